From an optimization exercise on the open Yosys and OpenROAD flow, aimed at small area and a short achievable clock period; shortcuts taken in it are not production practice. Only simulation tests tie the RTL to the original design; equivalence was not proved. Runs are listed by start time; runs that overlapped did not see each other's results, and the first one shown may already differ from the original design. Some runs may be left out. An edit can pass the tests and still lose a function that they never use.

==> flow/design.v <==
`timescale 1ns / 1ps
module ABC(
    input                               clk                        ,
    input                               rst_n                      ,
    input wrdata_en,
    input [255:0] wrdata_pld,
    input wrdata_lw,
    input rdata_en,
    output rdatardy,
    output arb_req,
    output arb_lw,
    output [255:0] arb_pld
    );
reg [7:0] cnt;
wire cnt_add_flag;
wire cnt_sub_flag;
wire wr_en;
wire rd_en;
wire [256:0] wr_data;
wire [256:0] rd_data;
wire fifo_data_rdy;
reg fifo_data_rdy_1ff;
wire cnt_hold_flag;
wire empty;
wire full;
assign cnt_add_flag = wrdata_lw & wr_en;
assign cnt_sub_flag = arb_lw & rd_en;
assign cnt_hold_flag = cnt_add_flag & cnt_sub_flag;
assign wr_en = (wrdata_en == 1'b1) && (rdatardy == 1'b1);
assign wr_data = {wrdata_lw, wrdata_pld};
assign rdatardy = (full != 1);
always @(posedge clk or negedge rst_n) begin
    if(rst_n == 1'b0) begin
        cnt <= 8'd0;
    end
    else if(cnt_hold_flag == 1'b1) begin
        cnt <= cnt;
    end
    else if(cnt_add_flag == 1'b1) begin
        cnt <= cnt + 1'b1;
    end
    else if(cnt_sub_flag == 1'b1) begin
        cnt <= cnt - 1'b1;
    end
end
assign rd_en = (fifo_data_rdy == 1'b1) && (rdata_en == 1'b1) ;  
assign fifo_data_rdy = (cnt != 8'd0);    
assign arb_req = rd_en;         
assign arb_lw = rd_data[256];
assign arb_pld = rd_data[255:0];      
sync_fifo
#(.DATA_WIDTH(257), .ADDR_WIDTH(4), .FIFO_DEPTH(16))
U_SYNC (
    .clk(clk)        ,
    .rst_n(rst_n)    ,
    .rd_en(rd_en)    ,
    .rd_data(rd_data),
    .wr_en(wr_en)    ,
    .wr_data(wr_data),
    .empty(empty)    ,
    .full(full)
);                                                            
endmodule
module sync_fifo
#(parameter DATA_WIDTH = 256,
  parameter ADDR_WIDTH = 7,
  parameter FIFO_DEPTH = 16)(
    input   wire            clk,
    input   wire            rst_n,
    input   wire            wr_en,
    input   wire            rd_en,
    input   wire    [DATA_WIDTH - 1:0]   wr_data,
    output  wire            empty,
    output  wire            full,
    output          [DATA_WIDTH - 1:0]  rd_data
);
reg  [DATA_WIDTH - 1:0]  mem[FIFO_DEPTH - 1:0];
wire [ADDR_WIDTH - 1:0]  w_addr,r_addr;
reg  [ADDR_WIDTH:0]      r_addr_a, w_addr_a; 
assign r_addr = r_addr_a[ADDR_WIDTH - 1:0];
assign w_addr = w_addr_a[ADDR_WIDTH - 1:0];
assign rd_data = mem[r_addr];
always@(posedge clk or negedge rst_n) begin
    if(rst_n == 1'b0)
        r_addr_a <= {ADDR_WIDTH{1'b0}};
    else begin
        if(rd_en==1 && empty==0) begin
            r_addr_a <= r_addr_a + 1;
        end
    end
end
always@(posedge clk or negedge rst_n)
    if(rst_n == 1'b0)
        w_addr_a <= {ADDR_WIDTH{1'b0}};
    else begin
        if(wr_en==1 && full==0) begin
            mem[w_addr] <= wr_data;
            w_addr_a <= w_addr_a + 1;
        end
    end
assign empty = (r_addr_a == w_addr_a) ? 1 : 0;
assign full  = (r_addr_a[ADDR_WIDTH] != w_addr_a[ADDR_WIDTH]  && r_addr_a[ADDR_WIDTH - 1:0] == w_addr_a[ADDR_WIDTH - 1:0]) ? 1 : 0; 
endmodule
==> flow/run.sh <==
#!/bin/bash
# synth_recipe.tcl (not shown) runs the flow's synth.tcl, then flattens the netlist and writes it again
# the make line also repeats each setting of config.mk as NAME=value (left out here)
make -C /OpenROAD-flow-scripts/flow DESIGN_CONFIG=/design/flow/config.mk WORK_HOME=/design/flow/orfs CLKGATE_MAP_FILE= SYNTH_SCRIPT=/design/flow/synth_recipe.tcl finish
==> flow/config.mk <==
export PLATFORM = sky130hd
export DESIGN_NAME = ABC
export DESIGN_NICKNAME = ABC
export VERILOG_FILES = /design/flow/design.v
export SDC_FILE = /design/flow/constraint.sdc
export NUM_CORES = 4
export LEC_CHECK = 0
export CAP_MARGIN = 20
export CORE_MARGIN = 2
export CORE_UTILIZATION = 40
export SLEW_MARGIN = 20
==> flow/constraint.sdc <==
create_clock -name core_clock -period 5.5 [get_ports {clk}]
set_input_delay 1.1000 -clock core_clock [delete_from_list [all_inputs] [get_ports {clk}]]
set_output_delay 1.1000 -clock core_clock [all_outputs]
set_load 0.01 [all_outputs]
==> run summary, run 1 <==
fin. max-slew vios=0; PortBufs=519; CTS H-tree depth=5; worst r2r path cells=10; io pins=520; Core Area=382000 um^2; Worst Setup Start Kind=flop; commonest cells after routing, fill and taps aside=edfxtp_1, a22oi_1, clkdlybuf4s50_1; Netlist cell types=77; RR Endpoint=U_SYNC.mem[10][175]; #FFs+latches synth=4130; drt first-iter violations=13400; Crit Path Class=flop to output port; Syn Std Cell Area=153000 um^2; wl on met1=200000 um; synth warn=3; hold path start=cnt[7]; die area=388000 um^2; drt total wl=528000 um; Slew @ Worst Pin=1210 ps; Tcrit/Tclk final=99.5%; syn avg cell area=18.0 um^2; Layout area overhead=18.9%; Post-Syn Instances=8518; Cells after DPL=13800; Clock Sinks=4130; CTS Buffer Depth=4; initial core utilization=40.1%; Fin. Hold Viols=0; Routability Congestion=0.800; Post-synth ARST share=0.436%; most area-consuming cells after synthesis=edfxtp_1, a22oi_1, a221oi_1; number of global-route vias before repair=88900; DR top layer=met5; HPWL Detailed=277000 um; Vias per Instance=6.26; post-route minimum period=5470 ps; Die H=623 um; Final setup viols=0; # hold bufs at CTS=0; Routed Antenna Nets=0; clock slew at reported path FFs=60 ps; Rel. slew slack=19.1%; number of synthesized flops with an enable pin=4112; via count=92200; R2R setup slack=1220 ps; Yosys top cell by area=edfxtp_1; WL met2=251000 um; largest net degree at the start of global routing=125; HP Class=flop to flop; layout net count=9557; WL met3=54300 um; # rows=227; clock latency on the worst-skew pair=1000 ps; RR Startpoint=U_SYNC.r_addr_a[2]; Worst setup EP type=output port; slowest stage delay, CP=640 ps; GRT Overall Usage=26.4%; global-route wire length before repair=720000 um; TritonCTS clock tree=done; Filler cells=31700; initial antenna violation count=103; commonest non-fill, non-tap cell in the layout=edfxtp_1; Top FF cell, synth=edfxtp_1; layout cell share with drive strength beyond 1=13.5%; DIE WIDTH=623 um; hold endpoint=cnt[7]; CP Cell Sequence=ha_4, buf_16, buf_16, a21oi_1, a221oi_1, a21oi_1, a31oi_1, clkdlybuf4s50_1; worst hold stages=1; total CTS buffers=413; worst path required time=4400 ps; RSZ-0062 raised after global routing=true; post-route DRC violation count=0; Non-Filler Instances=14700; clk_skew=53.7 ps; root buf cell=clkbuf_16; Max Fanout on Critical Path=62; critical path's slowest cell=clkdlybuf4s50_1; drt pass-1 iters=7; sequential area share after synthesis=80.9%; routed wire length per instance=35.8 um; status=finished clean; area share of the largest cell type after synthesis=80.6%; arrival time at the worst endpoint=4370 ps; net count after synthesis=8794; Remaining Overflow, GRT=0; fmax=183 MHz; MaxCap Viol Count=0
==> critical path: cells and delay by family, from the launching register on <==
family / cells / cell delay [ps]
AOI/OAI and AO/OA: 4 / 1070
adders and majority gates: 1 / 300
buffers and inverters: 3 / 1350
DFF: 1 / 460
==> metrics by stage <==
stage               instance area [um^2]  worst slack (ps)  utilization [%]  setup TNS [ps]  hold slack, ps
global route                      182000             -23.3             47.7           -29.2             501
CTS                               182000             -94.6             47.6            -110             480
global placement                  167000               216             43.8               0             459
finish                            182000              27.3             47.7               0             478
detailed placement                167000               460             43.8               0             468
floorplan                         153000             -4270                -               -             439
==> cell families after synthesis <==
| kind of cell | synth area share [%] |
|---|---|
| AO/OA/AOI/OAI | 12.1 |
| XOR/XNOR | 0.120 |
| adder cells (fa/ha/maj) | 0.127 |
| buffers and inverters | 1.83 |
| flip-flops | 80.9 |
| multiplexers | 2.37 |
| AND/OR/NAND/NOR | 2.54 |
==> state kept, by name, indices dropped and copies added, names as in the netlist <==
name             flops
U_SYNC.mem        4112
U_SYNC.r_addr_a      5
U_SYNC.w_addr_a      5
cnt                  8
==> worst max path at each step <==
| stage | start | end | slack, ps |
|---|---|---|---|
| finish | U_SYNC.r_addr_a[0] | arb_pld[72] | 30 |
| global route | U_SYNC.r_addr_a[1] | arb_pld[72] | -20 |
| CTS | U_SYNC.r_addr_a[2] | arb_pld[71] | -90 |
| detailed placement | U_SYNC.r_addr_a[3] | arb_pld[227] | 460 |
| global placement | U_SYNC.r_addr_a[3] | arb_pld[227] | 220 |
| floorplan | wrdata_en | U_SYNC.mem[3][0] | -4270 |
==> synth_stat cells (18+ instances only) <==
cell type,n
o2111ai_1,20
edfxtp_1,4112
o21ai_0,250
mux2_2,78
a41oi_1,64
buf_1,76
buf_4,36
o22a_1,50
a221oi_1,321
a222oi_1,218
mux2i_1,210
mux4_2,22
dfrtp_1,18
a211oi_1,24
nand2_1,370
nor2_1,398
a22oi_1,658
a22o_1,214
buf_2,214
clkbuf_1,278
a31oi_1,133
a21oi_1,297
nand3_1,54
a221o_1,24
o211ai_1,25
nor3_1,28
and3_1,30
o22ai_1,69
==> cell type report <==
type                    instances  area (um^2)  area share [%]
diodes                         50          125          0.0687
well taps                    5038         6300            3.46
multi-input cells            3765        27400            15.0
clock buffers                 498        10700            5.90
repair buffers                958        10900            5.97
inverters                      13         75.1          0.0412
flip-flops and latches       4130       124000            68.1
clock inverters               267         2650            1.45
==> timing repair <==
item / CTS / global route
resized for setup: 99 / 31
buffers inserted: 56 / 14
pin swaps: 11 / 3
gates cloned: 5 / 3
setup endpoints to repair: 236 / 75
==> per-layer routing <==
layer / vias to the layer above / global-route usage (%)
met5: - / 0
met4: 54 / 11.0
met3: 926 / 5.37
met2: 5643 / 42.6
met1: 48400 / 34.8
li1: 37100 / -
Power of run 1 is not shown: the default activity estimate is doubtful for this run.
==> run 2: changes to the inputs <==
==> flow/design.v (replaced) <==
module ABC(
    input          clk,
    input          rst_n,
    input          wrdata_en,
    input  [255:0] wrdata_pld,
    input          wrdata_lw,
    input          rdata_en,
    output         rdatardy,
    output         arb_req,
    output         arb_lw,
    output [255:0] arb_pld
    );
reg  [256:0] hd;         
reg          hv;         
reg  [256:0] ram [0:14];
reg  [14:0]  wp;         
reg  [14:0]  rp;         
reg  [15:0]  hsel;       
reg  [3:0]   rcnt;       
reg          rne;        
reg          rfull;      
reg          full;       
reg  [4:0]   pcnt;       
reg          pnz;        
wire wr = wrdata_en & ~full;
wire rd = rdata_en & pnz;
assign rdatardy = ~full;
assign arb_req  = rd;
assign arb_pld  = hd[255:0];
assign arb_lw   = hd[256];
wire [256:0] din = {wrdata_lw, wrdata_pld};
genvar g;
generate
    for (g = 0; g < 15; g = g + 1) begin : g_ent
        always @(posedge clk)
            if (wp[g] & ~rfull)
                ram[g] <= din;
    end
endgenerate
reg [256:0] hnext;
integer k;
always @(*) begin
    hnext = {257{hsel[15]}} & din;
    for (k = 0; k < 15; k = k + 1)
        hnext = hnext | ({257{hsel[k]}} & ram[k]);
end
wire hload  = rd | ~hv;
always @(posedge clk)
    if (hload)
        hd <= hnext;
wire pop    = hload & rne;
wire push   = wr & (rne | (hv & ~rd));
wire hv_n   = hload ? (rne | wr) : 1'b1;
wire [3:0]  rcnt_n = rcnt + {3'd0, push} - {3'd0, pop};
wire [14:0] wp_n   = push ? {wp[13:0], wp[14]} : wp;
wire [14:0] rp_n   = pop  ? {rp[13:0], rp[14]} : rp;
wire        rne_n  = (rcnt_n != 4'd0);
wire        padd   = wr & wrdata_lw;
wire        psub   = rd & hd[256];
wire [4:0]  pcnt_n = pcnt + {4'd0, padd} - {4'd0, psub};
always @(posedge clk or negedge rst_n) begin
    if (!rst_n) begin
        hv    <= 1'b0;
        wp    <= 15'd1;
        rp    <= 15'd1;
        hsel  <= 16'h8000;
        rcnt  <= 4'd0;
        rne   <= 1'b0;
        rfull <= 1'b0;
        full  <= 1'b0;
        pcnt  <= 5'd0;
        pnz   <= 1'b0;
    end else begin
        hv    <= hv_n;
        wp    <= wp_n;
        rp    <= rp_n;
        hsel  <= rne_n ? {1'b0, rp_n} : 16'h8000;
        rcnt  <= rcnt_n;
        rne   <= rne_n;
        rfull <= (rcnt_n == 4'd15);
        full  <= hv_n & (rcnt_n == 4'd15);
        pcnt  <= pcnt_n;
        pnz   <= (pcnt_n != 5'd0);
    end
end
endmodule
==> run 2 against run 1 <==
Wire length fell by 16%. Synthesized area decreased by 3.2%. First-iteration DRC count is 26% lower. Flip-flop and latch count up 42. Register-to-register slack improved by 780 ps. Clock skew is 13 ps higher. Setup slack gained 1800 ps. Final cell count down 11%. Final area shrank 5.1%. Still clean. Critical path depth rose by 6.
==> run summary, run 2 <==
critical path's slowest cell=a21oi_4; Rel. slew slack=22.2%; Remaining Overflow, GRT=0; # hold bufs at CTS=0; RSZ-0062 raised after global routing=false; net count after synthesis=7344; Post-synth ARST share=1.44%; fin util=46.8%; root buf cell=clkbuf_16; Routability Congestion=0.751; Top FF cell, synth=edfxtp_1; top-count cell post-synth=edfxtp_1; HPWL Detailed=203000 um; Crit path max-delay family=simple AND/OR/NAND/NOR gates; Tcrit/Tclk final=67.4%; Post-Syn Instances=7072; post-route minimum period=3710 ps; Max Fanout on Critical Path=55; DIE WIDTH=613 um; Syn Std Cell Area=148000 um^2; max FFs per register=3855; initial antenna violation count=117; Non-Filler Instances=13000; Clock Sinks=4172; TritonCTS clock tree=done; worst path required time=6330 ps; RR Startpoint=pnz; syn avg cell area=21.0 um^2; layout cell share with drive strength beyond 1=10.0%; RR Endpoint=hsel[11]; post-route DRC violation count=0; Crit Path Class=primary input to flop; largest reg by FF count=ram; most area-consuming cells after synthesis=edfxtp_1, a221oi_1, a22o_1; clk_skew=67.0 ps; clock latency on the worst-skew pair=970 ps; fmax=270 MHz; Top Registers=ram x3855, hd x257, hsel x16; number of global-route vias before repair=79600; worst r2r path cells=13; sequential area share after synthesis=84.3%; # rows=223; MaxCap Viol Count=0; number of synthesized flops with an enable pin=4112; commonest non-fill, non-tap cell in the layout=edfxtp_1; WP depth=14; synth warn=2; Worst Setup Start Kind=primary input; CTS H-tree depth=5; Post-CTS Setup Bufs=0; Core Area=369000 um^2; Setup WS pre-CTS=808 ps; Final setup viols=0; HP Class=primary input to asynchronous set/reset pin; setup ws final=1790 ps; CTS Buffer Depth=4; Routed Antenna Nets=0; die area=375000 um^2; Fin. Hold Viols=0; io pins=520; area share of the largest cell type after synthesis=83.3%; Layout area overhead=16.6%; Worst setup EP type=flop; post_cts resized=0; slowest stage delay, CP=440 ps; drt first-iter violations=9898; routed wire length per instance=34.0 um; arrival time at the worst endpoint=4530 ps; commonest cells after routing, fill and taps aside=edfxtp_1, a22o_1, a221oi_1; total CTS buffers=409; CP Cell Sequence=clkdlybuf4s50_1, and2_4, nor2b_4, inv_16, nand2_8, inv_1, ha_1, inv_1, ha_1, fa_1, xor2_1, or3_4, a21oi_4, nor2b_1; largest net degree at the start of global routing=111; R2R setup slack=2000 ps; #FFs+latches synth=4172; status=finished clean; GRT Overall Usage=23.0%; global-route wire length before repair=614000 um; Netlist cell types=42; Vias per Instance=6.16; post-placement cell area=159000 um^2; Crit path buffers/inverters=4; fin. max-slew vios=0; layout net count=7959; Post-synth top cells=edfxtp_1, a221oi_1, a22o_1, nand4_1, clkbuf_1; Slew @ Worst Pin=1170 ps; final instance area=173000 um^2; PortBufs=519; Die H=613 um; drt total wl=443000 um; Cells after DPL=12200; Yosys top cell by area=edfxtp_1; clock slew at reported path FFs=60 ps; initial core utilization=40.2%; via count=80200; drt pass-1 iters=6
[run 2: cell types whose count changed after synthesis, moves of 69 or more]
cell / before / now
mux2i_1: 210 / 0
a31oi_1: 133 / 0
a22oi_1: 658 / 0
clkbuf_1: 278 / 165
buf_6: 8 / 81
a222oi_1: 218 / 0
nand4_1: 5 / 257
a22o_1: 214 / 1028
nor2_1: 398 / 0
o21ai_0: 250 / 1
o22ai_1: 69 / 0
a221oi_1: 321 / 1028
a21oi_1: 297 / 1
nand2_1: 370 / 1
[run 2: metrics by stage]
stage | hold WS, ps | setup TNS, ps
floorplan | 478 | -9038360
global placement | 500 | 0
detailed placement | 498 | 0
CTS | 224 | 0
global route | 312 | 0
finish | 275 | 0
[run 2: how the worst max path moves through the flow]
stage	startpoint	end	slack (ps)
global placement	rdata_en	hsel[7]	840
floorplan	rfull	ram[0][0]	-2460
global route	rdata_en	hsel[11]	1670
CTS	rdata_en	hsel[11]	1870
finish	rdata_en	hsel[11]	1790
detailed placement	rdata_en	hsel[11]	810
[run 2: worst reg2reg max path: stages (launching register included)]
cell and delay (ps):
dfrtp_1 370, and2_4 150, nor2b_4 260, inv_16 170, nand2_8 240, inv_1 70, ha_1 290, inv_1 50
ha_1 210, fa_1 430, xor2_1 200, or3_4 360, a21oi_4 440, nor2b_1 120
[run 2: final cells by class]
type / instances / area [um^2]
repair buffers: 672 / 7460
flip-flops and latches: 4172 / 125000
well taps: 4950 / 6190
inverters: 16 / 76.3
clock buffers: 490 / 10600
multi-input cells: 2416 / 20700
diodes: 60 / 150
fillers: 30500 / 196000
clock inverters: 257 / 2550
[run 2: routing by layer]
metal	GRT usage (%)	wire [um]
met5	0	326
met1	30.1	173000
met4	8.15	13800
met2	38.6	219000
met3	3.83	36500
[run 2: kinds of logic after synthesis]
| family | count (synthesis) | share of synthesized area [%] |
|---|---|---|
| adder cells (fa/ha/maj) | 11 | 0.103 |
| XOR/XNOR | 5 | 0.0295 |
| buffers and inverters | 484 | 1.79 |
| AND/OR/NAND/NOR | 305 | 1.31 |
| AO/OA/AOI/OAI | 2065 | 12.2 |
| flip-flops | 4172 | 84.3 |
| multiplexers | 30 | 0.251 |
Power of run 2 is not shown: the default activity estimate is doubtful for this run.
==> run 3: changes to the inputs <==
--- a/flow/design.v
+++ b/flow/design.v
@@ -12,9 +12,10 @@
     );
 reg  [256:0] hd;         
 reg          hv;         
-reg  [256:0] ram [0:14];
+reg  [15*257-1:0] ram;   
 reg  [14:0]  wp;         
 reg  [14:0]  rp;         
+reg  [14:0]  occ;        
 reg  [15:0]  hsel;       
 reg  [3:0]   rcnt;       
 reg          rne;        
@@ -32,37 +33,60 @@
 genvar g;
 generate
     for (g = 0; g < 15; g = g + 1) begin : g_ent
+        wire we   = wp[g] & ~rfull;
+        wire keep = occ[g];
         always @(posedge clk)
-            if (wp[g] & ~rfull)
-                ram[g] <= din;
+            ram[g*257 +: 257] <= ({257{we}} & din) | ({257{keep}} & ram[g*257 +: 257]);
     end
 endgenerate
+wire hload  = rd | ~hv;
 reg [256:0] hnext;
 integer k;
 always @(*) begin
-    hnext = {257{hsel[15]}} & din;
+    hnext = ({257{~hload}} & hd) | ({257{hload & hsel[15]}} & din);
     for (k = 0; k < 15; k = k + 1)
-        hnext = hnext | ({257{hsel[k]}} & ram[k]);
+        hnext = hnext | ({257{hload & hsel[k]}} & ram[k*257 +: 257]);
 end
-wire hload  = rd | ~hv;
 always @(posedge clk)
-    if (hload)
-        hd <= hnext;
+    hd <= hnext;
 wire pop    = hload & rne;
 wire push   = wr & (rne | (hv & ~rd));
 wire hv_n   = hload ? (rne | wr) : 1'b1;
-wire [3:0]  rcnt_n = rcnt + {3'd0, push} - {3'd0, pop};
+wire [3:0]  rcnt_i = rcnt + 4'd1;
+wire [3:0]  rcnt_d = rcnt - 4'd1;
+wire        r_is1  = (rcnt == 4'd1);
+wire        r_is14 = (rcnt == 4'd14);
+reg  [3:0]  rcnt_n;
+reg         rne_n, rfull_n;
+always @(*) begin
+    case ({push, pop})
+        2'b10:   begin rcnt_n = rcnt_i; rne_n = 1'b1;   rfull_n = r_is14; end
+        2'b01:   begin rcnt_n = rcnt_d; rne_n = ~r_is1; rfull_n = 1'b0;   end
+        default: begin rcnt_n = rcnt;   rne_n = rne;    rfull_n = rfull;  end
+    endcase
+end
 wire [14:0] wp_n   = push ? {wp[13:0], wp[14]} : wp;
 wire [14:0] rp_n   = pop  ? {rp[13:0], rp[14]} : rp;
-wire        rne_n  = (rcnt_n != 4'd0);
 wire        padd   = wr & wrdata_lw;
 wire        psub   = rd & hd[256];
-wire [4:0]  pcnt_n = pcnt + {4'd0, padd} - {4'd0, psub};
+wire [4:0]  pcnt_i = pcnt + 5'd1;
+wire [4:0]  pcnt_d = pcnt - 5'd1;
+wire        p_is1  = (pcnt == 5'd1);
+reg  [4:0]  pcnt_n;
+reg         pnz_n;
+always @(*) begin
+    case ({padd, psub})
+        2'b10:   begin pcnt_n = pcnt_i; pnz_n = 1'b1;   end
+        2'b01:   begin pcnt_n = pcnt_d; pnz_n = ~p_is1; end
+        default: begin pcnt_n = pcnt;   pnz_n = pnz;    end
+    endcase
+end
 always @(posedge clk or negedge rst_n) begin
     if (!rst_n) begin
         hv    <= 1'b0;
         wp    <= 15'd1;
         rp    <= 15'd1;
+        occ   <= 15'd0;
         hsel  <= 16'h8000;
         rcnt  <= 4'd0;
         rne   <= 1'b0;
@@ -74,13 +98,14 @@
         hv    <= hv_n;
         wp    <= wp_n;
         rp    <= rp_n;
+        occ   <= (occ & ~({15{pop}} & rp)) | ({15{push}} & wp);
         hsel  <= rne_n ? {1'b0, rp_n} : 16'h8000;
         rcnt  <= rcnt_n;
         rne   <= rne_n;
-        rfull <= (rcnt_n == 4'd15);
-        full  <= hv_n & (rcnt_n == 4'd15);
+        rfull <= rfull_n;
+        full  <= hv_n & rfull_n;
         pcnt  <= pcnt_n;
-        pnz   <= (pcnt_n != 5'd0);
+        pnz   <= pnz_n;
     end
 end
 endmodule
==> flow/flow/run.sh (new file) <==
#!/bin/bash
set -euo pipefail
cd "$(dirname "$0")/.."
bash standard.sh \
  MATCH_CELL_FOOTPRINT=0 \
  "BUFFER_PORTS_ARGS=-buffer_cell sky130_fd_sc_hd__buf_2" \
  finish > flow_make.log 2>&1
==> flow/standard.sh (new file) <==
#!/bin/bash
# synth_recipe.tcl (not shown) runs the flow's synth.tcl, then flattens the netlist and writes it again
# the make line also repeats each setting of config.mk as NAME=value (left out here)
make -C /OpenROAD-flow-scripts/flow DESIGN_CONFIG=/design/flow/config.mk WORK_HOME=/design/flow/orfs CLKGATE_MAP_FILE= SYNTH_SCRIPT=/design/flow/synth_recipe.tcl "${@:-finish}"
--- a/flow/config.mk
+++ b/flow/config.mk
@@ -7,5 +7,6 @@
 export LEC_CHECK = 0
 export CAP_MARGIN = 20
 export CORE_MARGIN = 2
-export CORE_UTILIZATION = 40
+export CORE_UTILIZATION = 65
+export SETUP_SLACK_MARGIN = 2.5
 export SLEW_MARGIN = 20
removed: flow/run.sh
==> run 3 against run 2 <==
Critical endpoint is now hd[34]. Synthesized area rose by 0.15%. Sequential share of layout area fell by 21 points. Register-to-register slack improved by 440 ps. Wire length rose by 30%. Final area fell by 5.2%. Synthesized cell count rose by 87%. Count of clock-buffer cells in the layout rose by 95. Hold slack got worse by 180 ps. Global-route usage rose by 24 points. Highest routed layer unchanged. Critical path depth fell by 10. First-iteration DRC count rose by 110%. Flip-flop and latch count rose by 15.
==> run summary, run 3 <==
met1 Use GR=62.1%; global-route wire length before repair=829000 um; RR Endpoint=hd[34]; Worst setup EP type=flop; Routability Congestion=0.826; via count=127000; Filler cells=16000; RR Startpoint=hsel[10]; Remaining Overflow, GRT=0; largest reg by FF count=ram; CTS H-tree depth=5; arrival time at the worst endpoint=3970 ps; fin. max-slew vios=0; max FFs per register=3855; io pins=520; syn avg cell area=11.2 um^2; total CTS buffers=411; met3 Use GR=13.4%; clock latency on the worst-skew pair=990 ps; Core Area=227000 um^2; synth warn=1; Rel. slew slack=10.4%; sequential area share after synthesis=56.7%; HPWL Detailed=257000 um; Top Registers=ram x3855, hd x257, hsel x16; # rows=175; post-route DRC violation count=0; Netlist cell types=41; Worst Setup Start Kind=flop; Crit path max-delay family=simple AND/OR/NAND/NOR gates; Post-synth top cells=dfxtp_1, a22o_1, a22oi_1, clkbuf_1, nand3_1; post-route minimum period=3060 ps; CTS Buffer Depth=4; number of synthesized flops with an enable pin=0; PortBufs=519; Fin. Hold Viols=0; clk_skew=45.9 ps; critical path's slowest cell=dfrtp_4; post-placement cell area=150000 um^2; MaxCap Viol Count=0; Slew @ Worst Pin=1340 ps; status=finished clean; met2 GRT Util=69.8%; grt peak-use layer=met2; Die H=482 um; Post-Syn Instances=13200; CP Cell Sequence=and2_4, buf_4, a22oi_1, nand3_1; largest net degree at the start of global routing=165; DIE WIDTH=482 um; fmax=327 MHz; Syn Std Cell Area=148000 um^2; #FFs+latches synth=4187; Top FF cell, synth=dfxtp_1; top-count cell post-synth=dfxtp_1; Critical path origin=hsel[10]; commonest cells after routing, fill and taps aside=dfxtp_1, a22o_1, a22oi_1; Crit Path Class=flop to flop; routed wire length per instance=36.4 um; GRT Overall Usage=47.2%; initial core utilization=65.3%; Layout area overhead=10.4%; commonest non-fill, non-tap cell in the layout=dfxtp_1; layout net count=12700; Max Fanout on Critical Path=43; RSZ-0062 raised after global routing=false; most area-consuming cells after synthesis=dfxtp_1, a22o_1, a22oi_1; TritonCTS clock tree=done; Vias per Instance=8.03; Yosys top cell by area=dfxtp_1; root buf cell=clkbuf_16; worst r2r path cells=4; clock slew at reported path FFs=60 ps; drt first-iter violations=20700; number of global-route vias before repair=121000; final instance area=164000 um^2; R2R setup slack=2440 ps; Post-synth ARST share=1.79%; die area=232000 um^2; Final setup viols=0; slowest stage delay, CP=1080 ps; setup_tns=0 ps; HP Class=primary input to asynchronous set/reset pin; Crit path buffers/inverters=1; area share of the largest cell type after synthesis=55.4%; drt total wl=576000 um; drt pass-1 iters=11; initial antenna violation count=111; Routed Antenna Nets=0; Tcrit/Tclk final=55.6%; layout cell share with drive strength beyond 1=11.4%; Clock Sinks=4187; worst path required time=6410 ps; net count after synthesis=13500
==> run 3: logic make-up (layout without fill, tap and decap cells) <==
| family | Yosys count | after routing | share of synthesized area, % |
|---|---|---|---|
| compound gates | 6209 | 6209 | 34.5 |
| xor+xnor | 9 | 9 | 0.0531 |
| fa+ha+maj | 10 | 10 | 0.0843 |
| buf+inv | 1922 | 1432 | 5.43 |
| flops | 4187 | 4187 | 56.7 |
| mux | 17 | 17 | 0.127 |
| other cells | 0 | 81 | 0 |
| simple gates | 864 | 864 | 3.13 |
==> run 3: per-stage QoR <==
stage               util (%)  std cells  worst slack (ps)  hold slack [ps]
floorplan                  -      13200              2510              438
global placement        65.8      15000              1470              449
detailed placement      65.8      15000              1380              451
CTS                     72.0      15700              2520             72.2
global route            72.1      15800              2530              110
finish                  72.1      15800              2440             95.0
==> run 3: final cells by class <==
class                      instances  area [um^2]  area share [%]
inverter                           8         31.3          0.0191
timing repair buffer             695         5090            3.10
antenna                           81          203           0.124
multi-input combinational       7109        56300            34.4
clock inverter                   144         2040            1.24
sequential                      4187        84300            51.5
clock buffer                     585        12100            7.37
tap                             3009         3760            2.30
==> run 3: worst max path at each step <==
stage          slack (ps)       to  depth (start not counted)
2_1_floorplan        2510      rne                         10
3_3_place_gp         1470      rne                          7
3_5_place_dp         1380  hsel[2]                          7
4_1_cts              2520  hd[113]                          6
5_1_grt              2530   hd[34]                          4
6_report             2440   hd[34]                          4
==> run 3: routing by layer <==
layer / up-vias / share of wire [%]
met5: - / 0.085
met4: 72 / 6.2
met3: 2412 / 14
met2: 11100 / 43
met1: 63100 / 37
li1: 50300 / -
==> run 3: repair_timing <==
action                     CTS  global route
pin swaps                    1             0
setup endpoints to repair   17            35
gates resized for setup      0             1
setup buffers                1             0
hold buffers                 0             0
cloned                       0             0
hold endpoints to repair     0             0
Power of run 3 is not shown: the default activity estimate is doubtful for this run.
==> run 4: changes to the inputs <==
==> flow/flow/run.sh (replaced) <==
#!/bin/bash
set -euo pipefail
cd "$(dirname "$0")/.."
here=$(pwd)
bash standard.sh \
  MATCH_CELL_FOOTPRINT=0 \
  "BUFFER_PORTS_ARGS=-buffer_cell sky130_fd_sc_hd__buf_2" \
  "CTS_ARGS=-sink_clustering_enable -repair_clock_nets -root_buf sky130_fd_sc_hd__clkbuf_16 -buf_list sky130_fd_sc_hd__clkbuf_16 -sink_clustering_size 25 -sink_clustering_max_diameter 50" \
  "POST_RESIZE_TCL=$here/flow/upsize.tcl" \
  finish > flow_make.log 2>&1
==> flow/flow/upsize.tcl (new file) <==
# Hook run after the placement resizer: the head-word registers, which drive
# the arb_pld/arb_lw port buffers over a long wire, get a stronger drive.
set n_up 0
foreach c [get_cells *] {
  set name [get_full_name $c]
  set ref [get_property $c ref_name]
  if {[regexp {^hd\[[0-9]+\]\$} $name]} {
    set to ""
    if {$ref eq "sky130_fd_sc_hd__dfxtp_1"} {
      set to sky130_fd_sc_hd__dfxtp_2
    }
    if {$to ne ""} {
      replace_cell $c $to
      incr n_up
    }
  }
}
puts "upsize.tcl: upsized $n_up registers"
--- a/flow/config.mk
+++ b/flow/config.mk
@@ -8,5 +8,5 @@
 export CAP_MARGIN = 20
 export CORE_MARGIN = 2
 export CORE_UTILIZATION = 65
-export SETUP_SLACK_MARGIN = 2.5
+export SETUP_SLACK_MARGIN = 2.6
 export SLEW_MARGIN = 20
==> run 4 against run 3 <==
Still clean on timing, DRC and antenna. Wire length rose by 0.45%. Final cell count shrank 0.80%. Flip-flop and latch count unchanged. Via count down 0.45%. Register-to-register slack worse by 60 ps. Clock skew up 4.1 ps. Global-route usage rose by 0.067 points. First-iteration DRC count up 6.8%. Sequential share of layout area up 0.94 points. Die area stayed put. Count of clock-buffer cells in the layout decreased by 245. Critical endpoint is now hd[68]. Largest cell class unchanged.
==> run summary, run 4 <==
drt total wl=578000 um; Post-Syn Instances=13200; RSZ-0062 raised after global routing=true; clock latency on the worst-skew pair=980 ps; clock slew at reported path FFs=80 ps; Post-synth ARST share=1.79%; via count=126000; synth warn=1; sequential area share after synthesis=56.7%; io pins=520; number of synthesized flops with an enable pin=0; Top Registers=ram x3855, hd x257, hsel x16; Fin. Hold Viols=0; status=finished clean; drt first-iter violations=22100; combinational family with the most area after synthesis=compound AO/OA/AOI/OAI gates; WHS=454 ps; Max Fanout on Critical Path=66; commonest non-fill, non-tap cell in the layout=a22o_1; Worst setup EP type=flop; MaxCap Viol Count=0; syn avg cell area=11.2 um^2; DIE WIDTH=482 um; Rel. slew slack=18.1%; RR Startpoint=hv; Post-Synth XOR/XNOR Area=0.0531%; fmax=321 MHz; Vias per Instance=8.06; HPWL Detailed=259000 um; worst path required time=6380 ps; post-route minimum period=3110 ps; Compound-Gate Fraction of Synth Area=34.5%; mux cell area share after synthesis=0.127%; GRT Overall Usage=47.3%; Tcrit/Tclk final=56.6%; layout net count=12600; Critical path origin=hv; PortBufs=519; Routability Congestion=0.839; die area=232000 um^2; CTS H-tree depth=5; Post-synth top cells=dfxtp_1, a22o_1, a22oi_1, clkbuf_1, nand3_1; arrival time at the worst endpoint=3990 ps; global-route wire length before repair=828000 um; post-placement cell area=150000 um^2; net count after synthesis=13500; clk_skew=50.0 ps; area share of the largest cell type after synthesis=55.4%; total CTS buffers=335; initial antenna violation count=116; CTS Buffer Depth=4; final instance area=162000 um^2; Slew @ Worst Pin=1230 ps; largest net degree at the start of global routing=140; Core Area=227000 um^2; post-route DRC violation count=0; routed wire length per instance=36.8 um; Layout area overhead=8.80%; Adder-Cell Fraction of Synth Area=0.0843%; #FFs+latches synth=4187; Syn Std Cell Area=148000 um^2; setup_tns=0 ps; Netlist cell types=41; Yosys top cell by area=dfxtp_1; # rows=175; Clock Sinks=4187; Remaining Overflow, GRT=0; Filler cells=16300; drt pass-1 iters=9; most area-consuming cells after synthesis=dfxtp_1, a22o_1, a22oi_1; Top FF cell, synth=dfxtp_1; commonest cells after routing, fill and taps aside=a22o_1, dfxtp_1, a22oi_1; fin. max-slew vios=0; HP Class=flop to flop; largest reg by FF count=ram; layout cell share with drive strength beyond 1=12.8%; Crit Path Class=flop to flop; Final setup viols=0; Routed Antenna Nets=0; Worst Setup Start Kind=flop; top-count cell post-synth=dfxtp_1; initial core utilization=65.3%; Simple-Gate Fraction of Synth Area=3.13%; number of global-route vias before repair=121000; Die H=482 um; root buf cell=clkbuf_16; TritonCTS clock tree=done; hold path start=ram[2712]; max FFs per register=3855
## run 4: metal layers
metal / track usage (%) / part of all wire [%] / up-vias
met1: 62.8 / 37 / 62800
met3: 14.4 / 15 / 2198
li1: - / - / 50200
met5: 0 / 0.091 / -
met2: 69.3 / 43 / 11100
met4: 25.1 / 5.6 / 80
## run 4: logic make-up (layout without fill, tap and decap cells)
kind of cell             Yosys count  count (layout)
buffers and inverters           1922            1300
flip-flops                      4187            4187
other                              0              82
multiplexers                      17              17
adder cells (fa/ha/maj)           10              10
XOR/XNOR                           9               9
AND/OR/NAND/NOR                  864             868
AO/OA/AOI/OAI                   6209            6209
## run 4: worst max-delay path: stages (launching register included)
cell and delay (ps):
dfrtp_1 390, a21bo_4 560, and2_4 970, buf_12 400
a22oi_1 210, nand3_1 130
## run 4: layout make-up
type,count,area (um^2),share of cell area [%]
tap,3009,3760,2.33
sequential,4187,84600,52.4
clock buffer,340,8510,5.27
multi-input combinational,7113,56400,34.9
inverter,8,31.3,0.0194
timing repair buffer,698,5080,3.15
clock inverter,254,2910,1.80
antenna,82,205,0.127
## run 4: what timing repair did
action,in CTS,in global routing
buffers inserted,2,0
hold endpoints to repair,8,0
endpoints found under the setup margin,55,126
gates cloned,3,2
resized for setup,2,2
hold buffers,1,0
pin swaps,3,0
## run 4: through the flow
stage / setup slack, ps / util [%] / std cells
finish: 2390 / 71.1 / 15700
global route: 2510 / 71.0 / 15700
CTS: 2610 / 70.9 / 15600
detailed placement: 1280 / 65.9 / 15000
global placement: 1360 / 65.7 / 15000
floorplan: 2600 / - / 13200
## run 4: path summary, 6_finish.rpt
check	endpoint	slack [ps]	cells after the start
setup / recovery	hd[68]	2390	5
hold / removal	hd[142]	450	2
setup reg to reg	hd[68]	2390	5
hold reg to reg	hd[142]	450	2
max in group asynchronous	occ[12]	3730	3
min in group asynchronous	pnz	520	2
Power of run 4 is not shown: the default activity estimate is doubtful for this run.
==> run 5: changes to the inputs <==
--- a/flow/config.mk
+++ b/flow/config.mk
@@ -9,4 +9,4 @@
 export CORE_MARGIN = 2
 export CORE_UTILIZATION = 65
 export SETUP_SLACK_MARGIN = 2.6
-export SLEW_MARGIN = 20
+export SLEW_MARGIN = 50
==> run 5 against run 4 <==
Via count is 0.16% higher. Register-to-register slack better by 190 ps. Still clean on timing, DRC and antenna. Final area is 1.7% higher. Largest cell class unchanged. Highest routed layer unchanged. Flip-flop and latch count stayed put. Setup slack better by 190 ps. Critical endpoint is now hd[39]. Core utilization is 1.2 points higher. Maximum frequency is 6.6% higher. Critical path depth is 1 higher. Final cell count is 0.67% higher. Clock skew is 2.6 ps higher.
==> run summary, run 5 <==
Compound-Gate Fraction of Synth Area=34.5%; Max Fanout on Critical Path=115; Netlist cell types=41; RSZ-0062 raised after global routing=true; initial antenna violation count=120; Crit path max-delay family=buffers and inverters; CTS Buffer Depth=4; Final setup viols=0; worst hold stages=2; io pins=520; slowest stage delay, CP=620 ps; Post-synth ARST share=1.79%; setup_tns=0 ps; multi-input logic area=56400 um^2; critical path's slowest cell=buf_4; HP Class=flop to flop; Worst setup EP type=flop; HPWL Detailed=288000 um; Top Registers=ram x3855, hd x257, hsel x16; drt pass-1 iters=9; root buf cell=clkbuf_16; Yosys top cell by area=dfxtp_1; MaxCap Viol Count=0; commonest cells after routing, fill and taps aside=a22o_1, dfxtp_1, a22oi_1; worst path required time=6360 ps; combinational family with the most area after synthesis=compound AO/OA/AOI/OAI gates; most used cell, CP=nand3_1; largest reg by FF count=ram; top-count cell post-synth=dfxtp_1; Clock Sinks=4187; Die H=482 um; arrival time at the worst endpoint=3770 ps; Layout area overhead=10.7%; fin util=72.3%; Routed Antenna Nets=0; Syn Std Cell Area=148000 um^2; die area=232000 um^2; worst r2r path cells=6; synth warn=1; fin. max-slew vios=0; Fin. Hold Viols=0; TritonCTS clock tree=done; status=finished clean; mux cell area share after synthesis=0.127%; drt total wl=575000 um; drt first-iter violations=21600; Adder-Cell Fraction of Synth Area=0.0843%; CP Cell Sequence=a21bo_4, buf_4, buf_12, nand3_1, o22ai_1, nand3_1; number of synthesized flops with an enable pin=0; commonest non-fill, non-tap cell in the layout=a22o_1; syn avg cell area=11.2 um^2; #FFs+latches synth=4187; global-route wire length before repair=831000 um; Post-Synth XOR/XNOR Area=0.0531%; GRT Overall Usage=47.4%; Routability Congestion=0.839; most area-consuming cells after synthesis=dfxtp_1, a22o_1, a22oi_1; Simple-Gate Fraction of Synth Area=3.13%; sequential area share after synthesis=56.7%; clock slew at reported path FFs=90 ps; WP depth=6; Vias per Instance=8.02; routed wire length per instance=36.4 um; Crit Path Class=flop to flop; Core Area=227000 um^2; post-route minimum period=2920 ps; post-route DRC violation count=0; Filler cells=15900; Worst Setup Start Kind=flop; storage element area=84600 um^2; clock latency on the worst-skew pair=990 ps; fmax=343 MHz; largest net degree at the start of global routing=116; PortBufs=519; Tcrit/Tclk final=53.1%; Post-Syn Instances=13200; area share of the largest cell type after synthesis=55.4%; via count=127000; net count after synthesis=13500; Top FF cell, synth=dfxtp_1; max FFs per register=3855; clk_skew=52.6 ps; number of global-route vias before repair=122000; # rows=175; DIE WIDTH=482 um; Rel. slew slack=41.5%; layout cell share with drive strength beyond 1=13.5%; Slew @ Worst Pin=878 ps; initial core utilization=65.3%; Post-synth top cells=dfxtp_1, a22o_1, a22oi_1, clkbuf_1, nand3_1; layout net count=12700; total CTS buffers=332; Crit path buffers/inverters=2; Remaining Overflow, GRT=0; CTS H-tree depth=5
run 5: changes by cell type in the layout (fill, tap and decap cells not counted), sizes merged:
cell / change
buf: +109
and2: -4
clkbuf: +2
clkinv: +1
bufinv: +1
inv: -15
clkinvlp: +11
run 5: cells by family after synthesis:
logic type	count (synthesis)
xor gates and xnor gates	9
AOI/OAI and AO/OA	6209
and+or+nand+nor	864
buffers and inverters	1922
adders and majority gates	10
muxes	17
DFF	4187
run 5: repair_timing:
action,CTS,global route
hold endpoints to repair,8,0
endpoints found under the setup margin,17,32
pin swaps,0,1
setup buffers,0,3
hold buffers,1,0
resized for setup,2,2
run 5: final cells by class:
type / instances / area share (%)
multi-input cells: 7109 / 34.3
clock buffers: 340 / 5.18
repair buffers: 809 / 4.80
well taps: 3009 / 2.29
flip-flops and latches: 4187 / 51.5
clock inverters: 252 / 1.78
inverters: 8 / 0.0190
diodes: 82 / 0.125
run 5: path summary, 6_finish.rpt:
path | start | to | slack, ps
max in group asynchronous | rst_n | occ[3] | 4020
min in group asynchronous | rst_n | pnz | 510
setup reg to reg | hv | hd[39] | 2580
hold / removal | ram[2668] | hd[98] | 470
setup / recovery | hv | hd[39] | 2580
hold reg to reg | ram[2668] | hd[98] | 470
run 5: per-stage QoR:
stage          setup WS (ps)  std cells  cell area, um^2  hold WS [ps]
6_report                2580      15800           164000           469
5_1_grt                 2530      15800           164000           487
4_1_cts                 2660      15700           164000           456
3_5_place_dp            1430      15100           152000           457
3_3_place_gp            1360      15000           149000           454
2_1_floorplan           2600      13200           149000           438
run 5: routing by layer:
layer,GRT usage (%),vias up,part of all wire [%]
met2,69.7,10900,43
li1,-,50400,-
met3,15.1,2215,15
met5,0,-,0.10
met4,25.7,94,5.6
met1,62.2,63000,37
run 5: worst reg2reg max path, cell delays in order (launching register included):
cell and delay (ps):
dfrtp_1 390, a21bo_4 510, buf_4 660, buf_12 530, nand3_1 410, o22ai_1 180
nand3_1 110
Power of run 5 is not shown: the default activity estimate is doubtful for this run.
==> run 6: changes to the inputs <==
==> flow/design.v (replaced) <==
module ABC(
    input          clk,
    input          rst_n,
    input          wrdata_en,
    input  [255:0] wrdata_pld,
    input          wrdata_lw,
    input          rdata_en,
    output         rdatardy,
    output         arb_req,
    output         arb_lw,
    output [255:0] arb_pld
    );
reg  [256:0] hd;         
reg          hv;         
reg  [15*257-1:0] ram;   
reg  [14:0]  wp;         
reg  [14:0]  rp;         
reg  [14:0]  occ;        
reg  [15:0]  hsel;       
reg  [3:0]   rcnt;       
reg          rne;        
reg          rfull;      
reg          full;       
reg  [4:0]   pcnt;       
reg          pnz;        
reg          pz;         
reg          nhv;        
reg          hvnp;       
reg          nhvp;       
wire wr = wrdata_en & ~rfull;   
wire rd = rdata_en & ~pz;
assign rdatardy = ~full;
assign arb_req  = rdata_en & pnz;
assign arb_pld  = hd[255:0];
assign arb_lw   = hd[256];
wire [256:0] din = {wrdata_lw, wrdata_pld};
genvar g;
generate
    for (g = 0; g < 15; g = g + 1) begin : g_ent
        wire we   = wp[g] & ~rfull;
        wire keep = occ[g];
        always @(posedge clk)
            ram[g*257 +: 257] <= ({257{we}} & din) | ({257{keep}} & ram[g*257 +: 257]);
    end
endgenerate
wire [3:0] hload;
assign hload[0] = rdata_en ? nhvp : nhv;
assign hload[1] = rdata_en ? ~hvnp : ~hv;
assign hload[2] = (rdata_en & ~pz) | nhv;
assign hload[3] = (rdata_en & ~pz) | ~hv;
reg [256:0] hnext;
integer k;
always @(*) begin
    hnext = {257{hsel[15]}} & din;
    for (k = 0; k < 15; k = k + 1)
        hnext = hnext | ({257{hsel[k]}} & ram[k*257 +: 257]);
end
always @(posedge clk) begin
    hd[63:0]    <= hload[0] ? hnext[63:0]    : (hd[63:0]    & {64{hv}});
    hd[127:64]  <= hload[1] ? hnext[127:64]  : (hd[127:64]  & {64{hv}});
    hd[191:128] <= hload[2] ? hnext[191:128] : (hd[191:128] & {64{hv}});
    hd[256:192] <= hload[3] ? hnext[256:192] : (hd[256:192] & {65{hv}});
end
wire [14:0] wp_r   = {wp[13:0], wp[14]};
wire [14:0] rp_r   = {rp[13:0], rp[14]};
wire [3:0]  rcnt_i = rcnt + 4'd1;
wire [3:0]  rcnt_d = rcnt - 4'd1;
wire        r_is1  = (rcnt == 4'd1);
wire        r_is14 = (rcnt == 4'd14);
reg         hv_n, rne_n, rfull_n;
reg  [3:0]  rcnt_n;
reg  [14:0] wp_n, rp_n, occ_n;
reg  [15:0] hsel_n;
always @(*) begin
    case ({rd, wr})
        2'b01: begin
            hv_n    = 1'b1;
            rne_n   = rne | hv;
            rfull_n = hv & r_is14;
            rcnt_n  = hv ? rcnt_i : rcnt;
            wp_n    = hv ? wp_r : wp;
            rp_n    = rp;
            occ_n   = hv ? (occ | wp) : occ;
            hsel_n  = (hv & ~rne) ? {1'b0, rp} : hsel;
        end
        2'b10: begin
            hv_n    = rne;
            rne_n   = rne & ~r_is1;
            rfull_n = 1'b0;
            rcnt_n  = rne ? rcnt_d : rcnt;
            wp_n    = wp;
            rp_n    = rne ? rp_r : rp;
            occ_n   = rne ? (occ & ~rp) : occ;
            hsel_n  = (rne & ~r_is1) ? {1'b0, rp_r} : 16'h8000;
        end
        2'b11: begin
            hv_n    = 1'b1;
            rne_n   = rne;
            rfull_n = 1'b0;
            rcnt_n  = rcnt;
            wp_n    = rne ? wp_r : wp;
            rp_n    = rne ? rp_r : rp;
            occ_n   = rne ? ((occ & ~rp) | wp) : occ;
            hsel_n  = rne ? {1'b0, rp_r} : 16'h8000;
        end
        default: begin
            hv_n    = hv;
            rne_n   = rne;
            rfull_n = rfull;
            rcnt_n  = rcnt;
            wp_n    = wp;
            rp_n    = rp;
            occ_n   = occ;
            hsel_n  = hsel;
        end
    endcase
end
wire        full_n = hv_n & rfull_n;
wire        padd   = wr & wrdata_lw;
wire        psub   = rd & hd[256];
wire [4:0]  pcnt_i = pcnt + 5'd1;
wire [4:0]  pcnt_d = pcnt - 5'd1;
wire        p_is1  = (pcnt == 5'd1);
reg  [4:0]  pcnt_n;
reg         pnz_n;
always @(*) begin
    case ({padd, psub})
        2'b10:   begin pcnt_n = pcnt_i; pnz_n = 1'b1;   end
        2'b01:   begin pcnt_n = pcnt_d; pnz_n = ~p_is1; end
        default: begin pcnt_n = pcnt;   pnz_n = ~pz;    end
    endcase
end
always @(posedge clk or negedge rst_n) begin
    if (!rst_n) begin
        hv    <= 1'b0;
        wp    <= 15'd1;
        rp    <= 15'd1;
        occ   <= 15'd0;
        hsel  <= 16'h8000;
        rcnt  <= 4'd0;
        rne   <= 1'b0;
        rfull <= 1'b0;
        full  <= 1'b0;
        pcnt  <= 5'd0;
        pnz   <= 1'b0;
        pz    <= 1'b1;
        nhv   <= 1'b1;
        hvnp  <= 1'b0;
        nhvp  <= 1'b1;
    end else begin
        hv    <= hv_n;
        wp    <= wp_n;
        rp    <= rp_n;
        occ   <= occ_n;
        hsel  <= hsel_n;
        rcnt  <= rcnt_n;
        rne   <= rne_n;
        rfull <= rfull_n;
        full  <= full_n;
        pcnt  <= pcnt_n;
        pnz   <= pnz_n;
        pz    <= ~pnz_n;
        nhv   <= ~hv_n;
        hvnp  <= hv_n & ~pnz_n;
        nhvp  <= pnz_n | ~hv_n;
    end
end
endmodule
==> run 6 against run 5 <==
First-iteration DRC count down 4.9%. Critical path type is now flop to output port. Wire length down 0.11%. Highest routed layer unchanged. Non-clock buffer count down 10. Register-to-register slack better by 110 ps. Critical path depth down 4. Final area up 0.96%.
==> run summary, run 6 <==
most area-consuming cells after synthesis=dfxtp_1, a22o_1, a221oi_1; Max Fanout on Critical Path=1; Post-synth ARST share=1.88%; drt pass-1 iters=8; commonest non-fill, non-tap cell in the layout=a22o_1; commonest cells after routing, fill and taps aside=a22o_1, dfxtp_1, a221oi_1; Post-synth top cells=a22o_1, dfxtp_1, clkbuf_1, a221oi_1, buf_2; clock slew at reported path FFs=90 ps; fin. max-slew vios=0; R2R setup slack=2690 ps; MaxCap Viol Count=0; Syn Std Cell Area=151000 um^2; via count=126000; RSZ-0062 raised after global routing=false; HPWL Detailed=275000 um; Post-Syn Instances=13000; Tcrit/Tclk final=51.8%; syn avg cell area=11.6 um^2; status=finished clean; # rows=176; arrival time at the worst endpoint=1750 ps; number of global-route vias before repair=121000; post-placement cell area=154000 um^2; critical path's slowest cell=dfrtp_1; # hold bufs at CTS=0; layout cell share with drive strength beyond 1=13.7%; clock latency on the worst-skew pair=990 ps; clk_skew=54.3 ps; CTS Buffer Depth=4; top-count cell post-synth=a22o_1; worst path required time=4400 ps; WHS=171 ps; Crit Path Class=flop to output port; global-route wire length before repair=827000 um; HP Class=primary input to asynchronous set/reset pin; number of synthesized flops with an enable pin=0; Routed Antenna Nets=0; final instance area=166000 um^2; Layout area overhead=10.2%; GRT Overall Usage=46.3%; Netlist cell types=49; PortBufs=519; drt total wl=574000 um; setup ws final=2650 ps; Setup WS pre-CTS=2030 ps; routed wire length per instance=36.8 um; Post-CTS Setup Bufs=0; Fin. Hold Viols=0; Die H=485 um; max FFs per register=3855; Top Registers=ram x3855, hd x257, hsel x16; CTS H-tree depth=5; Routability Congestion=0.830; CP Cell Sequence=and2_1, buf_2; sequential area share after synthesis=56.0%; root buf cell=clkbuf_16; Worst setup EP type=output port; Yosys top cell by area=dfxtp_1; io pins=520; initial antenna violation count=123; Clock Sinks=4191; synth warn=1; Rel. slew slack=37.6%; post_cts resized=0; largest reg by FF count=ram; RR Endpoint=ram[680]; net count after synthesis=13300; Core Area=230000 um^2; largest net degree at the start of global routing=100; slowest stage delay, CP=480 ps; initial core utilization=65.4%; worst r2r path cells=7; Vias per Instance=8.10; drt first-iter violations=20600; DIE WIDTH=485 um; Top FF cell, synth=dfxtp_1; Remaining Overflow, GRT=0; Final setup viols=0; die area=235000 um^2; setup_tns=0 ps; area share of the largest cell type after synthesis=54.7%; Slew @ Worst Pin=935 ps; TritonCTS clock tree=done; post-route minimum period=2850 ps; layout net count=12500; total CTS buffers=334; Worst Setup Start Kind=flop; post-route DRC violation count=0; fmax=351 MHz; RR Startpoint=rfull; #FFs+latches synth=4191
run 6: cell count changes in the layout (fill, tap and decap cells not counted), moves of 76 or more:
cell,change
a22oi_1,-1906
a22o_1,+1009
a221oi_1,+960
nand3_1,-385
o22ai_1,-256
nand4_1,-193
and4_1,+128
o21ai_0,+121
nor2_1,+76
run 6: worst max-delay path: cells and delay by family, from the launching register on:
family	cells	cell delay, ps
and+or+nand+nor	1	200
DFF	1	480
buffers and inverters	1	130
run 6: through the flow:
stage | util, % | std cells
after global placement | 65.8 | 14800
after CTS | 71.9 | 15500
after global routing | 72.1 | 15600
after detailed placement | 67.0 | 14900
after floorplan | - | 13000
final | 72.1 | 15600
run 6: final cells by class:
| class | count | area [um^2] |
|---|---|---|
| sequential | 4191 | 84700 |
| multi-input combinational | 6880 | 58000 |
| antenna | 84 | 210 |
| clock inverter | 255 | 2890 |
| fill | 15900 | 64200 |
| clock buffer | 340 | 8510 |
| tap | 3026 | 3790 |
| inverter | 13 | 48.8 |
| timing repair buffer | 799 | 7660 |
run 6: cell families (layout without fill, tap and decap cells):
kind of cell / after synthesis / in the layout / synth area share, %
AO/OA/AOI/OAI: 6248 / 6248 / 35.8
flip-flops: 4191 / 4191 / 56.0
buffers and inverters: 1952 / 1407 / 5.55
AND/OR/NAND/NOR: 591 / 591 / 2.32
multiplexers: 19 / 19 / 0.140
adder cells (fa/ha/maj): 13 / 13 / 0.108
XOR/XNOR: 9 / 9 / 0.0524
other: 0 / 84 / 0
run 6: layer usage:
layer | vias up | global-route usage, % | wire (um)
li1 | 50200 | - | -
met1 | 63200 | 60.8 | 214000
met2 | 10600 | 69.4 | 249000
met3 | 2173 | 12.1 | 77900
met4 | 88 | 25.9 | 32600
met5 | - | 0 | 579
run 6: worst max path at each step:
stage	from	end	slack, ps	depth (start not counted)
after floorplan	rdata_en	wp[10]	2630	8
after global routing	pnz	arb_req	2650	2
after CTS	pnz	arb_req	2640	2
after global placement	rdata_en	rcnt[3]	2020	8
after detailed placement	rdata_en	wp[13]	2030	8
final	pnz	arb_req	2650	2
Power of run 6 is not shown: the default activity estimate is doubtful for this run.
==> run 7: changes to the inputs <==
--- a/flow/config.mk
+++ b/flow/config.mk
@@ -8,5 +8,5 @@
 export CAP_MARGIN = 20
 export CORE_MARGIN = 2
 export CORE_UTILIZATION = 65
-export SETUP_SLACK_MARGIN = 2.6
+export SETUP_SLACK_MARGIN = 2.8
 export SLEW_MARGIN = 50
==> run 7 against run 6 <==
Still clean on timing, DRC and antenna. Hold slack gained 15 ps. Non-clock buffer count rose by 11. Synthesized cell count unchanged. Critical path type unchanged.
==> run summary, run 7 <==
Final setup viols=0; total CTS buffers=337; RSZ-0062 raised after global routing=true; fmax=357 MHz; post-placement cell area=154000 um^2; GRT Overall Usage=46.7%; area share of the largest cell type after synthesis=54.7%; clk_skew=59.3 ps; Max Fanout on Critical Path=1; synth warn=1; critical path's slowest cell=dfrtp_2; io pins=520; commonest cells after routing, fill and taps aside=a22o_1, dfxtp_1, a221oi_1; worst path required time=4400 ps; Top Registers=ram x3855, hd x257, hsel x16; max FFs per register=3855; die area=235000 um^2; CTS H-tree depth=5; initial core utilization=65.4%; Worst setup EP type=output port; clock slew at reported path FFs=70 ps; Non-Filler Instances=15600; Syn Std Cell Area=151000 um^2; fin. max-slew vios=0; worst r2r path cells=5; top-count cell post-synth=a22o_1; post-route minimum period=2800 ps; # hold bufs at CTS=0; most area-consuming cells after synthesis=dfxtp_1, a22o_1, a221oi_1; Critical path origin=pnz; Tcrit/Tclk final=50.9%; HPWL Detailed=278000 um; largest net degree at the start of global routing=129; number of global-route vias before repair=122000; #FFs+latches synth=4191; CTS Buffer Depth=4; arrival time at the worst endpoint=1700 ps; layout net count=12500; Cells after DPL=14900; clock latency on the worst-skew pair=990 ps; HP Class=primary input to asynchronous set/reset pin; Routed Antenna Nets=0; RR Startpoint=rfull; global-route wire length before repair=835000 um; status=finished clean; root buf cell=clkbuf_16; initial antenna violation count=122; Post-synth top cells=a22o_1, dfxtp_1, clkbuf_1, a221oi_1, buf_2; largest reg by FF count=ram; R2R setup slack=2830 ps; RR Endpoint=ram[2603]; storage element area=84800 um^2; syn avg cell area=11.6 um^2; DIE WIDTH=485 um; drt first-iter violations=20600; Core Area=230000 um^2; drt pass-1 iters=9; Crit Path Class=flop to output port; CP Cell Sequence=and2_4, buf_6; post-route DRC violation count=0; MaxCap Viol Count=0; routed wire length per instance=37.0 um; Layout area overhead=10.5%; Top FF cell, synth=dfxtp_1; Fin. Hold Viols=0; via count=127000; sequential area share after synthesis=56.0%; number of synthesized flops with an enable pin=0; setup_tns=0 ps; layout cell share with drive strength beyond 1=13.8%; Post-Syn Instances=13000; # rows=176; final instance area=166000 um^2; Remaining Overflow, GRT=0; Worst Setup Start Kind=flop; PortBufs=519; Slew @ Worst Pin=896 ps; Post-synth ARST share=1.88%; Rel. slew slack=40.3%; TritonCTS clock tree=done; Filler cells=15900; Yosys top cell by area=dfxtp_1; Netlist cell types=49; drt total wl=577000 um; net count after synthesis=13300; multi-input logic area=58100 um^2; Routability Congestion=0.841; commonest non-fill, non-tap cell in the layout=a22o_1; slowest stage delay, CP=470 ps; Vias per Instance=8.14; Clock Sinks=4191; Die H=485 um
## run 7: cell counts after synthesis
Identical to the previous run, type by type.
## run 7: final cells by class
class,instances,share of cell area (%)
repair buffers,810,4.68
clock inverters,259,1.85
flip-flops and latches,4191,51.0
diodes,84,0.126
well taps,3026,2.28
multi-input cells,6880,34.9
inverters,13,0.0308
clock buffers,341,5.13
## run 7: per-layer routing
| metal | up-vias | GRT usage (%) | routed length [um] | part of all wire (%) |
|---|---|---|---|---|
| met5 | - | 0 | 658 | 0.11 |
| met4 | 104 | 26.6 | 33900 | 5.9 |
| met3 | 2298 | 13.1 | 81900 | 14 |
| met2 | 10900 | 69.3 | 248000 | 43 |
| met1 | 63400 | 61.1 | 212000 | 37 |
| li1 | 50300 | - | - | - |
## run 7: how the worst max path moves through the flow
stage | endpoint | slack (ps) | cells after the start
final | arb_req | 2700 | 2
after global routing | arb_req | 2680 | 2
after CTS | arb_req | 2670 | 2
after detailed placement | wp[8] | 1810 | 8
after global placement | rcnt[3] | 1470 | 8
after floorplan | pcnt[3] | 2810 | 10
## run 7: logic make-up after synthesis
kind of cell,after synthesis,synth area share (%)
flip-flops,4191,56.0
AND/OR/NAND/NOR,591,2.32
AO/OA/AOI/OAI,6248,35.8
adder cells (fa/ha/maj),13,0.108
multiplexers,19,0.140
buffers and inverters,1952,5.55
XOR/XNOR,9,0.0524
## run 7: what timing repair did
item | 4_1_cts | 5_1_grt
setup buffers | 0 | 2
resized for setup | 6 | 12
setup endpoints to repair | 12 | 52
## run 7: metrics by stage
| stage | utilization, % | hold WS [ps] | setup WS (ps) |
|---|---|---|---|
| 2_1_floorplan | - | 435 | 2810 |
| 3_3_place_gp | 65.8 | 456 | 1470 |
| 3_5_place_dp | 67.0 | 451 | 1810 |
| 4_1_cts | 72.1 | 179 | 2670 |
| 5_1_grt | 72.2 | 216 | 2680 |
| 6_report | 72.3 | 186 | 2700 |
## run 7: critical path, delay by kind of cell (launching register included)
kind          cells  cell delay [ps]
flops             1              470
simple gates      1              180
buf+inv           1              110
Power of run 7 is not shown: the default activity estimate is doubtful for this run.
==> run 8: changes to the inputs <==
==> flow/flow/run.sh (replaced) <==
#!/bin/bash
set -euo pipefail
cd "$(dirname "$0")/.."
here=$(pwd)
bash standard.sh \
  MATCH_CELL_FOOTPRINT=0 \
  "BUFFER_PORTS_ARGS=-buffer_cell sky130_fd_sc_hd__buf_2" \
  "CTS_ARGS=-sink_clustering_enable -repair_clock_nets -root_buf sky130_fd_sc_hd__clkbuf_16 -buf_list sky130_fd_sc_hd__clkbuf_16 -sink_clustering_size 30 -sink_clustering_max_diameter 60" \
  "POST_RESIZE_TCL=$here/flow/upsize.tcl" \
  finish > flow_make.log 2>&1
==> run 8 against run 7 <==
Non-clock buffer count decreased by 3. Count of clock-buffer cells in the layout decreased by 128. Flip-flop and latch count unchanged. Synthesized area unchanged. Wire length decreased by 0.78%.
==> run summary, run 8 <==
status=finished clean; sequential area share after synthesis=56.0%; fmax=361 MHz; via count=126000; layout cell share with drive strength beyond 1=12.3%; WL met2=247000 um; TritonCTS clock tree=done; GRT Overall Usage=46.2%; HPWL Detailed=278000 um; DIE WIDTH=485 um; drt first-iter violations=19800; Die H=485 um; Filler cells=16500; CTS H-tree depth=4; Routed Antenna Nets=0; MaxCap Viol Count=0; Layout area overhead=7.55%; Max Fanout on Critical Path=1; Routability Congestion=0.841; most area-consuming cells after synthesis=dfxtp_1, a22o_1, a221oi_1; WL met3=80700 um; worst path required time=4400 ps; #FFs+latches synth=4191; Core Area=230000 um^2; RSZ-0062 raised after global routing=true; Top Registers=ram x3855, hd x257, hsel x16; commonest cells after routing, fill and taps aside=a22o_1, dfxtp_1, a221oi_1; CP Cell Sequence=and2_4, buf_6; top-count cell post-synth=a22o_1; routed wire length per instance=37.3 um; slowest stage delay, CP=480 ps; Top FF cell, synth=dfxtp_1; global-route wire length before repair=827000 um; area share of the largest cell type after synthesis=54.7%; largest net degree at the start of global routing=129; Post-Syn Instances=13000; arrival time at the worst endpoint=1670 ps; Cells after DPL=14900; Post-synth ARST share=1.88%; Yosys top cell by area=dfxtp_1; # rows=176; Worst Setup Start Kind=flop; die area=235000 um^2; io pins=520; Final setup viols=0; PortBufs=519; Post-synth top cells=a22o_1, dfxtp_1, clkbuf_1, a221oi_1, buf_2; Netlist cell types=49; critical path's slowest cell=dfrtp_2; DR top layer=met5; total CTS buffers=203; initial core utilization=65.4%; drt total wl=572000 um; Vias per Instance=8.17; syn avg cell area=11.6 um^2; Fin. Hold Viols=0; largest reg by FF count=ram; Syn Std Cell Area=151000 um^2; layout net count=12400; synth warn=1; HP Class=primary input to asynchronous set/reset pin; drt pass-1 iters=9; root buf cell=clkbuf_16; Crit Path Class=flop to output port; post-route minimum period=2770 ps; Non-Filler Instances=15400; # hold bufs at CTS=0; wl on met1=212000 um; clock slew at reported path FFs=100 ps; net count after synthesis=13300; max FFs per register=3855; number of global-route vias before repair=120000; number of synthesized flops with an enable pin=0; commonest non-fill, non-tap cell in the layout=a22o_1; clock latency on the worst-skew pair=940 ps; post-route DRC violation count=0; fin. max-slew vios=0; Rel. slew slack=45.3%; initial antenna violation count=122; R2R setup slack=2820 ps; Worst setup EP type=output port; clk_skew=40.0 ps; Remaining Overflow, GRT=0; setup_tns=0 ps; Slew @ Worst Pin=820 ps; CTS Buffer Depth=3; Tcrit/Tclk final=50.4%; Clock Sinks=4191
-- run 8: cell counts after synthesis --
Identical to the previous run, type by type.
-- run 8: cell type report --
type | instances | area, um^2 | area share (%)
repair buffers | 807 | 7700 | 4.76
flip-flops and latches | 4191 | 84700 | 52.4
clock buffers | 213 | 5330 | 3.29
diodes | 80 | 200 | 0.124
clock inverters | 150 | 1950 | 1.21
well taps | 3026 | 3790 | 2.34
multi-input cells | 6880 | 58100 | 35.9
inverters | 13 | 51.3 | 0.0317
-- run 8: stage by stage --
step	utilization (%)	worst slack (ps)	cell area [um^2]	hold slack (ps)
after floorplan	-	2810	151000	435
after global placement	65.8	1470	151000	456
after detailed placement	67.0	1810	154000	451
after CTS	70.2	2720	161000	236
after global routing	70.3	2720	162000	251
final	70.3	2730	162000	215
-- run 8: logic make-up (layout without fill, tap and decap cells) --
group                    Yosys count  in the layout  synth area share, %
AO/OA/AOI/OAI                   6248           6248                 35.8
XOR/XNOR                           9              9               0.0524
adder cells (fa/ha/maj)           13             13                0.108
buffers and inverters           1952           1183                 5.55
flip-flops                      4191           4191                 56.0
multiplexers                      19             19                0.140
other                              0             80                    0
AND/OR/NAND/NOR                  591            591                 2.32
-- run 8: path summary, 6_finish.rpt --
kind,startpoint,to,cells past startpoint
hold reg to reg,hd[110],hd[110],1
min in group core_clock,hd[110],hd[110],1
setup / recovery,pnz,arb_req,2
setup reg to reg,hsel[15],hd[153],6
hold / removal,rst_n,hsel[5],1
max in group asynchronous,rst_n,occ[4],1
-- run 8: layer usage --
layer	vias to the layer above	global-route usage, %
met5	-	0
met4	93	25.4
met3	2135	13.1
met2	10500	69.0
met1	63000	60.5
li1	49800	-
-- run 8: critical path, delay by kind of cell (launching register included) --
family | cells | cell delay [ps]
flops | 1 | 480
simple gates | 1 | 180
buf+inv | 1 | 110
-- run 8: what timing repair did --
action / 4_1_cts / 5_1_grt
buffers inserted: 0 / 2
endpoints found under the setup margin: 9 / 60
resized for setup: 2 / 7
pin swaps: 0 / 0
Power of run 8 is not shown: the default activity estimate is doubtful for this run.
==> run 9: changes to the inputs <==
==> flow/flow/run.sh (replaced) <==
#!/bin/bash
set -euo pipefail
cd "$(dirname "$0")/.."
here=$(pwd)
bash standard.sh \
  MATCH_CELL_FOOTPRINT=0 \
  "BUFFER_PORTS_ARGS=-buffer_cell sky130_fd_sc_hd__buf_2" \
  "CTS_ARGS=-sink_clustering_enable -repair_clock_nets -root_buf sky130_fd_sc_hd__clkbuf_16 -buf_list sky130_fd_sc_hd__clkbuf_16 -sink_clustering_size 25 -sink_clustering_max_diameter 50" \
  "POST_RESIZE_TCL=$here/flow/upsize.tcl" \
  finish > flow_make.log 2>&1
--- a/flow/config.mk
+++ b/flow/config.mk
@@ -8,5 +8,5 @@
 export CAP_MARGIN = 20
 export CORE_MARGIN = 2
 export CORE_UTILIZATION = 65
-export SETUP_SLACK_MARGIN = 2.8
+export SETUP_SLACK_MARGIN = 3.0
 export SLEW_MARGIN = 50
==> run 9 against run 8 <==
Still clean. Flip-flop and latch count unchanged. Register-to-register slack better by 80 ps. Sequential share of layout area is 2.0 points lower. Synthesized area is the same. Setup slack worse by 83 ps. First-iteration DRC count increased by 8.8%.
==> run summary, run 9 <==
slowest stage delay, CP=330 ps; clock slew at reported path FFs=80 ps; die area=235000 um^2; Routability Congestion=0.828; Crit path max-delay family=buffers and inverters; number of synthesized flops with an enable pin=0; Post-synth ARST share=1.88%; number of global-route vias before repair=122000; Tcrit/Tclk final=51.9%; drt pass-1 iters=9; Vias per Instance=8.12; most area-consuming cells after synthesis=dfxtp_1, a22o_1, a221oi_1; Routed Antenna Nets=0; Worst Setup Start Kind=primary input; CP Cell Sequence=buf_2, and2_4, buf_6; PortBufs=519; post-route DRC violation count=0; clock latency on the worst-skew pair=1000 ps; max FFs per register=3855; critical path's slowest cell=buf_2; arrival time at the worst endpoint=1750 ps; commonest cells after routing, fill and taps aside=a22o_1, dfxtp_1, a221oi_1; layout net count=12600; Layout area overhead=12.0%; final instance area=169000 um^2; Syn Std Cell Area=151000 um^2; total CTS buffers=329; status=finished clean; io pins=520; setup_tns=0 ps; # rows=176; net count after synthesis=13300; sequential area share after synthesis=56.0%; syn avg cell area=11.6 um^2; post-route minimum period=2850 ps; Netlist cell types=49; Fin. Hold Viols=0; RSZ-0062 raised after global routing=true; commonest non-fill, non-tap cell in the layout=a22o_1; global-route wire length before repair=840000 um; Die H=485 um; top-count cell post-synth=a22o_1; GRT Overall Usage=47.1%; Clock Sinks=4191; HP Class=primary input to asynchronous set/reset pin; root buf cell=clkbuf_16; Yosys top cell by area=dfxtp_1; #FFs+latches synth=4191; TritonCTS clock tree=done; initial core utilization=65.4%; clk_skew=59.3 ps; layout cell share with drive strength beyond 1=14.4%; synth warn=1; Post-synth top cells=a22o_1, dfxtp_1, clkbuf_1, a221oi_1, buf_2; Crit Path Class=primary input to output port; Remaining Overflow, GRT=0; routed wire length per instance=37.3 um; Max Fanout on Critical Path=5; HPWL Detailed=278000 um; Post-Syn Instances=13000; area share of the largest cell type after synthesis=54.7%; fmax=350 MHz; Rel. slew slack=43.2%; Top FF cell, synth=dfxtp_1; fin. max-slew vios=0; post-placement cell area=154000 um^2; MaxCap Viol Count=0; RR Endpoint=ram[3047]; Top Registers=ram x3855, hd x257, hsel x16; largest net degree at the start of global routing=131; DIE WIDTH=485 um; worst path required time=4400 ps; Crit path buffers/inverters=2; Slew @ Worst Pin=852 ps; worst r2r path cells=6; Worst setup EP type=output port; initial antenna violation count=115; largest reg by FF count=ram; via count=127000; # hold bufs at CTS=0; Final setup viols=0; R2R setup slack=2900 ps; CTS H-tree depth=5; Core Area=230000 um^2; CTS Buffer Depth=4; RR Startpoint=rfull; drt first-iter violations=21500; drt total wl=584000 um
-- run 9: cell types whose count changed in the layout (fill, tap and decap cells not counted), moves of 14 or more --
cell / change
clkinv_4: +17
dfxtp_2: -63
inv_8: -16
dfxtp_4: +63
buf_2: -257
clkinv_1: +14
buf_6: +267
clkbuf_16: +122
clkinvlp_4: +20
inv_6: +28
buf_4: +64
-- run 9: layer usage --
metal	vias up	part of all wire (%)	GRT usage (%)
met5	-	0.11	0
met4	90	5.7	26.4
met3	2179	14	12.7
met2	10900	43	70.8
met1	63600	37	61.5
li1	50400	-	-
-- run 9: area by class of cell --
class	count	area, um^2
diodes	77	193
well taps	3026	3790
multi-input cells	6880	58200
clock inverters	254	3000
clock buffers	332	8310
fillers	15600	61500
flip-flops and latches	4191	84900
repair buffers	892	10200
inverters	13	53.8
-- run 9: worst max-delay path by stage --
stage | start | endpoint | slack, ps | cells after the start
after floorplan | rdata_en | wp[10] | 2900 | 8
after global placement | rdata_en | rcnt[3] | 1900 | 8
after detailed placement | rdata_en | rcnt[3] | 2110 | 8
after CTS | pnz | arb_req | 2660 | 2
after global routing | pnz | arb_req | 2650 | 2
final | rdata_en | arb_req | 2650 | 3
-- run 9: kinds of logic after synthesis --
family	count (synthesis)	synth area share [%]
adder cells (fa/ha/maj)	13	0.108
multiplexers	19	0.140
flip-flops	4191	56.0
AO/OA/AOI/OAI	6248	35.8
buffers and inverters	1952	5.55
AND/OR/NAND/NOR	591	2.32
XOR/XNOR	9	0.0524
-- run 9: repair_timing --
| item | in CTS | in global routing |
|---|---|---|
| cloned | 2 | 3 |
| hold endpoints to repair | 0 | 0 |
| endpoints found under the setup margin | 451 | 353 |
| gates resized for setup | 428 | 21 |
| setup buffers | 61 | 17 |
| pin swaps | 1 | 2 |
-- run 9: metrics by stage --
step                      worst slack [ps]  hold WS (ps)  util, %  instances
after global routing                  2650           204     73.2      15600
after CTS                             2660           161     73.0      15600
after floorplan                       2900           435        -      13000
after global placement                1900           457     65.8      14800
after detailed placement              2110           453     67.0      14900
final                                 2650           162     73.3      15700
Power of run 9 is not shown: the default activity estimate is doubtful for this run.
==> run 10: changes to the inputs <==
==> flow/flow/run.sh (replaced) <==
#!/bin/bash
set -euo pipefail
cd "$(dirname "$0")/.."
here=$(pwd)
bash standard.sh \
  MATCH_CELL_FOOTPRINT=0 \
  "BUFFER_PORTS_ARGS=-buffer_cell sky130_fd_sc_hd__buf_2" \
  "CTS_ARGS=-sink_clustering_enable -repair_clock_nets -root_buf sky130_fd_sc_hd__clkbuf_16 -buf_list sky130_fd_sc_hd__clkbuf_16 -sink_clustering_size 30 -sink_clustering_max_diameter 60" \
  "POST_RESIZE_TCL=$here/flow/upsize.tcl" \
  finish > flow_make.log 2>&1
--- a/flow/config.mk
+++ b/flow/config.mk
@@ -7,6 +7,6 @@
 export LEC_CHECK = 0
 export CAP_MARGIN = 20
 export CORE_MARGIN = 2
-export CORE_UTILIZATION = 65
-export SETUP_SLACK_MARGIN = 3.0
+export CORE_UTILIZATION = 70
+export SETUP_SLACK_MARGIN = 2.8
 export SLEW_MARGIN = 50
==> run 10 against run 9 <==
First-iteration DRC count increased by 4.7%. Critical endpoint unchanged. Critical path depth did not move. Maximum frequency grew 6.6%. Synthesized area is the same. Flip-flop and latch count stayed put. Sequential share of layout area rose by 2.1 points. Count of clock-buffer cells in the layout is 130 lower. Core utilization grew 2.2 points. Clock skew down 3.7 ps. Synthesized cell count stayed put. Hold slack gained 70 ps. Via count up 0.12%.
==> run summary, run 10 <==
Netlist cell types=49; Filler cells=14200; Max Fanout on Critical Path=5; Post-Syn Instances=13000; # hold bufs at CTS=0; CTS Buffer Depth=3; Fin. Hold Viols=0; number of global-route vias before repair=121000; arrival time at the worst endpoint=1580 ps; clock slew at reported path FFs=100 ps; Post-synth top cells=a22o_1, dfxtp_1, clkbuf_1, a221oi_1, buf_2; io pins=520; Remaining Overflow, GRT=0; DIE WIDTH=468 um; Top Registers=ram x3855, hd x257, hsel x16; initial core utilization=70.3%; TritonCTS clock tree=done; synth warn=1; Routed Antenna Nets=0; Final setup viols=0; Die H=468 um; root buf cell=clkbuf_16; die area=219000 um^2; RR Endpoint=hd[169]; Rel. slew slack=40.8%; CTS H-tree depth=4; total CTS buffers=198; WL met2=244000 um; multi-input logic area=58100 um^2; post-route minimum period=2680 ps; clock latency on the worst-skew pair=920 ps; RR Startpoint=hsel[5]; via count=127000; fmax=374 MHz; HPWL Detailed=279000 um; syn avg cell area=11.6 um^2; Tcrit/Tclk final=48.7%; status=finished clean; drt pass-1 iters=9; Routability Congestion=0.837; Vias per Instance=8.40; worst r2r path cells=8; R2R setup slack=2830 ps; largest net degree at the start of global routing=128; Clock Sinks=4191; Crit Path Class=primary input to output port; post-route DRC violation count=0; routed wire length per instance=37.4 um; fin. max-slew vios=0; most area-consuming cells after synthesis=dfxtp_1, a22o_1, a221oi_1; critical path's slowest cell=and2_4; Layout area overhead=7.35%; number of synthesized flops with an enable pin=0; Post-synth ARST share=1.88%; net count after synthesis=13300; GRT Overall Usage=49.4%; slowest stage delay, CP=220 ps; commonest cells after routing, fill and taps aside=a22o_1, dfxtp_1, a221oi_1; max FFs per register=3855; sequential area share after synthesis=56.0%; RSZ-0062 raised after global routing=true; storage element area=84700 um^2; CP Cell Sequence=buf_6, and2_4, buf_6; most used cell, CP=buf_6; DR top layer=met5; top-count cell post-synth=a22o_1; layout net count=12400; Worst setup EP type=output port; setup_tns=0 ps; Top FF cell, synth=dfxtp_1; Core Area=214000 um^2; #FFs+latches synth=4191; Syn Std Cell Area=151000 um^2; initial antenna violation count=119; wl on met1=203000 um; drt first-iter violations=22500; Worst Setup Start Kind=primary input; largest reg by FF count=ram; commonest non-fill, non-tap cell in the layout=a22o_1; global-route wire length before repair=820000 um; WL met3=83800 um; worst path required time=4400 ps; MaxCap Viol Count=0; HP Class=primary input to asynchronous set/reset pin; drt total wl=567000 um; Yosys top cell by area=dfxtp_1; # rows=170; Slew @ Worst Pin=888 ps; clk_skew=55.6 ps; PortBufs=519; layout cell share with drive strength beyond 1=12.2%; area share of the largest cell type after synthesis=54.7%
## run 10: worst max path at each step
stage	startpoint	end	slack [ps]	cells past startpoint
CTS	rdata_en	arb_req	2770	3
floorplan	rdata_en	pcnt[3]	2810	10
global route	rfull	wp[14]	2770	8
finish	rdata_en	arb_req	2820	3
global placement	rdata_en	rcnt[3]	1930	9
detailed placement	rdata_en	wp[14]	2000	9
## run 10: logic make-up after synthesis
logic type	after synthesis	share of synthesized area, %
XOR/XNOR	9	0.0524
buffers and inverters	1952	5.55
adder cells (fa/ha/maj)	13	0.108
AO/OA/AOI/OAI	6248	35.8
flip-flops	4191	56.0
AND/OR/NAND/NOR	591	2.32
multiplexers	19	0.140
## run 10: area by class of cell
type | count | area share, %
Antenna cell | 85 | 0.132
Clock buffer | 202 | 3.13
Clock inverter | 147 | 1.14
Inverter | 13 | 0.0318
Multi-Input combinational cell | 6880 | 36.0
Sequential cell | 4191 | 52.5
Tap cell | 2838 | 2.20
Timing Repair Buffer | 813 | 4.95
## run 10: metal layers
| metal | vias up | GRT usage, % |
|---|---|---|
| met5 | - | 0 |
| met4 | 94 | 29.0 |
| met3 | 2493 | 13.8 |
| met2 | 11800 | 73.4 |
| met1 | 63200 | 64.6 |
| li1 | 49800 | - |
## run 10: through the flow
| stage | util, % | area, um^2 | hold slack (ps) | std cells | worst slack (ps) |
|---|---|---|---|---|---|
| CTS | 75.2 | 161000 | 228 | 15100 | 2770 |
| global route | 75.4 | 161000 | 257 | 15100 | 2770 |
| floorplan | - | 151000 | 435 | 13000 | 2810 |
| detailed placement | 72.0 | 154000 | 451 | 14700 | 2000 |
| finish | 75.4 | 162000 | 232 | 15200 | 2820 |
| global placement | 70.5 | 151000 | 450 | 14600 | 1930 |
## run 10: timing repair
| item | in CTS | in global routing |
|---|---|---|
| pin swaps | 1 | 2 |
| endpoints found under the setup margin | 11 | 34 |
| gates resized for setup | 7 | 8 |
| setup buffers | 0 | 6 |
## run 10: critical path: cells and delay by family
kind | cells | cell delay, ps
buf+inv | 2 | 250
simple gates | 1 | 220
Power of run 10 is not shown: the default activity estimate is doubtful for this run.

-- port drivers added, routing unchanged --
In the flow no input, the clock included, has a driving cell. The finished layouts below were timed again as built, in two steps. Step 1: set_driving_cell puts a clkbuf_16 on clk and a buf_2 on each other input, an assumption about the parent block. Step 2, shift: input delay + t, output delay - t, t = (earliest + latest rising clock arrival at the registers) / 2. This alone moves slack from input paths to output paths. Slacks: ideal ports / drivers / drivers and shift; pairs: ideal ports / drivers.
run | t, ns | setup slack, ns | hold WS [ns] | pins driven straight from the clock port
run 1 | 1.085 | 0.027 / -0.081 / 0.779 | 0.478 / 0.478 / 0.478 | 1
run 2 | 1.051 | 1.795 / 1.866 / 0.815 | 0.275 / 0.228 / 0.506 | 1
run 3 | 1.062 | 2.443 / 2.443 / 1.702 | 0.095 / 0.024 / 0.468 | 1
run 4 | 1.070 | 2.387 / 2.387 / 1.581 | 0.454 / 0.429 / 0.454 | 1
run 5 | 1.075 | 2.581 / 2.581 / 1.799 | 0.469 / 0.423 / 0.469 | 1
run 6 | 1.063 | 2.650 / 2.550 / 1.975 | 0.171 / 0.260 / 0.467 | 1
run 7 | 1.075 | 2.698 / 2.587 / 2.125 | 0.186 / 0.261 / 0.466 | 1
run 8 | 1.012 | 2.730 / 2.632 / 2.134 | 0.215 / 0.327 / 0.469 | 1
run 9 | 1.086 | 2.647 / 2.556 / 2.166 | 0.162 / 0.223 / 0.475 | 1
run 10 | 1.003 | 2.824 / 2.665 / 2.146 | 0.232 / 0.288 / 0.474 | 1
After both steps setup and hold are still met in every run listed. The setup slack of run 2, which loses most, moves by +0.071 ns with the drivers and by -0.980 ns with both steps.
